This is an optimization exercise on Yosys and OpenROAD, whose aim is a short achievable clock period and few clock cycles, not a production implementation.
In this exercise RTL edits were held to simulation tests only and were not proved equivalent to the original.
Order is by start time. A run may have started before the one above it ended, and the first run may already hold edits.
Some runs may be left out. An edit can pass the tests and still lose a function that they never use.

--- design.v ---
module CPU
(
    input  logic CLK,
    input  logic RES,
    output logic        IF_REQ,
    output logic [15:0] IF_ADDR,
    input  logic [ 3:0] IF_CODE,
    input  logic        IF_RDY,
    output logic        DM_REQ,
    output logic        DM_WRITE,
    output logic [14:0] DM_ADDR,
    output logic [ 7:0] DM_WDATA,
    input  logic [ 7:0] DM_RDATA,
    input  logic        DM_RDY,
    output logic        IO_REQ,
    output logic        IO_WRITE,
    output logic [ 1:0] IO_ADDR,
    output logic [ 7:0] IO_WDATA,
    input  logic [ 7:0] IO_RDATA,
    input  logic        IO_RDY
);
logic slot;
assign slot = IF_RDY & DM_RDY & IO_RDY;
logic        if_do;
logic        if_do_dphase;
logic [15:0] if_addr;  
logic [ 3:0] if_code;
logic [ 3:0] if_code_keep;
assign IF_REQ  = if_do & slot;
assign IF_ADDR = if_addr;
always_ff @(posedge CLK, posedge RES)
begin
    if (RES)
        if_do_dphase <= 1'b0;
    else if (IF_REQ & IF_RDY)
        if_do_dphase <= 1'b1;
    else if (IF_RDY)
        if_do_dphase <= 1'b0;
end
always_ff @(posedge CLK, posedge RES)
begin
    if (RES)
        if_code_keep <= 4'hf;
    else if (if_do_dphase & IF_RDY)
        if_code_keep <= IF_CODE;    
end
assign if_code = (if_do_dphase & IF_RDY)? IF_CODE : if_code_keep;
logic        dr_do;
logic        dr_do_dphase;
logic        dw_do;
logic [14:0] dm_addr;
logic [ 7:0] dw_data;
logic [ 7:0] dr_data;
logic [ 7:0] dr_data_keep;
assign DM_REQ   = (dr_do | dw_do) & slot;
assign DM_WRITE = dw_do;
assign DM_ADDR  = dm_addr;
assign DM_WDATA = dw_data;
always_ff @(posedge CLK, posedge RES)
begin
    if (RES)
        dr_do_dphase <= 1'b0;
    else if (DM_REQ & ~DM_WRITE & DM_RDY)
        dr_do_dphase <= 1'b1;
    else if (DM_RDY)
        dr_do_dphase <= 1'b0;
end
always_ff @(posedge CLK, posedge RES)
begin
    if (RES)
        dr_data_keep <= 8'h00;
    else if (dr_do_dphase & DM_RDY)
        dr_data_keep <= DM_RDATA;    
end
assign dr_data = (dr_do_dphase & DM_RDY)? DM_RDATA : dr_data_keep;
logic       ir_do;
logic       iw_do;
logic       ir_do_dphase;
logic [7:0] iw_data;
logic [7:0] ir_data;
logic [7:0] ir_data_keep;
logic [1:0] io_addr;
always_ff @(posedge CLK, posedge RES)
begin
    if (RES)
        ir_do_dphase <= 1'b0;
    else if (IO_REQ & ~IO_WRITE & IO_RDY)
        ir_do_dphase <= 1'b1;
    else if (slot)
        ir_do_dphase <= 1'b0;
end
assign IO_REQ   = (ir_do | iw_do) & slot;
assign IO_WRITE = iw_do;
assign IO_ADDR  = io_addr;
assign IO_WDATA = iw_data;
always_ff @(posedge CLK, posedge RES)
begin
    if (RES)
        ir_data_keep <= 8'h00;
    else if (ir_do_dphase & IO_RDY)
        ir_data_keep <= IO_RDATA;    
end
assign ir_data = (ir_do_dphase & IO_RDY)? IO_RDATA : ir_data_keep;
logic [15:0] pc;   
logic        pc_clr;
logic        pc_inc;
logic        pc_dec;
logic        pc_inc2;
logic        pc_dec2;
always_ff @(posedge CLK, posedge RES)
begin
    if (RES)
        pc <= 16'h0000;
    else if (pc_clr & slot)
        pc <= 16'h0000;
    else if (pc_inc & slot)
        pc <= pc + 16'h0001;
    else if (pc_dec & slot)
        pc <= pc - 16'h0001;
    else if (pc_inc2 & slot)
        pc <= pc + 16'h0002;
    else if (pc_dec2 & slot)
        pc <= pc - 16'h0002;
end
assign if_addr = pc;
logic [14:0] ptr;  
logic        ptr_clr;
logic        ptr_inc;
logic        ptr_dec;
logic        ptr_end;
always_ff @(posedge CLK, posedge RES)
begin
    if (RES)
        ptr <= 15'h0000;
    else if (ptr_clr & slot)
        ptr <= 15'h0000;
    else if (ptr_inc & slot)
        ptr <= ptr + 15'h0001;
    else if (ptr_dec & slot)
        ptr <= ptr - 15'h0001;
end
assign dm_addr = ptr;
assign ptr_end      = (ptr == 15'h001d);
logic [15:0] indent;
logic        indent_clr;
logic        indent_inc;
logic        indent_dec;
logic        indent_zero;
logic        indent_plus;
always_ff @(posedge CLK, posedge RES)
begin
    if (RES)
        indent <= 16'h0000;
    else if (indent_clr & slot)
        indent <= 16'h0000;
    else if (indent_inc & slot)
        indent <= indent + 16'h0001;
    else if (indent_dec & slot)
        indent <= indent - 16'h0001;
end
assign indent_zero = (indent == 16'h0000);
assign indent_plus = ~indent[15] & (|indent[14:0]);
logic [3:0] alufunc;
logic [7:0] aluinx;
logic [7:0] aluout;
logic       aluzero;
logic       aluinx_dr;
logic       aluinx_ir;
assign aluinx = (aluinx_dr)? dr_data
              : (aluinx_ir)? ir_data
              : 8'h00;
always_comb
begin
    case (alufunc)
        4'h0 : aluout = 8'h00;
        4'h1 : aluout = aluinx;
        4'h2  : aluout = aluinx + 8'h01;
        4'h3  : aluout = aluinx - 8'h01;
        default       : aluout = 8'h00;
    endcase
end
assign aluzero = (aluout == 8'h00);
assign dw_data = aluout;
assign iw_data = aluout;
logic [4:0] state;
logic [4:0] state_next;
logic [3:0] seq;
logic       seq_clr;
logic       seq_inc;
always_ff @(posedge CLK, posedge RES)
begin
    if (RES)
        state <= 5'h00;
    else if (slot)
        state <= state_next;
end
always_ff @(posedge CLK, posedge RES)
begin
    if (RES)
        seq <= 4'h0;
    else if (seq_clr & slot)
        seq <= 4'h0;
    else if (seq_inc & slot)
        seq <= seq + 4'h1;
end
always @*
begin
    state_next = 5'h00;
    seq_clr    = 1'b0;
    seq_inc    = 1'b0;
    if_do   = 1'b0;
    pc_clr  = 1'b0;
    pc_inc  = 1'b0;
    pc_dec  = 1'b0;
    pc_inc2 = 1'b0;
    pc_dec2 = 1'b0;
    ptr_clr = 1'b0;
    ptr_inc = 1'b0;
    ptr_dec = 1'b0;
    dr_do = 1'b0;
    dw_do = 1'b0;
    ir_do = 1'b0;
    iw_do = 1'b0;
    io_addr = 2'b00;
    indent_clr = 1'b0;
    indent_inc = 1'b0;
    indent_dec = 1'b0;
    alufunc   = 4'h0;
    aluinx_dr = 1'b0;
    aluinx_ir = 1'b0;
    casez ({state, seq})
        {5'h00, 4'h0} :
        begin
            pc_clr     = 1'b1;
            ptr_clr    = 1'b1;
            indent_clr = 1'b1;
            seq_inc    = 1'b1;
            state_next = 5'h00;
        end
        {5'h00, 4'h1} :
        begin
            if (ptr_end)
            begin
                dw_do   = 1'b1;
                alufunc = 4'h0;
                ptr_inc = 1'b1;
                seq_inc = 1'b1;
                state_next = 5'h00;
            end
            else
            begin
                dw_do   = 1'b1;
                alufunc = 4'h0;
                ptr_inc = 1'b1;
                state_next = 5'h00;
            end
        end
        {5'h00, 4'h2} :
        begin
            dr_do = 1'b1;
            seq_inc = 1'b1;
            state_next = 5'h00;
        end
        {5'h00, 4'h3} :
        begin
            aluinx_dr = 1'b1;
            alufunc   = 4'h1;
            iw_do = 1'b1;
            io_addr = 2'b10;
            ptr_inc = 1'b1;
            seq_inc = 1'b1;
            state_next = 5'h00;
        end
        {5'h00, 4'h4} :
        begin
            dr_do = 1'b1;
            seq_inc = 1'b1;
            state_next = 5'h00;
        end
        {5'h00, 4'h5} :
        begin
            aluinx_dr = 1'b1;
            alufunc   = 4'h1;
            iw_do = 1'b1;
            io_addr = 2'b11;
            ptr_clr = 1'b1;
            if_do  = 1'b1;
            pc_inc = 1'b1;
            seq_clr    = 1'b1;
            state_next = 5'h01;
        end
        {5'h01, 4'h0} :
        begin
            case (if_code)
                4'h0, 4'h1 :  
                begin
                    ptr_inc = ~if_code[0];
                    ptr_dec =  if_code[0];
                    if_do  = 1'b1;
                    pc_inc = 1'b1;
                    seq_clr    = 1'b1;
                    state_next = 5'h01;
                end
                4'h2, 4'h3 :
                begin
                    dr_do = 1'b1;
                    seq_inc    = 1'b1;
                    state_next = {1'b1, if_code};                
                end
                4'h4 :
                begin
                    dr_do = 1'b1;
                    seq_inc = 1'b1;
                    state_next = 5'h14;
                end
                4'h5 :
                begin
                    ir_do = 1'b1;
                    seq_inc = 1'b1;
                    state_next = 5'h15;
                end
                4'h6, 4'h7 :
                begin
                    dr_do = 1'b1;
                    seq_inc = 1'b1;
                    state_next = {1'b1, if_code};
                end
                4'h8 :
                begin
                    seq_clr = 1'b1;
                    state_next = 5'h00;
                end
                4'hf :
                begin
                    if_do  = 1'b1;
                    pc_inc = 1'b1;
                    seq_clr    = 1'b1;
                    state_next = 5'h01;
                end
                default :  
                begin
                    if_do  = 1'b1;
                    pc_inc = 1'b1;
                    seq_clr    = 1'b1;
                    state_next = 5'h01;
                end
            endcase        
        end        
        {5'h12, 4'h1}, {5'h13, 4'h1} :
        begin
            aluinx_dr = 1'b1;
            alufunc   = state[3:0];
            dw_do = 1'b1;
            if_do  = 1'b1;
            pc_inc = 1'b1;
            seq_clr    = 1'b1;
            state_next = 5'h01;
        end
        {5'h14, 4'h1} :
        begin
            aluinx_dr = 1'b1;
            alufunc   = 4'h1;
            iw_do = 1'b1;
            if_do  = 1'b1;
            pc_inc = 1'b1;
            seq_clr    = 1'b1;
            state_next = 5'h01;
        end
        {5'h15, 4'h1} :
        begin
            dr_do = 1'b1;
            seq_inc = 1'b1;
            state_next = 5'h15;
        end
        {5'h15, 4'h2} :
        begin
            aluinx_ir = 1'b1;
            alufunc   = 4'h1;
            dw_do = 1'b1;
            if_do  = 1'b1;
            pc_inc = 1'b1;
            seq_clr    = 1'b1;
            state_next = 5'h01;
        end
        {5'h16, 4'h1} :
        begin
            aluinx_dr = 1'b1;
            alufunc = 4'h1;
            if (~aluzero)
            begin
                if_do  = 1'b1;
                pc_inc = 1'b1;
                seq_clr    = 1'b1;
                state_next = 5'h01;
            end
            else
            begin
                if_do  = 1'b1;
                pc_inc = 1'b1;
                indent_clr = 1'b1;
                seq_inc = 1'b1;
                state_next = 5'h16;
            end
        end
        {5'h16, 4'h2} :
        begin
            if (indent_zero && (if_code == 4'h7))
            begin
                if_do  = 1'b1;
                pc_inc = 1'b1;
                seq_clr    = 1'b1;
                state_next = 5'h01;
            end
            else if (indent_plus && (if_code == 4'h7))
            begin
                indent_dec = 1'b1;
                if_do  = 1'b1;
                pc_inc = 1'b1;
                state_next = 5'h16;
            end
            else if (if_code == 4'h6)
            begin
                indent_inc = 1'b1;
                if_do  = 1'b1;
                pc_inc = 1'b1;
                state_next = 5'h16;
            end
            else
            begin
                if_do  = 1'b1;
                pc_inc = 1'b1;
                state_next = 5'h16;
            end                    
        end        
        {5'h17, 4'h1} :
        begin
            aluinx_dr = 1'b1;
            alufunc = 4'h1;
            if (aluzero)
            begin
                if_do  = 1'b1;
                pc_inc = 1'b1;
                seq_clr    = 1'b1;
                state_next = 5'h01;
            end
            else
            begin
                pc_dec2 = 1'b1;
                indent_clr = 1'b1;
                seq_inc = 1'b1;
                state_next = 5'h17;
            end
        end
        {5'h17, 4'h2} :
        begin
            if_do  = 1'b1;
            pc_dec = 1'b1;
            seq_inc = 1'b1;
            state_next = 5'h17;
        end
        {5'h17, 4'h3} :
        begin
            if (indent_zero && (if_code == 4'h6))
            begin
                pc_inc2 = 1'b1;
                seq_inc = 1'b1;
                state_next = 5'h17;
            end
            else if (indent_plus && (if_code == 4'h6))
            begin
                indent_dec = 1'b1;
                if_do  = 1'b1;
                pc_dec = 1'b1;
                state_next = 5'h17;
            end
            else if (if_code == 4'h7)
            begin
                indent_inc = 1'b1;
                if_do  = 1'b1;
                pc_dec = 1'b1;
                state_next = 5'h17;
            end
            else
            begin
                if_do  = 1'b1;
                pc_dec = 1'b1;
                state_next = 5'h17;
            end                    
        end        
        {5'h17, 4'h4} :
        begin
            if_do  = 1'b1;
            pc_inc = 1'b1;
            seq_clr    = 1'b1;
            state_next = 5'h01;
        end
        default :  
        begin
            seq_clr    = 1'b1;
            state_next = 5'h00;
        end
    endcase
end
endmodule
module CACHE
(
    input  logic CLK,
    input  logic RES,
    input  logic        IF_REQ,
    input  logic [15:0] IF_ADDR,
    output logic [ 3:0] IF_CODE,
    output logic        IF_RDY,
    input  logic        DM_REQ,
    input  logic        DM_WRITE,
    input  logic [14:0] DM_ADDR,
    input  logic [ 7:0] DM_WDATA,
    output logic [ 7:0] DM_RDATA,
    output logic        DM_RDY,
    output logic        BUS_REQ,
    output logic        BUS_WRITE,
    output logic [15:0] BUS_ADDR,
    output logic [ 7:0] BUS_WDATA,
    input  logic [ 7:0] BUS_RDATA,
    input  logic        BUS_RDY
);
logic if_slot;  
logic [10:0] ic_a0;  
logic [10:0] ic_a1;  
logic [10:0] ic_a2;  
logic [10:0] ic_a3;  
logic [31:0] ic_d0;  
logic [31:0] ic_d1;  
logic [31:0] ic_d2;  
logic [31:0] ic_d3;  
logic        ic_v0;  
logic        ic_v1;  
logic        ic_v2;  
logic        ic_v3;  
logic        if_hit;
logic        if_hit_dphase;
logic [ 4:0] if_hit_dphase_addr;  
assign if_hit = IF_REQ & ic_v0 & (IF_ADDR[4:3] == 2'b00) & (ic_a0 == IF_ADDR[15:5])
              | IF_REQ & ic_v1 & (IF_ADDR[4:3] == 2'b01) & (ic_a1 == IF_ADDR[15:5])
              | IF_REQ & ic_v2 & (IF_ADDR[4:3] == 2'b10) & (ic_a2 == IF_ADDR[15:5])
              | IF_REQ & ic_v3 & (IF_ADDR[4:3] == 2'b11) & (ic_a3 == IF_ADDR[15:5]);
always_ff @(posedge CLK, posedge RES)
begin
    if (RES)
    begin
        if_hit_dphase      <= 1'b0;
        if_hit_dphase_addr <= 5'b00_000;
    end
    else if (if_hit & if_slot)
    begin
        if_hit_dphase      <= 1'b1;
        if_hit_dphase_addr <= IF_ADDR[4:0];
    end
    else if (if_slot)
    begin
        if_hit_dphase      <= 1'b0;
        if_hit_dphase_addr <= 5'b00_000;
    end
end    
logic        if_mis_req;
logic [15:0] if_mis_req_addr;  
logic        if_mis_dphase;
logic [15:0] if_mis_dphase_addr;
logic [31:0] if_mis_dphase_rdata;
assign if_mis_req = IF_REQ & ~if_hit;
assign if_mis_req_addr = {1'b0, IF_ADDR[15:1]};
always_ff @(posedge CLK, posedge RES)
begin
    if (RES)
    begin
        if_mis_dphase      <= 1'b0;
        if_mis_dphase_addr <= 16'h0000;
    end
    else if (if_mis_req & if_slot)
    begin
        if_mis_dphase      <= 1'b1;
        if_mis_dphase_addr <= IF_ADDR[15:0];        
    end
    else if (if_slot)
    begin
        if_mis_dphase      <= 1'b0;
        if_mis_dphase_addr <= 16'h0000;
    end
end
always_ff @(posedge CLK, posedge RES)
begin
    if (RES)
    begin
        ic_v0 <= 1'b0;
        ic_v1 <= 1'b0;
        ic_v2 <= 1'b0;
        ic_v3 <= 1'b0;
    end
    else if (if_mis_req & if_slot & (IF_ADDR[4:3] == 2'b00))
        ic_v0 <= 1'b1;
    else if (if_mis_req & if_slot & (IF_ADDR[4:3] == 2'b01))
        ic_v1 <= 1'b1;
    else if (if_mis_req & if_slot & (IF_ADDR[4:3] == 2'b10))
        ic_v2 <= 1'b1;
    else if (if_mis_req & if_slot & (IF_ADDR[4:3] == 2'b11))
        ic_v3 <= 1'b1;
end
always_ff @(posedge CLK, posedge RES)
begin
    if (RES)
    begin
        ic_a0 <= 11'h000;
        ic_a1 <= 11'h000;
        ic_a2 <= 11'h000;
        ic_a3 <= 11'h000;
    end
    else if (if_mis_req & if_slot & (IF_ADDR[4:3] == 2'b00))
        ic_a0 <= IF_ADDR[15:5];
    else if (if_mis_req & if_slot & (IF_ADDR[4:3] == 2'b01))
        ic_a1 <= IF_ADDR[15:5];
    else if (if_mis_req & if_slot & (IF_ADDR[4:3] == 2'b10))
        ic_a2 <= IF_ADDR[15:5];
    else if (if_mis_req & if_slot & (IF_ADDR[4:3] == 2'b11))
        ic_a3 <= IF_ADDR[15:5];
end
always_ff @(posedge CLK, posedge RES)
begin
    if (RES)
    begin
        ic_d0 <= 32'h00000000;
        ic_d1 <= 32'h00000000;
        ic_d2 <= 32'h00000000;
        ic_d3 <= 32'h00000000;
    end
    else if (if_mis_dphase & if_slot & (if_mis_dphase_addr[4:3] == 2'b00))
        ic_d0 <= if_mis_dphase_rdata;
    else if (if_mis_dphase & if_slot & (if_mis_dphase_addr[4:3] == 2'b01))
        ic_d1 <= if_mis_dphase_rdata;
    else if (if_mis_dphase & if_slot & (if_mis_dphase_addr[4:3] == 2'b10))
        ic_d2 <= if_mis_dphase_rdata;
    else if (if_mis_dphase & if_slot & (if_mis_dphase_addr[4:3] == 2'b11))
        ic_d3 <= if_mis_dphase_rdata;
end
logic [3:0] ic_d0_out;
logic [3:0] ic_d1_out;
logic [3:0] ic_d2_out;
logic [3:0] ic_d3_out;
always @*
begin
    case (if_hit_dphase_addr[2:0])
        3'b000  : ic_d0_out = ic_d0[ 3: 0];
        3'b001  : ic_d0_out = ic_d0[ 7: 4];
        3'b010  : ic_d0_out = ic_d0[11: 8];
        3'b011  : ic_d0_out = ic_d0[15:12];
        3'b100  : ic_d0_out = ic_d0[19:16];
        3'b101  : ic_d0_out = ic_d0[23:20];
        3'b110  : ic_d0_out = ic_d0[27:24];
        3'b111  : ic_d0_out = ic_d0[31:28];
        default : ic_d0_out = 4'b1111;  
    endcase
end
always @*
begin
    case (if_hit_dphase_addr[2:0])
        3'b000  : ic_d1_out = ic_d1[ 3: 0];
        3'b001  : ic_d1_out = ic_d1[ 7: 4];
        3'b010  : ic_d1_out = ic_d1[11: 8];
        3'b011  : ic_d1_out = ic_d1[15:12];
        3'b100  : ic_d1_out = ic_d1[19:16];
        3'b101  : ic_d1_out = ic_d1[23:20];
        3'b110  : ic_d1_out = ic_d1[27:24];
        3'b111  : ic_d1_out = ic_d1[31:28];
        default : ic_d1_out = 4'b1111;  
    endcase
end
always @*
begin
    case (if_hit_dphase_addr[2:0])
        3'b000  : ic_d2_out = ic_d2[ 3: 0];
        3'b001  : ic_d2_out = ic_d2[ 7: 4];
        3'b010  : ic_d2_out = ic_d2[11: 8];
        3'b011  : ic_d2_out = ic_d2[15:12];
        3'b100  : ic_d2_out = ic_d2[19:16];
        3'b101  : ic_d2_out = ic_d2[23:20];
        3'b110  : ic_d2_out = ic_d2[27:24];
        3'b111  : ic_d2_out = ic_d2[31:28];
        default : ic_d2_out = 4'b1111;  
    endcase
end
always @*
begin
    case (if_hit_dphase_addr[2:0])
        3'b000  : ic_d3_out = ic_d3[ 3: 0];
        3'b001  : ic_d3_out = ic_d3[ 7: 4];
        3'b010  : ic_d3_out = ic_d3[11: 8];
        3'b011  : ic_d3_out = ic_d3[15:12];
        3'b100  : ic_d3_out = ic_d3[19:16];
        3'b101  : ic_d3_out = ic_d3[23:20];
        3'b110  : ic_d3_out = ic_d3[27:24];
        3'b111  : ic_d3_out = ic_d3[31:28];
        default : ic_d3_out = 4'b1111;  
    endcase
end
always @*
begin
    if (if_hit_dphase & if_slot)
    begin   
        IF_CODE = (if_hit_dphase_addr[4:3] == 2'b00)? ic_d0_out
                : (if_hit_dphase_addr[4:3] == 2'b01)? ic_d1_out
                : (if_hit_dphase_addr[4:3] == 2'b10)? ic_d2_out
                : (if_hit_dphase_addr[4:3] == 2'b11)? ic_d3_out
                : 4'hf;  
    end
    else if (if_mis_dphase & if_slot)
        IF_CODE = (if_mis_dphase_addr[2:0] == 3'b000)? if_mis_dphase_rdata[ 3: 0]
                : (if_mis_dphase_addr[2:0] == 3'b001)? if_mis_dphase_rdata[ 7: 4]
                : (if_mis_dphase_addr[2:0] == 3'b010)? if_mis_dphase_rdata[11: 8]
                : (if_mis_dphase_addr[2:0] == 3'b011)? if_mis_dphase_rdata[15:12]
                : (if_mis_dphase_addr[2:0] == 3'b100)? if_mis_dphase_rdata[19:16]
                : (if_mis_dphase_addr[2:0] == 3'b101)? if_mis_dphase_rdata[23:20]
                : (if_mis_dphase_addr[2:0] == 3'b110)? if_mis_dphase_rdata[27:24]
                : (if_mis_dphase_addr[2:0] == 3'b111)? if_mis_dphase_rdata[31:28]
                : 4'hf;  
    else
        IF_CODE = 4'hf;  
end
assign IF_RDY = if_slot;
logic dm_slot;  
logic [11:0] dc_a0;  
logic [11:0] dc_a1;  
logic [31:0] dc_d0;  
logic [31:0] dc_d1;  
logic        dc_v0;  
logic        dc_v1;  
logic        dm_hit;
logic        dm_hit_dphase;
logic        dm_hit_dphase_write;
logic [ 2:0] dm_hit_dphase_addr;  
logic [ 7:0] dm_hit_dphase_wdata;
logic [31:0] dm_hit_dphase_update_data0;
logic [31:0] dm_hit_dphase_update_data1;
assign dm_hit = DM_REQ & dc_v0 & ~DM_ADDR[2] & (dc_a0 == DM_ADDR[14:3])
              | DM_REQ & dc_v1 &  DM_ADDR[2] & (dc_a1 == DM_ADDR[14:3]);
always_ff @(posedge CLK, posedge RES)
begin
    if (RES)
    begin
        dm_hit_dphase       <= 1'b0;
        dm_hit_dphase_write <= 1'b0;
        dm_hit_dphase_addr  <= 3'b0_00;
        dm_hit_dphase_wdata <= 8'h00;
    end
    else if (dm_hit & dm_slot)
    begin
        dm_hit_dphase       <= 1'b1;
        dm_hit_dphase_write <= DM_WRITE;
        dm_hit_dphase_addr  <= DM_ADDR[2:0];
        dm_hit_dphase_wdata <= DM_WDATA;
    end
    else if (dm_slot)
    begin
        dm_hit_dphase       <= 1'b0;
        dm_hit_dphase_write <= 1'b0;
        dm_hit_dphase_addr  <= 3'b0_00;
        dm_hit_dphase_wdata <= 8'h00;
    end
end
logic        dm_mis_req;
logic        dm_mis_req_write;
logic [15:0] dm_mis_req_addr;
logic        dm_mis_replace;
logic [15:0] dm_mis_replace_addr;
logic        dm_mis_dphase;
logic [14:0] dm_mis_dphase_addr;
logic        dm_mis_dphase_write;
logic [ 7:0] dm_mis_dphase_wdata;
logic [31:0] dm_mis_dphase_rdata;
logic [31:0] dm_mis_dphase_update_data;
logic [31:0] dm_mis_dphase_writeback_data;
assign dm_mis_req       = DM_REQ & ~dm_hit;
assign dm_mis_req_write = DM_WRITE;
assign dm_mis_req_addr  = {1'b1, DM_ADDR};
assign dm_mis_replace   = dm_mis_req & dc_v0 & ~DM_ADDR[2]
                        | dm_mis_req & dc_v1 &  DM_ADDR[2];    
assign dm_mis_replace_addr = (~DM_ADDR[2])? {1'b1, dc_a0, 1'b0, 2'b00}
                           :                {1'b1, dc_a1, 1'b1, 2'b00};   
always_ff @(posedge CLK, posedge RES)
begin
    if (RES)
    begin
        dm_mis_dphase       <= 1'b0;
        dm_mis_dphase_write <= 1'b0;
        dm_mis_dphase_addr  <= 15'h0000;
        dm_mis_dphase_wdata <= 8'h00;
    end
    else if (dm_mis_req & dm_slot)
    begin
        dm_mis_dphase       <= 1'b1;
        dm_mis_dphase_write <= dm_mis_req_write;
        dm_mis_dphase_addr  <= DM_ADDR;
        dm_mis_dphase_wdata <= DM_WDATA;
    end
    else if (dm_slot)
    begin
        dm_mis_dphase       <= 1'b0;
        dm_mis_dphase_write <= 1'b0;
        dm_mis_dphase_addr  <= 15'h0000;
        dm_mis_dphase_wdata <= 8'h00;
    end
end
always_ff @(posedge CLK, posedge RES)
begin
    if (RES)
    begin
        dc_v0 <= 1'b0;
        dc_v1 <= 1'b0;
    end
    else if (dm_mis_req & dm_slot & ~DM_ADDR[2])
        dc_v0 <= 1'b1;
    else if (dm_mis_req & dm_slot &  DM_ADDR[2])
        dc_v1 <= 1'b1;
end
always_ff @(posedge CLK, posedge RES)
begin
    if (RES)
    begin
        dc_a0 <= 12'h000;
        dc_a1 <= 12'h000;
    end
    else if (dm_mis_req & dm_slot & ~DM_ADDR[2])
        dc_a0 <= DM_ADDR[14:3];
    else if (dm_mis_req & dm_slot &  DM_ADDR[2])
        dc_a1 <= DM_ADDR[14:3];
end
always_ff @(posedge CLK, posedge RES)
begin
    if (RES)
    begin
        dc_d0 <= 32'h00000000;
        dc_d1 <= 32'h00000000;
    end
    else if (dm_hit_dphase & dm_hit_dphase_write & dm_slot & ~dm_hit_dphase_addr[2])
        dc_d0 <= dm_hit_dphase_update_data0;
    else if (dm_hit_dphase & dm_hit_dphase_write & dm_slot &  dm_hit_dphase_addr[2])
        dc_d1 <= dm_hit_dphase_update_data1;
    else if (dm_mis_dphase & dm_mis_dphase_write & dm_slot & ~dm_mis_dphase_addr[2])
        dc_d0 <= dm_mis_dphase_update_data;
    else if (dm_mis_dphase & dm_mis_dphase_write & dm_slot &  dm_mis_dphase_addr[2])
        dc_d1 <= dm_mis_dphase_update_data;
    else if (dm_mis_dphase & dm_slot & ~dm_mis_dphase_addr[2])
        dc_d0 <= dm_mis_dphase_rdata;
    else if (dm_mis_dphase & dm_slot &  dm_mis_dphase_addr[2])
        dc_d1 <= dm_mis_dphase_rdata;
end
always @*
begin
    dm_hit_dphase_update_data0 = dc_d0;  
    if (dm_hit_dphase_addr[1:0] == 2'b00) dm_hit_dphase_update_data0[ 7: 0] = dm_hit_dphase_wdata;
    if (dm_hit_dphase_addr[1:0] == 2'b01) dm_hit_dphase_update_data0[15: 8] = dm_hit_dphase_wdata;
    if (dm_hit_dphase_addr[1:0] == 2'b10) dm_hit_dphase_update_data0[23:16] = dm_hit_dphase_wdata;
    if (dm_hit_dphase_addr[1:0] == 2'b11) dm_hit_dphase_update_data0[31:24] = dm_hit_dphase_wdata;
end
always @*
begin
    dm_hit_dphase_update_data1 = dc_d1;  
    if (dm_hit_dphase_addr[1:0] == 2'b00) dm_hit_dphase_update_data1[ 7: 0] = dm_hit_dphase_wdata;
    if (dm_hit_dphase_addr[1:0] == 2'b01) dm_hit_dphase_update_data1[15: 8] = dm_hit_dphase_wdata;
    if (dm_hit_dphase_addr[1:0] == 2'b10) dm_hit_dphase_update_data1[23:16] = dm_hit_dphase_wdata;
    if (dm_hit_dphase_addr[1:0] == 2'b11) dm_hit_dphase_update_data1[31:24] = dm_hit_dphase_wdata;
end
always @*
begin
    dm_mis_dphase_update_data = dm_mis_dphase_rdata;
    if (dm_mis_dphase_addr[1:0] == 2'b00) dm_mis_dphase_update_data[ 7: 0] = dm_mis_dphase_wdata;
    if (dm_mis_dphase_addr[1:0] == 2'b01) dm_mis_dphase_update_data[15: 8] = dm_mis_dphase_wdata;
    if (dm_mis_dphase_addr[1:0] == 2'b10) dm_mis_dphase_update_data[23:16] = dm_mis_dphase_wdata;
    if (dm_mis_dphase_addr[1:0] == 2'b11) dm_mis_dphase_update_data[31:24] = dm_mis_dphase_wdata;
end
always @*
begin
    if (dm_hit_dphase & ~dm_hit_dphase_write & dm_slot)
        DM_RDATA = (dm_hit_dphase_addr[2:0] == 3'b0_00)? dc_d0[ 7: 0]
                 : (dm_hit_dphase_addr[2:0] == 3'b0_01)? dc_d0[15: 8]
                 : (dm_hit_dphase_addr[2:0] == 3'b0_10)? dc_d0[23:16]
                 : (dm_hit_dphase_addr[2:0] == 3'b0_11)? dc_d0[31:24]
                 : (dm_hit_dphase_addr[2:0] == 3'b1_00)? dc_d1[ 7: 0]
                 : (dm_hit_dphase_addr[2:0] == 3'b1_01)? dc_d1[15: 8]
                 : (dm_hit_dphase_addr[2:0] == 3'b1_10)? dc_d1[23:16]
                 : (dm_hit_dphase_addr[2:0] == 3'b1_11)? dc_d1[31:24]
                 : 8'h00;
    else if (dm_mis_dphase & ~dm_mis_dphase_write & dm_slot)
        DM_RDATA = (dm_mis_dphase_addr[1:0] == 2'b00)? dm_mis_dphase_rdata[ 7: 0]
                 : (dm_mis_dphase_addr[1:0] == 2'b01)? dm_mis_dphase_rdata[15: 8]
                 : (dm_mis_dphase_addr[1:0] == 2'b10)? dm_mis_dphase_rdata[23:16]
                 : (dm_mis_dphase_addr[1:0] == 2'b11)? dm_mis_dphase_rdata[31:24]
                 : 8'h00;
    else
        DM_RDATA = 8'h00;
end
assign dm_mis_dphase_writeback_data
    = (dm_mis_req & dm_hit_dphase & ~dm_mis_req_addr[2] & ~dm_hit_dphase_addr[2])? dm_hit_dphase_update_data0
    : (dm_mis_req & dm_hit_dphase &  dm_mis_req_addr[2] &  dm_hit_dphase_addr[2])? dm_hit_dphase_update_data1
    : (dm_mis_req & ~dm_mis_req_addr[2])? dc_d0
    : (dm_mis_req &  dm_mis_req_addr[2])? dc_d1
    : (dm_mis_dphase                   )? dm_mis_dphase_update_data  
    : 32'h00000000;
assign DM_RDY = dm_slot;
logic        bus_req_inst;
logic        bus_req_data;
logic        bus_req_read;
logic        bus_req_wrte;
logic [15:0] bus_req_addr;
logic        bus_req_repl;
logic [15:0] bus_req_repl_addr;
logic [31:0] bus_req_wdata;
logic        bus_rdy;
logic [31:0] bus_rdy_rdata;
logic        if_mis_req_pend;
logic [15:0] if_mis_req_addr_pend;
assign bus_req_inst = (if_mis_req | if_mis_req_pend) & ~dm_mis_req;  
assign bus_req_data = dm_mis_req;
assign bus_req_read = dm_mis_req & ~dm_mis_req_write;
assign bus_req_wrte = dm_mis_req &  dm_mis_req_write;
assign bus_req_repl = dm_mis_replace;
assign bus_req_addr = (dm_mis_req     )? dm_mis_req_addr
                    : (if_mis_req_pend)? if_mis_req_addr_pend
                    : (if_mis_req     )? if_mis_req_addr
                    : 16'h0000;
assign bus_req_repl_addr = dm_mis_replace_addr;
assign bus_req_wdata = dm_mis_dphase_writeback_data;
assign if_mis_dphase_rdata = bus_rdy_rdata;
assign dm_mis_dphase_rdata = bus_rdy_rdata;
logic        bus_inst;
logic        bus_read;
logic        bus_wrte;
logic        bus_repl;
logic [15:0] bus_repl_addr;
logic [15:0] bus_pend_addr;
logic [31:0] bus_pend_wdata;
logic [31:0] bus_pend_rdata;
logic [ 2:0] bus_count;
logic        bus_count_end;
logic        bus_count_0123;
always_ff @(posedge CLK, posedge RES)
begin
    if (RES)
        bus_count <= 3'b000;
    else if (bus_req_inst & BUS_RDY)
        bus_count <= 3'b101;
    else if ((bus_req_read | bus_req_wrte) &  bus_req_repl & BUS_RDY)
        bus_count <= 3'b001;
    else if ((bus_req_read | bus_req_wrte) & ~bus_req_repl & BUS_RDY)
        bus_count <= 3'b101;
    else if (bus_count_end & BUS_RDY)
        bus_count <= bus_count;
    else if ((|bus_count) & BUS_RDY)
        bus_count <= bus_count + 3'b001;
end
assign bus_count_end  = (bus_count == 3'b000);
assign bus_count_0123 = ~bus_count[2];
always_ff @(posedge CLK, posedge RES)
begin
    if (RES)
        bus_inst <= 1'b0; 
    else if (bus_req_inst & BUS_RDY)
        bus_inst <= 1'b1; 
    else if (bus_count_end & BUS_RDY)
        bus_inst <= 1'b0; 
end
always_ff @(posedge CLK, posedge RES)
begin
    if (RES)
        bus_read <= 1'b0; 
    else if (bus_req_read & BUS_RDY)
        bus_read <= 1'b1; 
    else if (bus_count_end & BUS_RDY)
        bus_read <= 1'b0; 
end
always_ff @(posedge CLK, posedge RES)
begin
    if (RES)
        bus_wrte <= 1'b0; 
    else if (bus_req_wrte & BUS_RDY)
        bus_wrte <= 1'b1; 
    else if (bus_count_end & BUS_RDY)
        bus_wrte <= 1'b0; 
end
always_ff @(posedge CLK, posedge RES)
begin
    if (RES)
    begin
        bus_repl      <= 1'b0; 
        bus_repl_addr <= 16'h0000;
    end
    else if ((bus_req_read | bus_req_wrte) & BUS_RDY)
    begin
        bus_repl      <= bus_req_repl; 
        bus_repl_addr <= bus_req_repl_addr;
    end
    else if (bus_count_end & BUS_RDY)
    begin
        bus_repl      <= 1'b0; 
        bus_repl_addr <= 16'h0000;
    end
end
always_ff @(posedge CLK, posedge RES)
begin
    if (RES)
        bus_pend_addr <= 16'h0000;
    else if ((bus_req_inst | bus_req_read | bus_req_wrte) & BUS_RDY)
        bus_pend_addr <= bus_req_addr;
end
always_ff @(posedge CLK, posedge RES)
begin
    if (RES)
        bus_pend_wdata <= 32'h00000000;
    else if ((bus_req_read | bus_req_wrte) & BUS_RDY)
        bus_pend_wdata <= bus_req_wdata;
end
assign BUS_REQ = bus_req_inst | bus_req_read | bus_req_wrte
               | ((bus_inst | bus_read | bus_wrte) & ~bus_count_end);
assign BUS_WRITE = ((bus_req_read | bus_req_wrte) & bus_req_repl)? 1'b1
                 : (bus_req_inst  | bus_inst                    )? 1'b0
                 : ((bus_read | bus_wrte) & bus_count_0123)? 1'b1
                 : 1'b0;
assign BUS_ADDR
    = ((bus_req_read | bus_req_wrte) & ~bus_req_repl)? {bus_req_addr [15:2]    , 2'b00}
    : ((bus_req_read | bus_req_wrte) &  bus_req_repl)? {bus_req_repl_addr[15:2], 2'b00}
    : (bus_req_inst                                 )? {bus_req_addr[15:2]     , 2'b00}
    : ((bus_read | bus_wrte) & bus_count_0123)? {bus_repl_addr[15:2], bus_count[1:0]}
    : ((bus_read | bus_wrte)                 )? {bus_pend_addr[15:2], bus_count[1:0]}
    : (bus_inst                              )? {bus_pend_addr[15:2], bus_count[1:0]}
    : 16'h0000;
always @*
begin
    if (bus_req_read | bus_req_wrte)
    begin
        BUS_WDATA = bus_req_wdata[7:0];
    end
    else if (bus_read | bus_wrte)
    begin
        BUS_WDATA = (bus_count == 3'b001)? bus_pend_wdata[15: 8]
                  : (bus_count == 3'b010)? bus_pend_wdata[23:16]
                  : (bus_count == 3'b011)? bus_pend_wdata[31:24]
                  : 8'h00;
    end
    else
    begin
        BUS_WDATA = 8'h00;
    end
end
always_ff @(posedge CLK, posedge RES)
begin
    if (RES)
        bus_pend_rdata <= 32'h00000000;
    else if (bus_inst & BUS_RDY)
    begin
        if (bus_count == 3'b101)
            bus_pend_rdata[ 7: 0] <= BUS_RDATA;
        else if (bus_count == 3'b110)
            bus_pend_rdata[15: 8] <= BUS_RDATA;
        else if (bus_count == 3'b111)
            bus_pend_rdata[23:16] <= BUS_RDATA;
        else if (bus_count == 3'b000)
            bus_pend_rdata[31:24] <= BUS_RDATA;
    end
    else if ((bus_read | bus_wrte) & BUS_RDY)
    begin
        if (bus_count == 3'b101)
            bus_pend_rdata[ 7: 0] <= BUS_RDATA;
        else if (bus_count == 3'b110)
            bus_pend_rdata[15: 8] <= BUS_RDATA;
        else if (bus_count == 3'b111)
            bus_pend_rdata[23:16] <= BUS_RDATA;
        else if (bus_count == 3'b000)
            bus_pend_rdata[31:24] <= BUS_RDATA;
    end
end
assign bus_rdy = bus_count_end & BUS_RDY;
assign bus_rdy_rdata = {BUS_RDATA, bus_pend_rdata[23:0]};
always_ff @(posedge CLK, posedge RES)
begin
    if (RES)
    begin
        if_mis_req_pend      <= 1'b0;
        if_mis_req_addr_pend <= 16'h0000;
    end
    else if (if_mis_req & dm_mis_req & bus_rdy)
    begin
        if_mis_req_pend      <= if_mis_req;
        if_mis_req_addr_pend <= if_mis_req_addr;
    end
    else if (if_mis_req_pend & ~dm_mis_req & bus_rdy)
    begin
        if_mis_req_pend      <= 1'b0;
        if_mis_req_addr_pend <= 16'h0000;
    end
end
assign if_slot = bus_rdy & ~if_mis_req_pend;
assign dm_slot = bus_rdy | dm_hit_dphase;
endmodule
module bfcpu_core
(
    input  logic CLK,
    input  logic RES_N,
    output logic        BUS_REQ,
    output logic        BUS_WRITE,
    output logic [15:0] BUS_ADDR,
    output logic [ 7:0] BUS_WDATA,
    input  logic [ 7:0] BUS_RDATA,
    input  logic        BUS_RDY,
    output logic        IO_REQ,
    output logic        IO_WRITE,
    output logic [ 1:0] IO_ADDR,
    output logic [ 7:0] IO_WDATA,
    input  logic [ 7:0] IO_RDATA,
    input  logic        IO_RDY
);
logic        if_req;
logic [15:0] if_addr;
logic [ 3:0] if_code;
logic        if_rdy;
logic        dm_req;
logic        dm_write;
logic [14:0] dm_addr;
logic [ 7:0] dm_wdata;
logic [ 7:0] dm_rdata;
logic        dm_rdy;
CPU U_CPU
(
    .CLK (CLK),
    .RES (~RES_N),
    .IF_REQ  (if_req),
    .IF_ADDR (if_addr),
    .IF_CODE (if_code),
    .IF_RDY  (if_rdy),
    .DM_REQ   (dm_req),
    .DM_WRITE (dm_write),
    .DM_ADDR  (dm_addr),
    .DM_WDATA (dm_wdata),
    .DM_RDATA (dm_rdata),
    .DM_RDY   (dm_rdy),
    .IO_REQ   (IO_REQ),
    .IO_WRITE (IO_WRITE),
    .IO_ADDR  (IO_ADDR),
    .IO_WDATA (IO_WDATA),
    .IO_RDATA (IO_RDATA),
    .IO_RDY   (IO_RDY)
);
CACHE U_CACHE
(
    .CLK (CLK),
    .RES (~RES_N),
    .IF_REQ  (if_req),
    .IF_ADDR (if_addr),
    .IF_CODE (if_code),
    .IF_RDY  (if_rdy),
    .DM_REQ   (dm_req),
    .DM_WRITE (dm_write),
    .DM_ADDR  (dm_addr),
    .DM_WDATA (dm_wdata),
    .DM_RDATA (dm_rdata),
    .DM_RDY   (dm_rdy),
    .BUS_REQ   (BUS_REQ),
    .BUS_WRITE (BUS_WRITE),
    .BUS_ADDR  (BUS_ADDR),
    .BUS_WDATA (BUS_WDATA),
    .BUS_RDATA (BUS_RDATA),
    .BUS_RDY   (BUS_RDY)
);
endmodule
--- run.sh ---
#!/bin/bash
# synth_recipe.tcl (not shown) runs the flow's synth.tcl, then flattens the netlist and writes it again
# the make line also repeats each setting of config.mk as NAME=value (left out here)
make -C /OpenROAD-flow-scripts/flow DESIGN_CONFIG=/design/flow/config.mk WORK_HOME=/design/flow/orfs CLKGATE_MAP_FILE= SYNTH_SCRIPT=/design/flow/synth_recipe.tcl finish
--- config.mk ---
export PLATFORM = sky130hd
export DESIGN_NAME = bfcpu_core
export DESIGN_NICKNAME = bfcpu_core
export VERILOG_FILES = /design/flow/design.v
export SDC_FILE = /design/flow/constraint.sdc
export NUM_CORES = 4
export LEC_CHECK = 0
export CAP_MARGIN = 20
export CORE_MARGIN = 2
export CORE_UTILIZATION = 40
export SLEW_MARGIN = 20
--- constraint.sdc ---
create_clock -name core_clock -period 10.0 [get_ports {CLK}]
set_input_delay 2.0000 -clock core_clock [delete_from_list [all_inputs] [get_ports {CLK}]]
set_output_delay 2.0000 -clock core_clock [all_outputs]
set_load 0.01 [all_outputs]
==> summary.txt, run 1 <==
STA
  • Setup_tns: 0 ns
  • Endpoints failing setup: 0
  • RSZ-0062 raised after global routing: false
  • Rel. slew slack: 26.34%
  • Peak Freq: 104.3 MHz
  • Fin. max-slew vios: 0
  • Worst setup margin: 0.4123 ns
  • Fin Clk Skew: 0.04079 ns
  • Final period util: between 90% and 100%
  • Final Hold Fails: 0
  • Final min period: 9.588 ns
  • Worst-margin pin slew: 1.098 ns

Die
  • Die Area: 75,860 sq um
  • Starting Density: 40.39%
  • I/O pin count: 58
  • Row cnt: between 90 and 100
  • Die X: 275.4 um
  • Core area: 72,960 sq um
  • Die H: 275.4 um

Place
  • Placed Area: 30,800 sq um
  • Post-DP HPWL: 67,680 um
  • Placed Instances: between 3k and 4k
  • Gpl congestion: 0.9661
  • Placement Setup Slack: 0.1997 ns
  • # port buffers: 57

Setup path
  • Worst reg2reg path startpoint: U_CACHE.if_hit_dphase_addr[0]
  • Req. time, crit path: 8.00 ns
  • Critical path arrival: 7.59 ns
  • Setup CP Type: input pin to output port
  • Crit path launch: BUS_RDY
  • Setup crit start kind: input pin
  • Critical path's slowest cell: clkdlybuf4s50_1
  • Crit path largest cell delay: 0.59 ns
  • Crit end category: output port
  • Cell Chain, Critical Path: clkdlybuf4s50_1 > and3b_1 > o2111a_1 > a221oi_1 > a21oi_1 > ha_1 > a21oi_1 > o21bai_1 > a211oi_1 > o21ai_0 > mux2i_1 > o22ai_1 > nand4b_2 > o21ai_4 > o21a_4 > nor3_2 > buf_6 > a221o_1 > clkdlybuf4s50_1
  • Crit Path Max Fanout: 8

Global route
  • Pin count of the biggest net entering global routing: 171
  • Grt total ovfl: 0
  • Global-route wire length before repair: 148,600 um
  • GRT Util Overall: approximately 25%
  • Initial antenna violation count: 4
  • Vias in the first global route: 23.95k

Final layout
  • Synth-to-Final Area Change: 10.72%
  • Final Net Count: 2,953
  • Share of layout cells above drive strength 1: between 15 and 20%
  • Inserted Diodes: 0
  • Fill count: 6,834
  • Design Area, Final: 32,630 sq um
  • Non-filler cells, final: 3,872

Clocking
  • Post-CTS setup buffers: 0
  • Longest Clk Path Bufs: 3
  • Hold_buf cts: 0
  • Post-cts sizing count: 0
  • Reg clk slew, reported paths: roughly 0.06 ns
  • CTS tree: done
  • Clk latency of the worst-skew pair: 0.64 ns
  • Clock sinks: 479
  • Root buf cell: clkbuf_16
  • H-tree depth: 2
  • Total CTS buffers: 54

Yosys
  • Post-Syn Instances: 2,911
  • Unique masters post-synth: 115
  • Number of synthesis warnings: 2
  • Avg Inst Size Synth: 10.12 sq um
  • Number of synthesized flops with an enable pin: 0
  • Netlist Area Pre-Place: 29,470 sq um
  • Top cells by area, synth: dfrtp_1 40%, mux2_2 8.8%, mux2i_1 6.8%
  • Yosys reg bits: 479
  • Sequential area share after synthesis: about two fifths
  • Mapped Nets: 2,993
  • Top-area cell type share of the netlist area: 40.33%
  • Most numerous cell in the Yosys netlist: dfrtp_1
  • Synth cell count leaders: 475 x dfrtp_1, 242 x nand2_1, 230 x mux2_2
  • Yosys top cell by area: dfrtp_1
  • Post-synthesis async set-or-reset flop share: 100.0%
  • Top FF cell, synth: dfrtp_1

Detailed routing
  • Drt initial violations: about 2.7k
  • Drc violations: 0
  • Wire per inst: 24.93 um
  • DRT antenna net count: 0
  • Post-Route WL: 96,520 um
  • Initial DRT Pass Iterations: 7
  • Vias/cell: between 6 and 7
  • Via count: 24.22k

Min path
  • Hold_sp: U_CACHE.ic_v2
  • HP Class: flip-flop to flip-flop

Flow run
  • Max-cap violation count: 0

Run status
  • Status: timing/DRC/antenna clean
==> critical path, delay by kind of cell <==
kind                     cells  cell delay [ns]
buffers and inverters        3             1.29
multiplexers                 1             0.21
AO/OA/AOI/OAI               11             2.87
adder cells (fa/ha/maj)      1             0.37
AND/OR/NAND/NOR              3             0.83
==> per-stage QoR <==
step,hold slack (ns),util (%)
3_5_place_dp,0.4570,42.22
2_1_floorplan,0.4343,-
3_3_place_gp,0.4489,42.21
6_report,0.4703,44.72
4_1_cts,0.4729,44.67
5_1_grt,0.4948,44.72
==> flip-flops by register name, indices dropped and copies added (netlist names), 8 cells and up <==
signal,count
U_CACHE.bus_pend_addr,14
U_CACHE.bus_pend_rdata,24
U_CACHE.bus_pend_wdata,24
U_CACHE.bus_repl_addr,14
U_CACHE.dc_a0,12
U_CACHE.dc_a1,12
U_CACHE.dc_d0,32
U_CACHE.dc_d1,32
U_CACHE.dm_hit_dphase_wdata,8
U_CACHE.dm_mis_dphase_wdata,8
U_CACHE.ic_a0,11
U_CACHE.ic_a1,11
U_CACHE.ic_a2,11
U_CACHE.ic_a3,11
U_CACHE.ic_d0,32
U_CACHE.ic_d1,32
U_CACHE.ic_d2,32
U_CACHE.ic_d3,32
U_CACHE.if_mis_req_addr_pend,13
U_CPU.dr_data_keep,8
U_CPU.indent,16
U_CPU.ir_data_keep,8
U_CPU.pc,16
U_CPU.ptr,15
==> final timing paths <==
check	to	slack, ns	cells past startpoint
max in group asynchronous	U_CACHE.bus_pend_addr[14]	7.14	2
setup / recovery	BUS_ADDR[9]	0.41	19
min in group asynchronous	U_CACHE.ic_d1[29]	1.36	1
setup reg to reg	U_CPU.pc[15]	2.54	21
hold reg to reg	U_CACHE.ic_v2	0.47	1
hold / removal	U_CACHE.ic_v2	0.47	1
==> cell usage in the layout, fill, tap and decap left out, types with 41 or more instances in the layout <==
cell	n
nand3_1	49
dfrtp_1	472
buf_4	71
o221ai_1	71
xnor2_1	75
a221o_1	67
inv_1	94
clkbuf_16	54
mux2_2	230
nand2_1	242
xor2_1	41
a21oi_1	104
nor2_1	218
clkdlybuf4s50_1	56
ha_1	58
mux2i_1	200
nor3_1	58
o21ai_0	135
==> per-layer routing <==
metal | GRT usage [%] | vias up | routed length [um]
li1 | - | 10624 | -
met1 | 34.61 | 12328 | 41250
met2 | 40.84 | 1044 | 44880
met3 | 4.263 | 217 | 6920
met4 | 8.450 | 6 | 3437
met5 | 0 | - | 35
==> cells by family (layout without fill, tap and decap cells) <==
logic type / Yosys count / in the layout / share of synthesized area, %
flops: 479 / 479 / 40.69
compound gates: 650 / 650 / 16.40
xor+xnor: 117 / 117 / 3.524
fa+ha+maj: 62 / 62 / 2.734
buf+inv: 325 / 327 / 4.793
mux: 486 / 486 / 18.92
simple gates: 792 / 792 / 12.94
==> layout make-up <==
cell class | count | area (sq um) | share of cell area, %
Clock buffer | 79 | 1595 | 4.889
Timing Repair Buffer | 132 | 1171 | 3.589
Multi-Input combinational cell | 2107 | 16110 | 49.37
Tap cell | 959 | 1200 | 3.677
Sequential cell | 479 | 12000 | 36.76
Clock inverter | 19 | 193.9 | 0.5943
Inverter | 97 | 364.1 | 1.116
Testbench counts, summed over its fixed seeds: cycles 1,212,392.
Power of run 1 is not shown: the default activity estimate is doubtful for this run.
==> run 2: changes to the inputs <==
==> design.v (replaced) <==
module bfcpu_core
(
    input  logic CLK,
    input  logic RES_N,
    output logic        BUS_REQ,
    output logic        BUS_WRITE,
    output logic [15:0] BUS_ADDR,
    output logic [ 7:0] BUS_WDATA,
    input  logic [ 7:0] BUS_RDATA,
    input  logic        BUS_RDY,
    output logic        IO_REQ,
    output logic        IO_WRITE,
    output logic [ 1:0] IO_ADDR,
    output logic [ 7:0] IO_WDATA,
    input  logic [ 7:0] IO_RDATA,
    input  logic        IO_RDY
);
localparam int W     = 8;    
localparam int QD    = 16;   
localparam int AHEAD = 24;   
localparam logic [2:0] OP_GRP  = 3'd0;   
localparam logic [2:0] OP_MV   = 3'd1;   
localparam logic [2:0] OP_ADD  = 3'd2;   
localparam logic [2:0] OP_OUT  = 3'd3;
localparam logic [2:0] OP_IN   = 3'd4;
localparam logic [2:0] OP_BEG  = 3'd5;
localparam logic [2:0] OP_END  = 3'd6;
localparam logic [2:0] OP_RST  = 3'd7;
localparam logic [3:0] ES_RUN  = 4'd0;
localparam logic [3:0] ES_INW  = 4'd1;
localparam logic [3:0] ES_SCAN = 4'd2;
localparam logic [3:0] ES_BCLR = 4'd3;
localparam logic [3:0] ES_BR0  = 4'd4;
localparam logic [3:0] ES_BR1  = 4'd5;
localparam logic [3:0] ES_JF1  = 4'd6;   
localparam logic [3:0] ES_JF2  = 4'd7;
localparam logic [3:0] ES_JF0  = 4'd8;   
localparam logic [1:0] BK_I  = 2'd0;
localparam logic [1:0] BK_D  = 2'd1;
localparam logic [1:0] BK_WB = 2'd2;
function automatic logic [2:0] opclass(input logic [3:0] c);
    case (c)
        4'h0, 4'h1 : opclass = OP_MV;
        4'h2, 4'h3 : opclass = OP_ADD;
        4'h4       : opclass = OP_OUT;
        4'h5       : opclass = OP_IN;
        4'h6       : opclass = OP_BEG;
        4'h7       : opclass = OP_END;
        4'h8       : opclass = OP_RST;
        default    : opclass = OP_GRP;
    endcase
endfunction
function automatic logic [3:0] pop8(input logic [7:0] v);
    logic [1:0] p0, p1, p2, p3;
    logic [2:0] s0, s1;
    p0 = {1'b0, v[0]} + {1'b0, v[1]};
    p1 = {1'b0, v[2]} + {1'b0, v[3]};
    p2 = {1'b0, v[4]} + {1'b0, v[5]};
    p3 = {1'b0, v[6]} + {1'b0, v[7]};
    s0 = {1'b0, p0} + {1'b0, p1};
    s1 = {1'b0, p2} + {1'b0, p3};
    pop8 = {1'b0, s0} + {1'b0, s1};
endfunction
function automatic logic [4:0] sum8(input logic [7:0] p, input logic [7:0] m);
    logic [1:0] t [0:7];
    logic [2:0] u [0:3];
    logic [3:0] v0, v1;
    for (int i = 0; i < 8; i++)
        t[i] = (p[i]) ? 2'b01 : (m[i]) ? 2'b11 : 2'b00;
    for (int i = 0; i < 4; i++)
        u[i] = {t[2*i][1], t[2*i]} + {t[2*i+1][1], t[2*i+1]};
    v0 = {u[0][2], u[0]} + {u[1][2], u[1]};
    v1 = {u[2][2], u[2]} + {u[3][2], u[3]};
    sum8 = {v0[3], v0} + {v1[3], v1};
endfunction
function automatic logic [15:0] therm(input logic [3:0] n);
    for (int i = 0; i < 16; i++)
        therm[i] = (n > i);
endfunction
function automatic logic [7:0] por8(input logic [7:0] v);
    logic [7:0] r;
    r = v;
    for (int i = 0; i < 8; i++) if (i % 2 == 1)        r[i] = r[i] | r[i - 1];
    for (int i = 0; i < 8; i++) if ((i / 2) % 2 == 1)  r[i] = r[i] | r[(i / 4) * 4 + 1];
    for (int i = 0; i < 8; i++) if (i >= 4)            r[i] = r[i] | r[3];
    por8 = r;
endfunction
function automatic logic [39:0] psum8(input logic [7:0] p, input logic [7:0] m);
    logic [4:0] r [0:7];
    for (int i = 0; i < 8; i++)
        r[i] = (p[i]) ? 5'd1 : (m[i]) ? 5'h1f : 5'd0;
    for (int i = 0; i < 8; i++) if (i % 2 == 1)        r[i] = r[i] + r[i - 1];
    for (int i = 0; i < 8; i++) if ((i / 2) % 2 == 1)  r[i] = r[i] + r[(i / 4) * 4 + 1];
    for (int i = 0; i < 8; i++) if (i >= 4)            r[i] = r[i] + r[3];
    for (int i = 0; i < 8; i++)
        psum8[5*i +: 5] = r[i];
endfunction
function automatic logic [7:0] sx8(input logic [4:0] v);
    sx8 = {{3{v[4]}}, v};
endfunction
logic [63:0]  ic_data [0:63];
logic [5:0]   ic_tag  [0:63];
logic [63:0]  ic_lv;             
logic [511:0] ic_bv;             
logic [7:0]   dmem    [0:127];
logic [127:0] dz;                
logic [7:0]   dc_tag  [0:15];
logic [15:0]  dc_lv;
logic [127:0] dc_bv;
logic [15:0]  dc_dirty;
logic [63:0]  jt_v;
logic [9:0]   jt_tag [0:63];
logic [15:0]  jt_tgt [0:63];
logic [31:0]  jt_pay [0:63];    
logic [12:0] fp;                 
logic [4*QD-1:0] q;              
logic [QD-1:0] qv;               
logic [4:0]  qn;                 
always_comb
begin
    qn = 5'd0;
    for (int i = 0; i < QD; i++)
        if (qv[i])
            qn = i[4:0] + 5'd1;
end
logic [2:0]  qoff;               
logic [15:0] pc_d;               
logic        e_v;
logic [2:0]  e_op;
logic [7:0]  e_aamt;             
logic [7:0]  e_naamt;            
logic [3:0]  e_mp, e_mm;         
logic        e_hasa;
logic        e_hasm;
logic [15:0] e_pc;
logic        e_jh;
logic [15:0] e_jt;
logic [31:0] e_pay;              
logic [15:0] e_jnx;              
logic [31:0] e_fq;               
logic [3:0]  e_fqn;
logic [15:0] e_fnx;              
logic [3:0]  es;
logic [14:0] ptr;
logic [7:0]  acc;
logic        acc_z;              
logic        acc_v;
logic        acc_d;
logic        in_got;
logic [7:0]  in_data;
logic        sc_fwd;
logic [15:0] sc_ind;
logic [15:0] sc_bpc;
logic        sc_chv;             
logic        sr_v;               
logic [31:0] sr_ch;
logic [12:0] sr_fp;
logic [31:0] sc_ch;
logic [12:0] sc_chfp;
logic [2:0]  sc_j;               
logic        sc_first;           
logic [7:0]  sc_isc;             
logic [44:0] sc_pre;             
logic [15:0] sc_t;               
logic [31:0] jf_a;
logic        io_req_q;
logic        io_wr_q;
logic [1:0]  io_addr_q;
logic [7:0]  io_wdata_q;
logic        io_rpend;
logic        pf_en;
logic [11:0] pf_line;
logic        b_busy;
logic [1:0]  b_kind;
logic [5:0]  b_idx;
logic [3:0]  b_cnt;
logic [3:0]  b_rcnt;
logic        bus_req_q;
logic        bus_wr_q;
logic [15:0] bus_addr_q;
logic [7:0]  bus_wdata_q;
logic        rp_v;
logic        rp_d;
logic [5:0]  rp_idx;
logic [2:0]  rp_off;
logic        rv_q;
logic        rv_d;
logic [5:0]  rv_idx;
logic [2:0]  rv_off;
logic [7:0]  rv_data;
assign BUS_REQ   = bus_req_q;
assign BUS_WRITE = bus_wr_q;
assign BUS_ADDR  = bus_addr_q;
assign BUS_WDATA = bus_wdata_q;
assign IO_REQ    = io_req_q;
assign IO_WRITE  = io_wr_q;
assign IO_ADDR   = io_addr_q;
assign IO_WDATA  = io_wdata_q;
logic [11:0] f_line;
logic [5:0]  f_idx;
logic        f_lhit;
logic        f_hit;
logic [31:0] f_chunk;
assign f_line  = fp[12:1];
assign f_idx   = f_line[5:0];
assign f_lhit  = ic_lv[f_idx] & (ic_tag[f_idx] == f_line[11:6]);
assign f_hit   = f_lhit & (&ic_bv[{f_idx, fp[0], 2'b00} +: 4]);
assign f_chunk = (fp[0]) ? ic_data[f_idx][63:32] : ic_data[f_idx][31:0];
logic [2:0]  d_op;
logic [3:0]  d_ap, d_am, d_mp, d_mm;
logic [7:0]  d_aamt;
logic        d_hasa;
logic        d_hasm;
logic [3:0]  d_len;
logic        d_valid;
logic [W-1:0] d_th;        
logic [W:1]   d_l1h;       
always_comb
begin
    logic [3:0]   n;
    logic [W-1:0] isn, ism, isa, sg, okk, cont, mvb, t;
    logic [W-1:0] oaa, om;
    logic         haa, hm;
    logic         grp;
    for (int i = 0; i < W; i++)
    begin
        n      = q[4*i +: 4];
        isn[i] = (n[3] & (n[2:0] != 3'b000));
        ism[i] = (n[3:1] == 3'b000);
        isa[i] = (n[3:1] == 3'b001);
        sg[i]  = n[0];
    end
    t    = por8(ism);
    mvb  = {t[W-2:0], 1'b0};
    okk  = qv[W-1:0] & (isn | ism | (isa & ~mvb));
    cont = ~por8(~okk);
    grp  = isn[0] | ism[0] | isa[0];
    d_th = (grp) ? cont : {{(W-1){1'b0}}, 1'b1};
    for (int k = 1; k <= W; k++)
        d_l1h[k] = d_th[k-1] & ((k == W) ? 1'b1 : ~d_th[k]);
    d_len = 4'd0;
    for (int k = 1; k <= W; k++)
        if (d_l1h[k])
            d_len = d_len | k[3:0];
    d_ap = pop8(d_th & isa & ~sg);
    d_am = pop8(d_th & isa &  sg);
    d_mp = pop8(d_th & ism & ~sg);
    d_mm = pop8(d_th & ism &  sg);
    d_aamt = {4'h0, d_ap} - {4'h0, d_am};
    oaa = por8(isa);
    om  = por8(ism);
    haa = 1'b0; hm = 1'b0;
    for (int k = 1; k <= W; k++)
    begin
        haa = haa | (d_l1h[k] & oaa[k-1]);
        hm  = hm  | (d_l1h[k] & om[k-1]);
    end
    d_hasm  = hm;
    d_hasa  = haa;
    d_op    = (grp) ? OP_GRP : opclass(q[3:0]);
    d_valid = qv[0];
end
logic [15:0] d_pcn;
logic [15:0] d_fnx;
always_comb
begin
    d_pcn = 16'h0000;
    for (int k = 1; k <= W; k++)
        d_pcn = d_pcn | ((d_l1h[k]) ? pc_d + k[15:0] : 16'h0000);
    d_fnx = (qv[8]) ? pc_d + 16'd9 : 16'h0000;
    for (int k = 1; k <= 8; k++)
        d_fnx = d_fnx | ((qv[k-1] & ~qv[k]) ? pc_d + k[15:0] : 16'h0000);
end
logic        d_jh;
logic [15:0] d_jt;
assign d_jh = jt_v[pc_d[5:0]] & (jt_tag[pc_d[5:0]] == pc_d[15:6]);
assign d_jt = jt_tgt[pc_d[5:0]];
logic [31:0] d_jpay;
logic [3:0]  d_fqn;
assign d_jpay = jt_pay[pc_d[5:0]];
assign d_fqn  = (qv[8]) ? 4'd8 : qn[3:0] - 4'd1;
logic [3:0]  pidx;
logic        dhit;
logic        dline;
logic [7:0]  dval;
logic [7:0]  cur;
logic        cur_ok;
logic        cur_z;
logic [7:0]  am_val;
assign pidx   = ptr[6:3];
assign dline  = dc_lv[pidx] & (dc_tag[pidx] == ptr[14:7]);
assign dhit   = dline & dc_bv[ptr[6:0]];
assign dval   = dmem[ptr[6:0]];
assign cur    = (acc_v) ? acc : dval;
assign cur_ok = acc_v | dhit;
assign cur_z  = (acc_v) ? acc_z : dz[ptr[6:0]];
assign am_val = cur + e_aamt;
logic am_z;
assign am_z = (cur == e_naamt);
logic        grp_p1;       
assign grp_p1 = ~e_hasa | cur_ok;
logic        sc_fast;
logic        sc_found;
logic        sc_last;        
logic [15:0] sc_tgt;         
logic [15:0] sc_ind_nx;
logic [2:0]  sc_j_nx;
logic [7:0]  sl_isc;
logic [44:0] sl_pre;
logic        sc_adv;         
logic        sr_mv;          
assign sc_adv = ~sc_chv | (sc_last & ~sc_found);
assign sr_mv  = ~sr_v | sc_adv;
always_comb
begin
    logic [3:0] c;
    logic [7:0] act, iso;
    logic [7:0] lt;
    for (int k = 0; k < 8; k++)
    begin
        c         = (sc_fwd) ? sr_ch[4*k +: 4] : sr_ch[4*(7-k) +: 4];
        act[k]    = ~sc_first | ((sc_fwd) ? (k[2:0] >= sc_j) : ((3'd7 - k[2:0]) <= sc_j));
        sl_isc[k] = act[k] & (c == ((sc_fwd) ? 4'h7 : 4'h6));
        iso[k]    = act[k] & (c == ((sc_fwd) ? 4'h6 : 4'h7));
    end
    for (int k = 0; k <= 8; k++)
    begin
        lt = (k == 8) ? 8'hff : ((8'd1 << k) - 8'd1);
        sl_pre[5*k +: 5] = {1'b0, pop8(iso & lt)} - {1'b0, pop8(sl_isc & lt)};
    end
end
always_comb
begin
    logic [2:0] fk;
    logic       f8;
    logic [3:0] c1;
    logic       f1;
    logic [4:0] pk;
    f8 = 1'b0;
    fk = 3'd0;
    for (int k = 7; k >= 0; k--)
    begin
        pk = sc_pre[5*k +: 5];
        if (sc_isc[k] & (sc_ind[15:4] == 12'd0) & ({1'b0, sc_ind[3:0]} == 5'd0 - pk))
        begin
            f8 = 1'b1;
            fk = k[2:0];
        end
    end
    sc_fast = (sc_ind < 16'h7ff0);
    c1 = sc_ch[4*sc_j +: 4];
    f1 = (sc_ind == 16'h0000) & (c1 == ((sc_fwd) ? 4'h7 : 4'h6));
    if (sc_fast)
    begin
        sc_found  = f8;
        sc_tgt    = {sc_chfp, ((sc_fwd) ? fk : 3'd7 - fk)};
        sc_ind_nx = sc_ind + {{11{sc_pre[44]}}, sc_pre[44:40]};
        sc_last   = 1'b1;
        sc_j_nx   = (sc_fwd) ? 3'd0 : 3'd7;
    end
    else
    begin
        sc_found  = f1;
        sc_tgt    = {sc_chfp, sc_j};
        sc_ind_nx = sc_ind;
        if (~sc_ind[15] & (|sc_ind[14:0]) & (c1 == ((sc_fwd) ? 4'h7 : 4'h6)))
            sc_ind_nx = sc_ind - 16'd1;
        else if (c1 == ((sc_fwd) ? 4'h6 : 4'h7))
            sc_ind_nx = sc_ind + 16'd1;
        sc_last   = (sc_fwd) ? (sc_j == 3'd7) : (sc_j == 3'd0);
        sc_j_nx   = (sc_fwd) ? sc_j + 3'd1 : sc_j - 3'd1;
    end
end
logic        e_done;       
logic        redir;        
logic [15:0] redir_pc;
logic        squash;       
logic        d_hold;       
logic        need_d;       
logic        io_post;
logic        io_post_rd;
logic [1:0]  io_post_addr;
logic [7:0]  io_post_data;
logic        acc_wb;       
logic        am_wr;        
logic        clr_wr;       
logic        jt_wr;
logic        sc_start;
logic        sc_done;
logic        redir_pay;    
logic [31:0] redir_q;
logic [3:0]  redir_qn;
logic [15:0] redir_nx;     
logic [31:0] jf_pay;
assign jf_pay = {f_chunk, jf_a} >> {sc_t[2:0], 2'b00};
logic [15:0] sc_t1;
assign sc_t1 = sc_t + 16'd1;
logic [15:0] sc_pos;       
assign sc_pos = (e_op == OP_BEG) ? e_pc + 16'd1 : e_pc - 16'd1;
always_comb
begin
    e_done       = 1'b0;
    redir        = 1'b0;
    redir_pc     = 16'h0000;
    squash       = 1'b0;
    need_d       = 1'b0;
    io_post      = 1'b0;
    io_post_rd   = 1'b0;
    io_post_addr = 2'b00;
    io_post_data = cur;
    acc_wb       = 1'b0;
    am_wr        = 1'b0;
    clr_wr       = 1'b0;
    jt_wr        = 1'b0;
    sc_start     = 1'b0;
    sc_done      = 1'b0;
    redir_pay    = 1'b0;
    redir_q      = e_pay;
    redir_qn     = 4'd8;
    redir_nx     = e_jnx;
    d_hold       = (es != ES_RUN) & (es != ES_INW);
    case (es)
        ES_RUN :
        if (e_v)
        begin
            case (e_op)
                OP_GRP : begin
                    e_done = grp_p1;
                    need_d = e_hasa & ~cur_ok;
                    am_wr  = e_hasa & e_hasm & cur_ok;
                    acc_wb = ~e_hasa & e_hasm & acc_v & acc_d;
                end
                OP_OUT : begin
                    need_d  = ~cur_ok;
                    e_done  = cur_ok & ~io_req_q;
                    io_post = e_done;
                end
                OP_IN : begin
                    io_post    = ~io_req_q & ~io_rpend;
                    io_post_rd = 1'b1;
                end
                OP_BEG : begin
                    need_d = ~cur_ok;
                    e_done = cur_ok;
                    if (cur_ok & cur_z)
                    begin
                        squash = 1'b1;
                        if (e_jh)
                        begin
                            redir     = 1'b1;
                            redir_pc  = e_jt;
                            redir_pay = 1'b1;
                        end
                        else
                            sc_start = 1'b1;
                    end
                end
                OP_END : begin
                    need_d = ~cur_ok;
                    e_done = cur_ok;
                    if (cur_ok & ~cur_z & ~e_jh)
                    begin
                        squash   = 1'b1;
                        sc_start = 1'b1;
                    end
                    else if (cur_ok & cur_z & e_jh)
                    begin
                        squash    = 1'b1;
                        redir     = 1'b1;
                        redir_pc  = e_pc + 16'd1;
                        redir_pay = 1'b1;
                        redir_q   = e_fq;
                        redir_qn  = e_fqn;
                        redir_nx  = e_fnx;
                    end
                end
                OP_RST : begin
                    e_done   = 1'b1;
                    squash   = 1'b1;
                    redir    = 1'b1;
                    redir_pc = 16'h0000;
                    acc_wb   = acc_v & acc_d;
                end
                default : e_done = 1'b1;
            endcase
        end
        ES_INW : begin
            need_d = ~cur_ok;
            e_done = in_got & cur_ok;
        end
        ES_SCAN : sc_done = sc_chv & sc_found;
        ES_JF2 : begin
            if (f_hit)
            begin
                jt_wr     = 1'b1;
                redir     = 1'b1;
                redir_pc  = sc_t;
                redir_pay = 1'b1;
                redir_q   = jf_pay;
                redir_nx  = {sc_t[15:3] + 13'd1, sc_t[2:0]};
            end
        end
        ES_BCLR : begin
            need_d = ~dhit;
            clr_wr = dhit;
        end
        ES_BR0, ES_BR1 : begin
            need_d       = ~dhit;
            io_post      = dhit & ~io_req_q;
            io_post_addr = (es == ES_BR0) ? 2'b10 : 2'b11;
            io_post_data = dval;
        end
        default : ;
    endcase
end
logic d_fire;
logic d_jump;
assign d_fire = d_valid & ~d_hold & ~squash & (~e_v | e_done);
assign d_jump = d_fire & (d_op == OP_END) & d_jh;
logic        f_app;
logic [31:0] f_chs;
logic [4*(QD+W)-1:0] q_app;    
logic [4*QD-1:0] q_sh;         
logic [QD+W-1:0] qv_app;
logic [QD-1:0]   qv_sh;
assign f_app  = f_hit & ~qv[8] & (es != ES_SCAN) & (es != ES_JF0) & (es != ES_JF1) & (es != ES_JF2);
assign f_chs  = f_chunk >> {qoff, 2'b00};
logic [4:0]  qn_full;                 
logic [QD-1:0] app_mask;               
logic [8:0]  qoh;                      
assign qn_full = qn + 5'd8 - {2'b00, qoff};
always_comb
begin
    for (int i = 0; i < QD; i++)
        app_mask[i] = ~qv[i] & (i < qn_full);
    qoh[0] = ~qv[0];
    for (int j = 1; j <= 8; j++)
        qoh[j] = qv[j-1] & ~qv[j];
end
always_comb
begin
    q_app = {{(4*W){1'b1}}, q};
    for (int i = 0; i < QD; i++)
        for (int j = 0; j <= 8; j++)
            if (qoh[j] & (i >= j) & (i < j + 8))
                q_app[4*i +: 4] = f_chs[4*(i - j) +: 4];
    qv_app = {{W{1'b0}}, qv};
    for (int i = 0; i < QD; i++)
        if (f_app & app_mask[i])
            qv_app[i] = 1'b1;
    for (int i = 0; i < QD; i++)
    begin
        qv_sh[i] = (d_fire) ? 1'b0 : qv_app[i];
        for (int k = 1; k <= W; k++)
            if (d_fire & d_l1h[k])
                qv_sh[i] = qv_sh[i] | qv_app[i+k];
    end
    for (int i = 0; i < QD; i++)
    begin
        q_sh[4*i +: 4] = (d_fire) ? 4'h0 : q_app[4*i +: 4];
        for (int k = 1; k <= W; k++)
            if (d_fire & d_l1h[k])
                q_sh[4*i +: 4] = q_sh[4*i +: 4] | q_app[4*(i+k) +: 4];
    end
end
always_ff @(posedge CLK, negedge RES_N)
begin
    if (~RES_N)
    begin
        fp    <= 13'h0000;
        q     <= {(4*QD){1'b1}};
        qv    <= {QD{1'b0}};
        qoff  <= 3'd0;
        pc_d  <= 16'h0000;
    end
    else if (redir | sc_start | sc_done)
    begin
        qv    <= {QD{1'b0}};
        if (sc_start)
            fp <= sc_pos[15:3];
        else if (redir_pay)
        begin
            q[31:0] <= redir_q;
            qv      <= therm(redir_qn);
            fp      <= redir_nx[15:3];
            qoff    <= redir_nx[2:0];
            pc_d    <= redir_pc;
        end
        else
        begin
            fp   <= redir_pc[15:3];
            qoff <= redir_pc[2:0];
            pc_d <= redir_pc;
        end
    end
    else if (d_jump)
    begin
        q[31:0] <= d_jpay;
        qv      <= {{(QD-8){1'b0}}, 8'hff};
        fp      <= d_jt[15:3] + 13'd1;
        qoff    <= d_jt[2:0];
        pc_d    <= d_jt;
    end
    else if (es == ES_JF0)
        fp <= sc_t1[15:3];
    else if (es == ES_JF1)
    begin
        if (f_hit)
            fp <= fp + 13'd1;
    end
    else if (es == ES_SCAN)
    begin
        if (f_hit & sr_mv)
            fp <= (sc_fwd) ? fp + 13'd1 : fp - 13'd1;
    end
    else
    begin
        if (d_fire)
        begin
            pc_d  <= d_pcn;
        end
        q  <= q_sh;
        qv <= qv_sh;
        if (f_app)
        begin
            qoff <= 3'd0;
            fp   <= fp + 13'd1;
        end
    end
end
always_ff @(posedge CLK, negedge RES_N)
begin
    if (~RES_N)
    begin
        e_v     <= 1'b0;
        e_op    <= OP_GRP;
        e_aamt  <= 8'h00;
        e_naamt <= 8'h00;
        e_mp    <= 4'h0;
        e_mm    <= 4'h0;
        e_hasa  <= 1'b0;
        e_hasm  <= 1'b0;
        e_pc    <= 16'h0000;
        e_jh    <= 1'b0;
        e_jt    <= 16'h0000;
        e_pay   <= 32'h0;
        e_jnx   <= 16'h0000;
        e_fq    <= 32'h0;
        e_fqn   <= 4'd0;
        e_fnx   <= 16'h0000;
        sc_t    <= 16'h0000;
        jf_a    <= 32'h0;
        es      <= ES_BCLR;
        ptr     <= 15'h0000;
        acc     <= 8'h00;
        acc_z   <= 1'b1;
        acc_v   <= 1'b0;
        acc_d   <= 1'b0;
        in_got  <= 1'b0;
        in_data <= 8'h00;
        sc_fwd  <= 1'b0;
        sc_ind  <= 16'h0000;
        sc_bpc  <= 16'h0000;
        sc_chv  <= 1'b0;
        sr_v    <= 1'b0;
        sr_ch   <= 32'h0;
        sr_fp   <= 13'h0000;
        sc_ch   <= 32'h0;
        sc_chfp <= 13'h0000;
        sc_j    <= 3'd0;
        sc_first <= 1'b0;
        sc_isc  <= 8'h00;
        sc_pre  <= 45'h0;
    end
    else
    begin
        if (d_fire)
        begin
            e_v    <= 1'b1;
            e_op   <= d_op;
            e_aamt <= d_aamt;
            e_naamt <= {4'h0, d_am} - {4'h0, d_ap};
            e_mp   <= d_mp;
            e_mm   <= d_mm;
            e_hasa <= d_hasa;
            e_hasm <= d_hasm;
            e_pc   <= pc_d;
            e_jh   <= d_jh;
            e_jt   <= d_jt;
            e_pay  <= d_jpay;
            e_jnx  <= {d_jt[15:3] + 13'd1, d_jt[2:0]};
            e_fq   <= q[35:4];
            e_fqn  <= d_fqn;
            e_fnx  <= d_fnx;
        end
        else if (e_done | squash)
            e_v <= 1'b0;
        if (io_rpend & IO_RDY)
        begin
            in_got  <= 1'b1;
            in_data <= IO_RDATA;
        end
        case (es)
            ES_RUN : if (e_v)
            begin
                case (e_op)
                    OP_GRP : if (e_hasm)
                    begin
                        if (grp_p1)
                        begin
                            ptr   <= ptr + {11'h000, e_mp} - {11'h000, e_mm};
                            acc_v <= 1'b0;
                            acc_d <= 1'b0;
                        end
                    end
                    else if (e_hasa & cur_ok)
                    begin
                        acc   <= am_val;
                        acc_z <= am_z;
                        acc_v <= 1'b1;
                        acc_d <= 1'b1;
                    end
                    OP_OUT, OP_BEG, OP_END : if (cur_ok)
                    begin
                        acc   <= cur;
                        acc_z <= cur_z;
                        acc_v <= 1'b1;
                    end
                    OP_IN : if (io_post)
                    begin
                        es     <= ES_INW;
                        in_got <= 1'b0;
                    end
                    OP_RST : begin
                        es    <= ES_BCLR;
                        ptr   <= 15'h0000;
                        acc_v <= 1'b0;
                        acc_d <= 1'b0;
                    end
                    default : ;
                endcase
                if (sc_start)
                begin
                    es     <= ES_SCAN;
                    sc_fwd <= (e_op == OP_BEG);
                    sc_ind <= 16'h0000;
                    sc_bpc <= e_pc;
                    sc_chv <= 1'b0;
                    sr_v   <= 1'b0;
                    sc_j   <= sc_pos[2:0];
                    sc_first <= 1'b1;
                end
            end
            ES_INW : if (e_done)
            begin
                es    <= ES_RUN;
                acc   <= in_data;
                acc_z <= (in_data == 8'h00);
                acc_v <= 1'b1;
                acc_d <= 1'b1;
            end
            ES_SCAN : begin
                if (sc_chv)
                begin
                    sc_ind <= sc_ind_nx;
                    sc_j   <= sc_j_nx;
                end
                if (sc_chv & sc_found)
                begin
                    es   <= ES_JF0;
                    sc_t <= sc_tgt;
                end
                else
                begin
                    if (sc_adv)
                    begin
                        sc_chv  <= sr_v;
                        sc_ch   <= sr_ch;
                        sc_chfp <= sr_fp;
                        sc_isc  <= sl_isc;
                        sc_pre  <= sl_pre;
                        if (sr_v)
                            sc_first <= 1'b0;
                    end
                    if (sr_mv)
                    begin
                        sr_v  <= f_hit;
                        sr_ch <= f_chunk;
                        sr_fp <= fp;
                    end
                end
            end
            ES_JF0 : begin
                sc_t <= sc_t1;
                es   <= ES_JF1;
            end
            ES_JF1 : if (f_hit)
            begin
                jf_a <= f_chunk;
                es   <= ES_JF2;
            end
            ES_JF2 : if (f_hit)
                es <= ES_RUN;
            ES_BCLR : if (dhit)
            begin
                if (ptr == 15'h001d)
                    es <= ES_BR0;
                ptr <= ptr + 15'd1;
            end
            ES_BR0 : if (io_post)
            begin
                es  <= ES_BR1;
                ptr <= ptr + 15'd1;
            end
            ES_BR1 : if (io_post)
            begin
                es    <= ES_RUN;
                ptr   <= 15'h0000;
                acc_v <= 1'b0;
                acc_d <= 1'b0;
            end
            default : es <= ES_BCLR;
        endcase
    end
end
logic        jw_v;
logic [15:0] jw_pc;
logic [15:0] jw_tgt;
logic [31:0] jw_pay;
always_ff @(posedge CLK, negedge RES_N)
begin
    if (~RES_N)
    begin
        jt_v   <= 64'h0;
        jw_v   <= 1'b0;
        jw_pc  <= 16'h0000;
        jw_tgt <= 16'h0000;
        jw_pay <= 32'h0;
    end
    else
    begin
        jw_v   <= jt_wr;
        jw_pc  <= sc_bpc;
        jw_tgt <= sc_t;
        jw_pay <= jf_pay;
        if (jw_v)
            jt_v[jw_pc[5:0]] <= 1'b1;
    end
end
always_ff @(posedge CLK)
begin
    if (jw_v)
    begin
        jt_tag[jw_pc[5:0]] <= jw_pc[15:6];
        jt_tgt[jw_pc[5:0]] <= jw_tgt;
        jt_pay[jw_pc[5:0]] <= jw_pay;
    end
end
always_ff @(posedge CLK, negedge RES_N)
begin
    if (~RES_N)
    begin
        io_req_q   <= 1'b0;
        io_wr_q    <= 1'b0;
        io_addr_q  <= 2'b00;
        io_wdata_q <= 8'h00;
        io_rpend   <= 1'b0;
    end
    else
    begin
        if (io_post)
        begin
            io_req_q   <= 1'b1;
            io_wr_q    <= ~io_post_rd;
            io_addr_q  <= io_post_addr;
            io_wdata_q <= io_post_data;
        end
        else if (io_req_q & IO_RDY)
            io_req_q <= 1'b0;
        if (io_req_q & IO_RDY & ~io_wr_q)
            io_rpend <= 1'b1;
        else if (IO_RDY)
            io_rpend <= 1'b0;
    end
end
logic        b_acc;
logic        b_resp;
logic        b_start;
logic [1:0]  b_start_kind;
logic [5:0]  b_start_idx;
logic [15:0] b_start_addr;
logic        ic_alloc;
logic        dc_alloc;
logic        bw_start;
logic [1:0]  bw_kind;
logic [5:0]  bw_idx;
logic [15:0] bw_addr;
logic        bw_ic;
logic        bw_dc;
logic        bq_v;
logic [1:0]  bq_kind;
logic [5:0]  bq_idx;
logic [15:0] bq_addr;
logic        bq_ic;
logic        bq_dc;
assign b_start      = bq_v;
assign b_start_kind = bq_kind;
assign b_start_idx  = bq_idx;
assign b_start_addr = bq_addr;
assign ic_alloc     = bq_v & bq_ic;
assign dc_alloc     = bq_v & bq_dc;
logic [11:0] cur_line;
logic [11:0] pf_dist;
logic        cur_alloc;
logic        pf_alloc;
assign b_acc  = bus_req_q & BUS_RDY;
assign b_resp = rp_v & BUS_RDY;
assign cur_line  = f_line;
assign pf_dist   = pf_line - cur_line;
assign cur_alloc = f_lhit;
assign pf_alloc  = ic_lv[pf_line[5:0]] & (ic_tag[pf_line[5:0]] == pf_line[11:6]);
always_comb
begin
    bw_start      = 1'b0;
    bw_kind = BK_I;
    bw_idx  = {2'b00, pidx};
    bw_addr = 16'h0000;
    bw_ic     = 1'b0;
    bw_dc     = 1'b0;
    if (~b_busy & ~bq_v)
    begin
        if (need_d & ~dline)
        begin
            bw_start = 1'b1;
            if (dc_lv[pidx] & dc_dirty[pidx])
            begin
                bw_kind = BK_WB;
                bw_addr = {1'b1, dc_tag[pidx], pidx, 3'b000};
            end
            else
            begin
                bw_kind = BK_D;
                bw_addr = {1'b1, ptr[14:0]};
                bw_dc     = 1'b1;
            end
        end
        else if (pf_en & ~pf_alloc & (pf_dist < AHEAD) & (cur_alloc | (pf_dist == 12'd0)))
        begin
            bw_start      = 1'b1;
            bw_kind = BK_I;
            bw_idx  = pf_line[5:0];
            bw_addr = {1'b0, pf_line, 3'b000};
            bw_ic     = 1'b1;
        end
    end
end
always_ff @(posedge CLK, negedge RES_N)
begin
    if (~RES_N)
    begin
        pf_en       <= 1'b0;
        pf_line     <= 12'h000;
        b_busy      <= 1'b0;
        bq_v        <= 1'b0;
        bq_kind     <= BK_I;
        bq_idx      <= 6'd0;
        bq_addr     <= 16'h0000;
        bq_ic       <= 1'b0;
        bq_dc       <= 1'b0;
        b_kind      <= BK_I;
        b_idx       <= 6'd0;
        b_cnt       <= 4'd0;
        b_rcnt      <= 4'd0;
        bus_req_q   <= 1'b0;
        bus_wr_q    <= 1'b0;
        bus_addr_q  <= 16'h0000;
        bus_wdata_q <= 8'h00;
        rp_v        <= 1'b0;
        rp_d        <= 1'b0;
        rp_idx      <= 6'd0;
        rp_off      <= 3'd0;
        rv_q        <= 1'b0;
        rv_d        <= 1'b0;
        rv_idx      <= 6'd0;
        rv_off      <= 3'd0;
        rv_data     <= 8'h00;
    end
    else
    begin
        if (io_req_q & IO_RDY & io_wr_q & (io_addr_q == 2'b11))
            pf_en <= 1'b1;
        else if (es == ES_BCLR)
            pf_en <= 1'b0;
        if (bw_start & bw_ic)
            pf_line <= pf_line + 12'd1;
        else if (~cur_alloc | (pf_dist[11:6] != 6'd0))
            pf_line <= cur_line;
        else if ((pf_dist < AHEAD) & pf_alloc)
            pf_line <= pf_line + 12'd1;
        bq_v    <= bw_start;
        bq_kind <= bw_kind;
        bq_idx  <= bw_idx;
        bq_addr <= bw_addr;
        bq_ic   <= bw_ic;
        bq_dc   <= bw_dc;
        if (b_start)
        begin
            b_busy      <= 1'b1;
            b_kind      <= b_start_kind;
            b_idx       <= b_start_idx;
            b_cnt       <= 4'd0;
            b_rcnt      <= 4'd0;
            bus_req_q   <= 1'b1;
            bus_wr_q    <= (b_start_kind == BK_WB);
            bus_addr_q  <= b_start_addr;
            bus_wdata_q <= dmem[{b_start_idx[3:0], 3'b000}];
        end
        else if (b_acc)
        begin
            b_cnt <= b_cnt + 4'd1;
            if (b_cnt[2:0] == 3'd7)
                bus_req_q <= 1'b0;
            bus_addr_q[2:0] <= bus_addr_q[2:0] + 3'd1;
            bus_wdata_q     <= dmem[{b_idx[3:0], b_cnt[2:0] + 3'd1}];
            if (bus_wr_q & (b_cnt[2:0] == 3'd7))
                b_busy <= 1'b0;
        end
        if (b_acc & ~bus_wr_q)
        begin
            rp_v   <= 1'b1;
            rp_d   <= (b_kind == BK_D);
            rp_idx <= b_idx;
            rp_off <= bus_addr_q[2:0];
        end
        else if (BUS_RDY)
            rp_v <= 1'b0;
        rv_q <= b_resp;
        if (b_resp)
        begin
            rv_d    <= rp_d;
            rv_idx  <= rp_idx;
            rv_off  <= rp_off;
            rv_data <= BUS_RDATA;
            b_rcnt  <= b_rcnt + 4'd1;
            if (b_rcnt[2:0] == 3'd7)
                b_busy <= 1'b0;
        end
    end
end
always_ff @(posedge CLK, negedge RES_N)
begin
    if (~RES_N)
    begin
        ic_lv    <= 64'h0;
        ic_bv    <= 512'h0;
        dc_lv    <= 16'h0;
        dc_bv    <= 128'h0;
        dc_dirty <= 16'h0;
    end
    else
    begin
        if (rv_q & ~rv_d)
            ic_bv[{rv_idx, rv_off}] <= 1'b1;
        if (rv_q & rv_d)
            dc_bv[{rv_idx[3:0], rv_off}] <= 1'b1;
        if (ic_alloc)
        begin
            ic_lv[b_start_idx]        <= 1'b1;
            ic_bv[b_start_idx*8 +: 8] <= 8'h00;
        end
        if (dc_alloc)
        begin
            dc_lv[b_start_idx[3:0]]        <= 1'b1;
            dc_bv[b_start_idx[3:0]*8 +: 8] <= 8'h00;
            dc_dirty[b_start_idx[3:0]]     <= 1'b0;
        end
        if (b_start & (b_start_kind == BK_WB))
            dc_dirty[b_start_idx[3:0]] <= 1'b0;
        if (acc_wb | am_wr | clr_wr)
            dc_dirty[pidx] <= 1'b1;
    end
end
always_ff @(posedge CLK)
begin
    if (ic_alloc)
        ic_tag[b_start_idx] <= b_start_addr[14:9];
    if (dc_alloc)
        dc_tag[b_start_idx[3:0]] <= b_start_addr[14:7];
    if (rv_q & ~rv_d)
        ic_data[rv_idx][rv_off*8 +: 8] <= rv_data;
end
always_ff @(posedge CLK)
begin
    if (rv_q & rv_d)
    begin
        dmem[{rv_idx[3:0], rv_off}] <= rv_data;
        dz[{rv_idx[3:0], rv_off}]   <= (rv_data == 8'h00);
    end
    if (acc_wb)
    begin
        dmem[ptr[6:0]] <= acc;
        dz[ptr[6:0]]   <= acc_z;
    end
    else if (am_wr)
    begin
        dmem[ptr[6:0]] <= am_val;
        dz[ptr[6:0]]   <= am_z;
    end
    else if (clr_wr)
    begin
        dmem[ptr[6:0]] <= 8'h00;
        dz[ptr[6:0]]   <= 1'b1;
    end
end
endmodule
--- a/config.mk
+++ b/config.mk
@@ -5,7 +5,11 @@
 export SDC_FILE = /design/flow/constraint.sdc
 export NUM_CORES = 4
 export LEC_CHECK = 0
+export ABC_CLOCK_PERIOD_IN_PS = 4000
 export CAP_MARGIN = 20
 export CORE_MARGIN = 2
 export CORE_UTILIZATION = 40
+export MIN_ROUTING_LAYER = met2
+export SETUP_SLACK_MARGIN = 4
 export SLEW_MARGIN = 20
+export TNS_END_PERCENT = 5
==> run 2 against run 1 <==
Against the previous run: the flow now stops in global routing; synthesized area increased to 16 times the previous value; synthesized cell count rose to 11 times the previous value.
==> summary.txt, run 2 <==
Place
  • Placed Instances: 45.79k (+1100%)
  • Gpl congestion: 1.034 (+7.0%)
  • Post-DP HPWL: 1,192,000 um (+1700%)
  • Placement Setup Slack: 1.879 ns (+1.679 ns)
  • # port buffers: 57 (unchanged)

Yosys
  • Top-area cell type share of the netlist area: 58.47% (+18 points)
  • Avg Inst Size Synth: 15.53 sq um (+53%)
  • Synth cell count leaders: 9,344 x edfxtp_1, 3,082 x nand2_1, 2,725 x mux4_2
  • Top cells by area, synth: edfxtp_1 58%, mux4_2 13%, dfrtp_1 7.5%
  • Post-synthesis async set-or-reset flop share: 13.75% (-86 points)
  • Sequential area share after synthesis: 66.90% (+26 points)
  • Most numerous cell in the Yosys netlist: edfxtp_1
  • Top FF cell, synth: edfxtp_1
  • Yosys top cell by area: edfxtp_1
  • Number of synthesis warnings: 73 (+71)
  • Yosys reg bits: 10.98k (+2200%)
  • Number of synthesized flops with an enable pin: 9,344 (+9,344)
  • Post-Syn Instances: 30.90k (+960%)
  • Mapped Nets: 31.17k (+940%)
  • Netlist Area Pre-Place: 479,900 sq um (+1500%)
  • Unique masters post-synth: 135 (+17%)

Global route
  • Grt total ovfl: 1
  • GRT Util Overall: 48.59%
  • Pin count of the biggest net entering global routing: around 140

Run status
  • Status: did not finish
  • Failed at: global routing
  • Stop err: [ERROR GRT-0232] Routing congestion too high. Check the congestion heatmap in the GUI.

Clocking
  • Hold_buf cts: 0 (unchanged)
  • H-tree depth: 7 (+5)
  • Longest Clk Path Bufs: 6 (+3)
  • Clock sinks: 10.98k (+2200%)
  • Root buf cell: clkbuf_16
  • Total CTS buffers: 1,256 (+2200%)

Die
  • Row cnt: 402 (+310%)
  • Die X: 1099 um (+300%)
  • Die H: 1099 um (+300%)
  • Starting Density: 40.09% (-0.31 points)
  • I/O pin count: 58 (unchanged)
## run 2: cell types whose count changed after synthesis, moves of 700 or more
cell	before	now
mux4_2	27	2725
o21ai_0	135	1949
nand2_1	242	3082
a22oi_1	14	714
dfrtp_1	475	1443
nor2_1	219	2345
a21oi_1	104	1460
clkbuf_1	131	1409
edfxtp_1	0	9344
## run 2: worst min path at each step
stage | startpoint | depth (start not counted) | slack (ns) | end
global placement | sc_bpc[4] | 0 | 0.36 | jw_pc[4]
CTS | sc_bpc[6] | 0 | 0.38 | jw_pc[6]
detailed placement | sc_bpc[6] | 0 | 0.36 | jw_pc[6]
floorplan | sc_bpc[10] | 0 | 0.35 | jw_pc[10]
## run 2: what timing repair did
action | CTS
buffers inserted | 206
gates cloned | 45
pin swaps | 62
setup endpoints to repair | 2532
gates resized for setup | 411
## run 2: stage by stage
step	utilization, %	cell area [sq um]
2_1_floorplan	-	479900
3_3_place_gp	41.92	501800
3_5_place_dp	41.95	502100
4_1_cts	45.64	546300
## run 2: logic make-up after synthesis
group / synth area share (%)
adder cells (fa/ha/maj): 0.7457
AO/OA/AOI/OAI: 8.130
flip-flops: 66.90
XOR/XNOR: 0.4672
multiplexers: 15.23
buffers and inverters: 2.412
AND/OR/NAND/NOR: 6.117
## run 2: layer usage
metal	track usage, %	overflow
met1	-	-
met2	53.28	1
met3	58.95	0
met4	23.69	0
met5	39.09	0
Testbench counts for the RTL of run 2, summed over its fixed seeds: cycles 95,149.
==> run 3: changes to the inputs <==
--- a/design.v
+++ b/design.v
@@ -17,7 +17,7 @@
 );
 localparam int W     = 8;    
 localparam int QD    = 16;   
-localparam int AHEAD = 24;   
+localparam int AHEAD = 16;   
 localparam logic [2:0] OP_GRP  = 3'd0;   
 localparam logic [2:0] OP_MV   = 3'd1;   
 localparam logic [2:0] OP_ADD  = 3'd2;   
@@ -98,20 +98,20 @@
 function automatic logic [7:0] sx8(input logic [4:0] v);
     sx8 = {{3{v[4]}}, v};
 endfunction
-logic [63:0]  ic_data [0:63];
-logic [5:0]   ic_tag  [0:63];
-logic [63:0]  ic_lv;             
-logic [511:0] ic_bv;             
+logic [63:0]  ic_data [0:31];
+logic [6:0]   ic_tag  [0:31];
+logic [31:0]  ic_lv;             
+logic [255:0] ic_bv;             
 logic [7:0]   dmem    [0:127];
 logic [127:0] dz;                
 logic [7:0]   dc_tag  [0:15];
 logic [15:0]  dc_lv;
 logic [127:0] dc_bv;
 logic [15:0]  dc_dirty;
-logic [63:0]  jt_v;
-logic [9:0]   jt_tag [0:63];
-logic [15:0]  jt_tgt [0:63];
-logic [31:0]  jt_pay [0:63];    
+logic [31:0]  jt_v;
+logic [10:0]  jt_tag [0:31];
+logic [15:0]  jt_tgt [0:31];
+logic [31:0]  jt_pay [0:31];    
 logic [12:0] fp;                 
 logic [4*QD-1:0] q;              
 logic [QD-1:0] qv;               
@@ -197,13 +197,13 @@
 assign IO_ADDR   = io_addr_q;
 assign IO_WDATA  = io_wdata_q;
 logic [11:0] f_line;
-logic [5:0]  f_idx;
+logic [4:0]  f_idx;
 logic        f_lhit;
 logic        f_hit;
 logic [31:0] f_chunk;
 assign f_line  = fp[12:1];
-assign f_idx   = f_line[5:0];
-assign f_lhit  = ic_lv[f_idx] & (ic_tag[f_idx] == f_line[11:6]);
+assign f_idx   = f_line[4:0];
+assign f_lhit  = ic_lv[f_idx] & (ic_tag[f_idx] == f_line[11:5]);
 assign f_hit   = f_lhit & (&ic_bv[{f_idx, fp[0], 2'b00} +: 4]);
 assign f_chunk = (fp[0]) ? ic_data[f_idx][63:32] : ic_data[f_idx][31:0];
 logic [2:0]  d_op;
@@ -273,11 +273,11 @@
 end
 logic        d_jh;
 logic [15:0] d_jt;
-assign d_jh = jt_v[pc_d[5:0]] & (jt_tag[pc_d[5:0]] == pc_d[15:6]);
-assign d_jt = jt_tgt[pc_d[5:0]];
+assign d_jh = jt_v[pc_d[4:0]] & (jt_tag[pc_d[4:0]] == pc_d[15:5]);
+assign d_jt = jt_tgt[pc_d[4:0]];
 logic [31:0] d_jpay;
 logic [3:0]  d_fqn;
-assign d_jpay = jt_pay[pc_d[5:0]];
+assign d_jpay = jt_pay[pc_d[4:0]];
 assign d_fqn  = (qv[8]) ? 4'd8 : qn[3:0] - 4'd1;
 logic [3:0]  pidx;
 logic        dhit;
@@ -831,7 +831,7 @@
 begin
     if (~RES_N)
     begin
-        jt_v   <= 64'h0;
+        jt_v   <= 32'h0;
         jw_v   <= 1'b0;
         jw_pc  <= 16'h0000;
         jw_tgt <= 16'h0000;
@@ -844,16 +844,16 @@
         jw_tgt <= sc_t;
         jw_pay <= jf_pay;
         if (jw_v)
-            jt_v[jw_pc[5:0]] <= 1'b1;
+            jt_v[jw_pc[4:0]] <= 1'b1;
     end
 end
 always_ff @(posedge CLK)
 begin
     if (jw_v)
     begin
-        jt_tag[jw_pc[5:0]] <= jw_pc[15:6];
-        jt_tgt[jw_pc[5:0]] <= jw_tgt;
-        jt_pay[jw_pc[5:0]] <= jw_pay;
+        jt_tag[jw_pc[4:0]] <= jw_pc[15:5];
+        jt_tgt[jw_pc[4:0]] <= jw_tgt;
+        jt_pay[jw_pc[4:0]] <= jw_pay;
     end
 end
 always_ff @(posedge CLK, negedge RES_N)
@@ -918,7 +918,7 @@
 assign cur_line  = f_line;
 assign pf_dist   = pf_line - cur_line;
 assign cur_alloc = f_lhit;
-assign pf_alloc  = ic_lv[pf_line[5:0]] & (ic_tag[pf_line[5:0]] == pf_line[11:6]);
+assign pf_alloc  = ic_lv[pf_line[4:0]] & (ic_tag[pf_line[4:0]] == pf_line[11:5]);
 always_comb
 begin
     bw_start      = 1'b0;
@@ -948,7 +948,7 @@
         begin
             bw_start      = 1'b1;
             bw_kind = BK_I;
-            bw_idx  = pf_line[5:0];
+            bw_idx  = {1'b0, pf_line[4:0]};
             bw_addr = {1'b0, pf_line, 3'b000};
             bw_ic     = 1'b1;
         end
@@ -993,7 +993,7 @@
             pf_en <= 1'b0;
         if (bw_start & bw_ic)
             pf_line <= pf_line + 12'd1;
-        else if (~cur_alloc | (pf_dist[11:6] != 6'd0))
+        else if (~cur_alloc | (pf_dist[11:5] != 7'd0))
             pf_line <= cur_line;
         else if ((pf_dist < AHEAD) & pf_alloc)
             pf_line <= pf_line + 12'd1;
@@ -1051,8 +1051,8 @@
 begin
     if (~RES_N)
     begin
-        ic_lv    <= 64'h0;
-        ic_bv    <= 512'h0;
+        ic_lv    <= 32'h0;
+        ic_bv    <= 256'h0;
         dc_lv    <= 16'h0;
         dc_bv    <= 128'h0;
         dc_dirty <= 16'h0;
@@ -1060,13 +1060,13 @@
     else
     begin
         if (rv_q & ~rv_d)
-            ic_bv[{rv_idx, rv_off}] <= 1'b1;
+            ic_bv[{rv_idx[4:0], rv_off}] <= 1'b1;
         if (rv_q & rv_d)
             dc_bv[{rv_idx[3:0], rv_off}] <= 1'b1;
         if (ic_alloc)
         begin
-            ic_lv[b_start_idx]        <= 1'b1;
-            ic_bv[b_start_idx*8 +: 8] <= 8'h00;
+            ic_lv[b_start_idx[4:0]]        <= 1'b1;
+            ic_bv[b_start_idx[4:0]*8 +: 8] <= 8'h00;
         end
         if (dc_alloc)
         begin
@@ -1083,11 +1083,11 @@
 always_ff @(posedge CLK)
 begin
     if (ic_alloc)
-        ic_tag[b_start_idx] <= b_start_addr[14:9];
+        ic_tag[b_start_idx[4:0]] <= b_start_addr[14:8];
     if (dc_alloc)
         dc_tag[b_start_idx[3:0]] <= b_start_addr[14:7];
     if (rv_q & ~rv_d)
-        ic_data[rv_idx][rv_off*8 +: 8] <= rv_data;
+        ic_data[rv_idx[4:0]][rv_off*8 +: 8] <= rv_data;
 end
 always_ff @(posedge CLK)
 begin
--- a/config.mk
+++ b/config.mk
@@ -8,8 +8,8 @@
 export ABC_CLOCK_PERIOD_IN_PS = 4000
 export CAP_MARGIN = 20
 export CORE_MARGIN = 2
-export CORE_UTILIZATION = 40
-export MIN_ROUTING_LAYER = met2
+export CORE_UTILIZATION = 30
+export PLACE_DENSITY = 0.4
 export SETUP_SLACK_MARGIN = 4
 export SLEW_MARGIN = 20
 export TNS_END_PERCENT = 5
==> run 3 against run 2 <==
Against the previous run: the run now finishes clean; synthesized area is 35% lower; synthesized cell count down 26%.
==> summary.txt, run 3 <==
Final layout
  • Commonest non-fill, non-tap cell in the layout: edfxtp_1
  • Synth-to-Final Area Change: 15.57%
  • Max reg flops: 2,048
  • Final Net Count: 23.23k
  • Most frequent cells in the layout: 5,312 x edfxtp_1, 2,748 x nand2_1, 1,889 x o21ai_0
  • Share of layout cells above drive strength 1: a little over a fifth

STA
  • Fin Clk Skew: 0.1687 ns
  • Final min period: 6.261 ns
  • Endpoints failing setup: 0
  • Final Hold Fails: 0
  • RSZ-0062 raised after global routing: true
  • Peak Freq: 159.7 MHz
  • Worst-margin pin slew: about 1.3 ns
  • Rel. slew slack: a little under an eighth
  • Final period util: roughly 63%
  • Fin. max-slew vios: 0
  • Setup_tns: 0 ns

Clocking
  • Longest Clk Path Bufs: 5 (-1)
  • Reg clk slew, reported paths: 0.06 ns
  • Total CTS buffers: 769 (-39%)
  • Clk latency of the worst-skew pair: about 1.2 ns
  • H-tree depth: 6 (-1)
  • Root buf cell: clkbuf_16
  • CTS tree: done
  • Hold_buf cts: 0 (unchanged)
  • Clock sinks: 6,626 (-40%)

Die
  • Die Area: between 1,000,000 and 1,500,000 sq um
  • Starting Density: 30.11% (-10 points)
  • Die X: 1022 um (-7.1%)
  • Core area: 1,032,000 sq um
  • Die H: 1022 um (-7.1%)
  • Row cnt: 373 (-7.2%)
  • I/O pin count: 58 (unchanged)

Detailed routing
  • Initial DRT Pass Iterations: 9
  • Drt initial violations: roughly 28k
  • Wire per inst: 36.80 um
  • Drc violations: 0
  • Via count: around 220k
  • DRT antenna net count: 0
  • Post-Route WL: 1,376,000 um
  • Vias/cell: just under 6

Setup path
  • Crit path launch: ptr[2]
  • Worst setup path endpoint: dz[29]
  • Crit end category: flip-flop
  • Setup crit start kind: flip-flop
  • Req. time, crit path: 11.04 ns
  • Critical path arrival: 7.30 ns
  • Worst R2R End: dz[29]
  • Crit Path Max Fanout: 45
  • Worst reg2reg path startpoint: ptr[2]
  • R2r setup slk: 3.74 ns
  • Setup CP Type: flip-flop to flip-flop
  • FF-to-FF path depth: 15

Yosys
  • Top cells by area, synth: edfxtp_1 51%, mux4_2 11%, dfrtp_1 9.0%
  • Synth cell count leaders: 5,312 x edfxtp_1, 2,839 x nand2_1, 1,963 x o21ai_0
  • Number of synthesis warnings: 73 (unchanged)
  • Mapped Nets: 23.09k (-26%)
  • Post-synthesis async set-or-reset flop share: 17.90% (+4.1 points)
  • Avg Inst Size Synth: 13.62 sq um (-12%)
  • Most numerous cell in the Yosys netlist: edfxtp_1
  • Yosys top cell by area: edfxtp_1
  • Sequential area share after synthesis: 61.75% (-5.2 points)
  • Top-area cell type share of the netlist area: 51.34% (-7.1 points)
  • Number of synthesized flops with an enable pin: 5,312 (-43%)
  • Post-Syn Instances: 22.82k (-26%)
  • Unique masters post-synth: 122 (-9.6%)
  • Top FF cell, synth: edfxtp_1
  • Yosys reg bits: 6,626 (-40%)
  • Netlist Area Pre-Place: 310,700 sq um (-35%)

Global route
  • Global-route wire length before repair: between 1,500,000 and 2,000,000 um
  • Vias in the first global route: between 200k and 250k
  • Pin count of the biggest net entering global routing: 194
  • Initial antenna violation count: 139
  • GRT Util Overall: 25.40%
  • Grt total ovfl: 0

Run status
  • Status: timing/DRC/antenna clean

Place
  • # port buffers: 57 (unchanged)
  • Post-DP HPWL: 895,800 um (-25%)
  • Gpl congestion: 0.9510 (-8.0%)

Min path
  • HP Class: flip-flop to flip-flop

Flow run
  • Max-cap violation count: 0
[run 3: per-layer routing]
layer | GRT usage (%) | routed length [um] | up-vias
met5 | 0 | 378 | -
met4 | 10.66 | 69470 | 54
met3 | 4.746 | 112400 | 2525
met2 | 39.73 | 620100 | 11137
met1 | 34.74 | 573200 | 114367
li1 | - | - | 88802
[run 3: logic make-up after synthesis]
family / count (synthesis) / synth area share, %
adders and majority gates: 255 / 1.159
AOI/OAI and AO/OA: 5272 / 10.69
and+or+nand+nor: 5754 / 7.937
buffers and inverters: 2067 / 2.956
xor gates and xnor gates: 240 / 0.6766
DFF: 6626 / 61.75
muxes: 2604 / 14.83
[run 3: final cells by class]
type	count	area, sq um
diodes	107	267.8
clock buffers	1015	20890
clock inverters	384	3990
fillers	99833	672800
inverters	284	1105
multi-input cells	14129	112500
flip-flops and latches	6626	192000
well taps	13687	17130
repair buffers	1150	11190
[run 3: worst max-delay path, stage by stage (launching register included)]
cell and delay, ns:
dfrtp_4 0.56, buf_12 0.23, buf_4 0.61, mux2_2 0.40, a221oi_1 0.28, o21ai_0 0.14
a2bb2oi_1 0.25, o21bai_1 0.64, mux4_2 0.58, a21oi_1 0.21, or3_1 0.37, o31a_1 0.29
or2_4 0.45, o31ai_1 0.30, nand2_1 0.46, o22ai_1 0.32
[run 3: metrics by stage]
step | instances | setup slack [ns] | hold WS [ns] | util, % | instance area [sq um]
final | 37382 | 3.739 | 0.3765 | 34.80 | 359100
after global routing | 37296 | 3.661 | 0.3880 | 34.78 | 358900
after CTS | 37209 | 3.706 | 0.3750 | 34.64 | 357400
after detailed placement | 35690 | 2.436 | 0.3680 | 31.92 | 329400
after global placement | 35675 | 1.802 | 0.3609 | 31.90 | 329100
after floorplan | 22818 | 4.284 | 0.3501 | - | 310700
[run 3: worst min-delay path by stage]
stage / from / to / cells after the start
after floorplan: sc_bpc[0] / jw_pc[0] / 0
after global placement: sc_bpc[8] / jw_pc[8] / 0
after detailed placement: sc_bpc[0] / jw_pc[0] / 0
after CTS: sc_bpc[11] / jw_pc[11] / 0
after global routing: sc_bpc[0] / jw_pc[0] / 0
final: sc_bpc[0] / jw_pc[0] / 0
[run 3: repair_timing]
action	in CTS	in global routing
endpoints found under the hold margin	0	0
cloned	16	7
resized for setup	355	179
endpoints found under the setup margin	2322	2140
pin swaps	44	26
buffers inserted	104	56
Testbench counts for the RTL of run 3, summed over its fixed seeds: cycles 98,331.
Power of run 3 is not shown: the default activity estimate is doubtful for this run.
==> run 4: changes to the inputs <==
==> design.v: back to that of run 2 <==
==> run 4 against run 3 <==
Against the previous run: cell count is 44% higher; via count increased by 43%; global-route usage is 0.60 points lower; register-to-register slack lost 0.09 ns; flip-flop and latch count up 4356; synthesized cell count increased by 35%; wire length is 50% higher; fmax shrank 1.4%; core utilization increased by 0.14 points; critical path depth up 3; clock skew shrank 0.035 ns; non-clock buffer count grew 340; highest routed layer unchanged.
==> summary.txt, run 4 <==
Final layout
  • Share of layout cells above drive strength 1: 22.56% (+1.7 points)
  • Final Net Count: 31.76k (+37%)
  • Commonest non-fill, non-tap cell in the layout: edfxtp_1
  • Max reg flops: 4,096 (+100%)
  • Most frequent cells in the layout: 9,344 x edfxtp_1, 2,999 x nand2_1, 2,725 x mux4_2
  • Synth-to-Final Area Change: 16.14%
  • Util after Layout: 34.93% (+0.14 points)
  • Non-filler cells, final: 53.89k (+44%)
  • Fill count: 152.4k (+53%)

Yosys
  • Top FF cell, synth: edfxtp_1
  • Sequential area share after synthesis: 66.90% (+5.2 points)
  • Top-area cell type share of the netlist area: 58.47% (+7.1 points)
  • Unique masters post-synth: 135 (+11%)
  • Most numerous cell in the Yosys netlist: edfxtp_1
  • Avg Inst Size Synth: 15.53 sq um (+14%)
  • Post-Syn Instances: 30.90k (+35%)
  • Number of synthesized flops with an enable pin: 9,344 (+76%)
  • Post-synthesis async set-or-reset flop share: 13.75% (-4.1 points)
  • Yosys reg bits: 10.98k (+66%)
  • Netlist Area Pre-Place: 479,900 sq um (+54%)
  • Number of synthesis warnings: 73 (unchanged)
  • Synth cell count leaders: 9,344 x edfxtp_1, 3,082 x nand2_1, 2,725 x mux4_2
  • Top cells by area, synth: edfxtp_1 58%, mux4_2 13%, dfrtp_1 7.5%
  • Yosys top cell by area: edfxtp_1
  • Mapped Nets: 31.17k (+35%)

Detailed routing
  • DRT antenna net count: 0 (unchanged)
  • Drt initial violations: 42.12k (+49%)
  • Initial DRT Pass Iterations: 10 (+1)
  • Drc violations: 0 (unchanged)
  • Uppermost routed layer: met5
  • Vias/cell: 5.769 (-0.57%)
  • Wire per inst: 38.31 um (+4.1%)
  • Via count: 310.9k (+43%)
  • Met3 wire length: 175,300 um (+56%)
  • Post-Route WL: 2,065,000 um (+50%)
  • Wire length on met2: 934,200 um (+51%)
  • Wire length on met1: 869,000 um (+52%)

Setup path
  • Crit path launch: ptr[0]
  • Req. time, crit path: 11.19 ns (+0.15 ns)
  • Worst setup path endpoint: pc_d[14]
  • Setup crit start kind: flip-flop
  • Setup CP Type: flip-flop to flip-flop
  • Worst reg2reg path startpoint: ptr[0]
  • Critical path arrival: 7.53 ns (+0.23 ns)
  • R2r setup slk: 3.65 ns (-0.09 ns)
  • FF-to-FF path depth: 18 (+3)
  • Worst R2R End: pc_d[14]
  • Crit end category: flip-flop
  • Crit Path Max Fanout: 38 (-16%)

STA
  • Final min period: 6.349 ns (+0.08730 ns)
  • Fin Clk Skew: 0.1333 ns (-0.03538 ns)
  • Rel. slew slack: 9.678% (-1.7 points)
  • Final period util: 63.49% (+0.87 points)
  • RSZ-0062 raised after global routing: true
  • Endpoints failing setup: 0 (unchanged)
  • Worst-margin pin slew: 1.344 ns (+0.01535 ns)
  • Setup_tns: 0 ns (unchanged)
  • Final Hold Fails: 0 (unchanged)
  • Fin. max-slew vios: 0 (unchanged)
  • Peak Freq: 157.5 MHz (-1.4%)
  • Worst setup margin: 3.651 ns (-0.08730 ns)

Clocking
  • Total CTS buffers: 1,360 (+77%)
  • CTS tree: done
  • Clk latency of the worst-skew pair: 1.37 ns (+0.16 ns)
  • Hold_buf cts: 0 (unchanged)
  • H-tree depth: 7 (+1)
  • Root buf cell: clkbuf_16
  • Reg clk slew, reported paths: 0.06 ns (about the same)
  • Clock sinks: 10.98k (+66%)
  • Longest Clk Path Bufs: 6 (+1)

Global route
  • Grt total ovfl: 0 (unchanged)
  • Vias in the first global route: 302.8k (+45%)
  • GRT Util Overall: 24.80% (-0.60 points)
  • Initial antenna violation count: 257 (+85%)
  • Pin count of the biggest net entering global routing: 186 (-4.1%)
  • Global-route wire length before repair: 2,756,000 um (+48%)

Die
  • Die Area: 1,610,000 sq um (+54%)
  • Core area: 1,595,000 sq um (+55%)
  • Die H: 1269 um (+24%)
  • Row cnt: 464 (+24%)
  • Starting Density: 30.08% (about the same)
  • I/O pin count: 58 (unchanged)
  • Die X: 1269 um (+24%)

Flow run
  • Max-cap violation count: 0 (unchanged)

Run status
  • Status: timing/DRC/antenna clean

Place
  • Post-DP HPWL: 1,287,000 um (+44%)
  • Gpl congestion: 0.9268 (-2.5%)
  • Placed Instances: 51.07k (+43%)
  • Placement Setup Slack: 2.215 ns (-0.2210 ns)
  • # port buffers: 57 (unchanged)

Min path
  • HP Class: flip-flop to flip-flop
run 4: cell types whose count changed after synthesis, sizes merged, moves of 77 or more:
cell,delta
dfrtp,+324
buf,+214
nor2,+771
a21oi,+423
a22oi,+381
mux2i,+77
mux4,+1197
edfxtp,+4032
nand2,+242
o21bai,+113
clkbuf,+273
run 4: how the worst min path moves through the flow:
stage,start,endpoint,slack [ns],cells after the start
after floorplan,sc_bpc[10],jw_pc[10],0.35,0
after global placement,sc_bpc[13],jw_pc[13],0.36,0
after detailed placement,sc_bpc[8],jw_pc[8],0.36,0
after CTS,sc_bpc[15],jw_pc[15],0.37,0
after global routing,sc_bpc[15],jw_pc[15],0.38,0
final,sc_bpc[8],jw_pc[8],0.37,0
run 4: final cells by class:
| class | count | area (sq um) | share of cell area (%) |
|---|---|---|---|
| Inverter | 277 | 1112 | 0.1996 |
| Timing Repair Buffer | 1490 | 15060 | 2.702 |
| Multi-Input combinational cell | 17378 | 151300 | 27.14 |
| Timing Repair inverter | 1 | 8.758 | 0.001571 |
| Clock inverter | 570 | 4581 | 0.8219 |
| Tap cell | 21203 | 26530 | 4.760 |
| Antenna cell | 201 | 503.0 | 0.09025 |
| Clock buffer | 1791 | 36940 | 6.628 |
| Sequential cell | 10982 | 321300 | 57.66 |
run 4: timing repair:
item	CTS	global route
gates cloned	35	10
pin swaps	53	28
setup endpoints to repair	2579	1538
gates resized for setup	397	180
buffers inserted	156	55
run 4: through the flow:
stage          hold slack [ns]  cell area [sq um]
6_report                0.3734             557300
5_1_grt                 0.3777             557000
4_1_cts                 0.3664             555200
3_5_place_dp            0.3598             509200
3_3_place_gp            0.3553             508800
2_1_floorplan           0.3486             479900
run 4: critical path, stage by stage, from the launching register on:
cell and delay, ns:
dfrtp_4 0.52, buf_12 0.15, buf_12 0.28, and2_1 0.43, buf_4 0.48, a22oi_1 0.29
a221oi_1 0.40, a31oi_1 0.08, nor4_1 0.49, a211oi_4 0.16, a21o_1 0.21, o31ai_1 0.22
o21a_2 0.43, or3_4 0.29, nor2_4 0.11, buf_4 0.26, a222oi_1 1.00, a21boi_0 0.25
o21ai_0 0.10
run 4: kinds of logic after synthesis:
family | synth area share, %
AO/OA/AOI/OAI | 8.130
XOR/XNOR | 0.4672
adder cells (fa/ha/maj) | 0.7457
buffers and inverters | 2.412
flip-flops | 66.90
multiplexers | 15.23
AND/OR/NAND/NOR | 6.117
run 4: per-layer routing:
metal,up-vias,global-route usage [%]
li1,123443,-
met1,167843,34.49
met2,16048,38.38
met3,3517,5.149
met4,60,9.170
met5,-,0
Testbench counts for the RTL of run 4, summed over its fixed seeds: cycles 95,149.
Power of run 4 is not shown: the default activity estimate is doubtful for this run.
==> run 5: changes to the inputs <==
--- a/design.v
+++ b/design.v
@@ -108,10 +108,10 @@
 logic [15:0]  dc_lv;
 logic [127:0] dc_bv;
 logic [15:0]  dc_dirty;
-logic [63:0]  jt_v;
-logic [9:0]   jt_tag [0:63];
-logic [15:0]  jt_tgt [0:63];
-logic [31:0]  jt_pay [0:63];    
+logic [31:0]  jt_v;
+logic [10:0]  jt_tag [0:31];
+logic [15:0]  jt_tgt [0:31];
+logic [31:0]  jt_pay [0:31];    
 logic [12:0] fp;                 
 logic [4*QD-1:0] q;              
 logic [QD-1:0] qv;               
@@ -273,11 +273,11 @@
 end
 logic        d_jh;
 logic [15:0] d_jt;
-assign d_jh = jt_v[pc_d[5:0]] & (jt_tag[pc_d[5:0]] == pc_d[15:6]);
-assign d_jt = jt_tgt[pc_d[5:0]];
+assign d_jh = jt_v[pc_d[4:0]] & (jt_tag[pc_d[4:0]] == pc_d[15:5]);
+assign d_jt = jt_tgt[pc_d[4:0]];
 logic [31:0] d_jpay;
 logic [3:0]  d_fqn;
-assign d_jpay = jt_pay[pc_d[5:0]];
+assign d_jpay = jt_pay[pc_d[4:0]];
 assign d_fqn  = (qv[8]) ? 4'd8 : qn[3:0] - 4'd1;
 logic [3:0]  pidx;
 logic        dhit;
@@ -831,7 +831,7 @@
 begin
     if (~RES_N)
     begin
-        jt_v   <= 64'h0;
+        jt_v   <= 32'h0;
         jw_v   <= 1'b0;
         jw_pc  <= 16'h0000;
         jw_tgt <= 16'h0000;
@@ -844,16 +844,16 @@
         jw_tgt <= sc_t;
         jw_pay <= jf_pay;
         if (jw_v)
-            jt_v[jw_pc[5:0]] <= 1'b1;
+            jt_v[jw_pc[4:0]] <= 1'b1;
     end
 end
 always_ff @(posedge CLK)
 begin
     if (jw_v)
     begin
-        jt_tag[jw_pc[5:0]] <= jw_pc[15:6];
-        jt_tgt[jw_pc[5:0]] <= jw_tgt;
-        jt_pay[jw_pc[5:0]] <= jw_pay;
+        jt_tag[jw_pc[4:0]] <= jw_pc[15:5];
+        jt_tgt[jw_pc[4:0]] <= jw_tgt;
+        jt_pay[jw_pc[4:0]] <= jw_pay;
     end
 end
 always_ff @(posedge CLK, negedge RES_N)
==> run 5 against run 4 <==
Against the previous run: still clean; setup slack got worse by 0.23 ns; synthesized cell count decreased by 9.2%; synthesized area decreased by 15%; wire length decreased by 11%; core utilization increased by 0.11 points; cell area decreased by 14%; largest cell class unchanged.
==> summary.txt, run 5 <==
Flow run
  • Max-cap violation count: 0 (unchanged)

STA
  • Final Hold Fails: 0 (unchanged)
  • Setup_tns: 0 ns (unchanged)
  • RSZ-0062 raised after global routing: true
  • Final min period: 6.583 ns (+0.2344 ns)
  • Peak Freq: 151.9 MHz (-3.6%)
  • Fin Clk Skew: 0.1181 ns (-0.01517 ns)
  • Fin. max-slew vios: 0 (unchanged)
  • Rel. slew slack: 12.58% (+2.9 points)
  • Final period util: 65.83% (+2.3 points)
  • Worst-margin pin slew: 1.300 ns (-0.04406 ns)
  • Endpoints failing setup: 0 (unchanged)

Die
  • Die X: 1173 um (-7.6%)
  • I/O pin count: 58 (unchanged)
  • Die Area: 1,375,000 sq um (-15%)
  • Starting Density: 30.06% (about the same)
  • Row cnt: 429 (-7.5%)
  • Die H: 1173 um (-7.6%)
  • Core area: 1,363,000 sq um (-15%)

Global route
  • Met2 Use GR: 39.41% (+1.0 points)
  • GRT Util Overall: 25.88% (+1.1 points)
  • Global-route wire length before repair: 2,453,000 um (-11%)
  • Grt total ovfl: 0 (unchanged)
  • Pin count of the biggest net entering global routing: 142 (-24%)
  • M3 GR Usage: 6.099% (+0.95 points)
  • Vias in the first global route: 267.8k (-12%)
  • Initial antenna violation count: 214 (-17%)
  • Met1 Resource Use GR: 36.04% (+1.5 points)
  • Grt peak-use layer: met2

Setup path
  • Setup CP Type: flip-flop to flip-flop
  • Critical path's most frequent cell: buf_4
  • Cell Chain, Critical Path: buf_12 > nand2_8 > buf_4 > buf_4 > a21oi_1 > or4_1 > and2_1 > a221o_1 > o21ai_0 > nor2_1 > o31ai_1 > nand2_2 > a22o_1 > nor4_4 > o22ai_1
  • Req. time, crit path: 11.15 ns (-0.04 ns)
  • Critical path arrival: 7.73 ns (+0.20 ns)
  • Crit path largest cell delay: 0.65 ns (-0.35 ns)
  • Setup crit start kind: flip-flop
  • Crit Path Max Fanout: 65 (+71%)
  • Crit end category: flip-flop
  • Critical path's slowest cell: dfrtp_4

Yosys
  • Post-synthesis async set-or-reset flop share: 16.20% (+2.4 points)
  • Synth cell count leaders: 7,520 x edfxtp_1, 2,793 x nand2_1, 2,293 x nor2_1
  • Number of synthesized flops with an enable pin: 7,520 (-20%)
  • Most numerous cell in the Yosys netlist: edfxtp_1
  • Sequential area share after synthesis: 64.78% (-2.1 points)
  • Mapped Nets: 28.33k (-9.1%)
  • Top-area cell type share of the netlist area: 55.11% (-3.4 points)
  • Netlist Area Pre-Place: 409,800 sq um (-15%)
  • Yosys reg bits: 9,126 (-17%)
  • Post-Syn Instances: 28.05k (-9.2%)
  • Number of synthesis warnings: 73 (unchanged)
  • Avg Inst Size Synth: 14.61 sq um (-5.9%)
  • Top cells by area, synth: edfxtp_1 55%, mux4_2 12%, dfrtp_1 8.6%
  • Top FF cell, synth: edfxtp_1
  • Yosys top cell by area: edfxtp_1
  • Unique masters post-synth: 142 (+5.2%)

Final layout
  • Util after Layout: 35.04% (+0.11 points)
  • Final Net Count: 28.84k (-9.2%)
  • Max reg flops: 4,096 (unchanged)
  • Synth-to-Final Area Change: 16.58%
  • Share of layout cells above drive strength 1: 22.14% (-0.42 points)
  • Most frequent cells in the layout: 7,520 x edfxtp_1, 2,733 x nand2_1, 2,144 x nor2_1
  • Commonest non-fill, non-tap cell in the layout: edfxtp_1

Min path
  • HP Class: flip-flop to flip-flop

Place
  • Gpl congestion: 0.9364 (+1.0%)
  • Post-DP HPWL: 1,179,000 um (-8.4%)
  • # port buffers: 57 (unchanged)

Detailed routing
  • DRT antenna net count: 0 (unchanged)
  • Vias/cell: 5.848 (+1.4%)
  • Initial DRT Pass Iterations: 10 (unchanged)
  • Drc violations: 0 (unchanged)
  • Drt initial violations: 38.63k (-8.3%)
  • Via count: 278.4k (-10%)
  • Wire per inst: 38.73 um (+1.1%)
  • Post-Route WL: 1,844,000 um (-11%)

Clocking
  • Total CTS buffers: 1,147 (-16%)
  • Clk latency of the worst-skew pair: 1.31 ns (-0.06 ns)
  • Longest Clk Path Bufs: 6 (unchanged)
  • Clock sinks: 9,126 (-17%)
  • Reg clk slew, reported paths: 0.06 ns (about the same)
  • Root buf cell: clkbuf_16
  • CTS tree: done
  • H-tree depth: 7 (unchanged)

Run status
  • Status: timing/DRC/antenna clean
==> run 5: cells by family after synthesis <==
logic type	count (synthesis)	synth area share (%)
fa+ha+maj	255	0.8793
xor+xnor	265	0.5664
buf+inv	2376	2.642
flops	9126	64.78
compound gates	6163	9.421
mux	3283	14.80
simple gates	6583	6.911
==> run 5: final cells by class <==
cell class	instances	area, sq um
clock buffer	1487	31130
tap	18102	22650
timing repair buffer	1451	14890
fill	131036	885600
antenna	147	367.9
timing repair inverter	1	11.26
inverter	279	1131
multi-input combinational	16559	138100
clock inverter	454	3914
sequential	9126	265600
==> run 5: through the flow <==
stage	setup WS, ns	area (sq um)	cells	hold slack (ns)
after floorplan	4.040	409800	28051	0.3519
after global placement	1.146	434600	45188	0.3593
after detailed placement	1.881	434900	45204	0.3611
after CTS	3.593	475500	47386	0.3763
after global routing	3.544	477500	47491	0.3794
final	3.417	477700	47606	0.3700
==> run 5: worst max-delay path, delay by kind of cell (launching register included) <==
kind | cells | cell delay (ns)
compound gates | 6 | 1.74
flops | 1 | 0.65
buf+inv | 3 | 1.13
simple gates | 6 | 2.47
==> run 5: path summary, 6_finish.rpt <==
check / end / slack, ns / cells after the start / from
max: q[31] / 3.42 / 15 / fp[6]
min: jw_pc[2] / 0.37 / 0 / sc_bpc[2]
max reg2reg: q[31] / 3.42 / 15 / fp[6]
min reg2reg: jw_pc[2] / 0.37 / 0 / sc_bpc[2]
max in group asynchronous: dc_bv[123] / 6.85 / 3 / RES_N
min in group asynchronous: ic_bv[194] / 0.67 / 1 / RES_N
==> run 5: what timing repair did <==
action | CTS | global route
hold buffers | 0 | 0
endpoints found under the setup margin | 2505 | 1794
cloned | 46 | 16
pin swaps | 49 | 46
setup buffers | 195 | 50
gates resized for setup | 602 | 262
==> run 5: metal layers <==
layer	part of all wire (%)	up-vias	wire length (um)
li1	-	110904	-
met1	42	148923	771000
met2	44	15237	817800
met3	9.5	3287	175300
met4	4.3	67	78590
met5	0.059	-	1084
Testbench counts for the RTL of run 5, summed over its fixed seeds: cycles 96,460.
Power of run 5 is not shown: the default activity estimate is doubtful for this run.

==> re-timing with driven ports <==
The results above use ideal ports. As a check the final layouts listed here were re-extracted and re-timed, cells and wires unchanged.
Step 1 assumes that a clkbuf_16 drives the clock port and a buf_2 every other input.
Step 2, shift: input delay + t, output delay - t, t = (earliest + latest rising clock arrival at the registers) / 2. This alone moves slack from input paths to output paths.
Slacks: no drivers / after step 1 / after step 2; pairs: no drivers / after step 1.
run	shift t [ns]	setup WS [ns]	worst hold slack (ns)	worst register clock-pin slew, ns	pins driven straight from the clock port
run 1	0.688	0.412 / 0.389 / 0.389	0.470 / 0.470 / 0.470	0.07 / 0.07	1
run 3	1.286	3.739 / 3.739 / 3.739	0.377 / 0.377 / 0.377	0.08 / 0.08	1
run 4	1.470	3.651 / 3.651 / 3.651	0.373 / 0.373 / 0.373	0.07 / 0.07	1
run 5	1.442	3.417 / 3.417 / 3.417	0.370 / 0.370 / 0.370	0.07 / 0.07	1
After both steps setup and hold are still met in every run listed. For run 1, which loses most, drivers alone change the setup slack by -0.023 ns; drivers and shift together by -0.023 ns.
